This is an optimization exercise on Yosys and OpenROAD, whose aim is small area, a short achievable clock period and few clock cycles, not a production implementation.
At most, simulation tests tie the RTL to the original design; equivalence was not proved.
Order is by start time. A run may have started before the one above it ended, and the first run may already hold edits.
The series may have gaps, and a smaller design here may also do less where the tests do not look.
No functional check of the RTL was part of run 2.
Power is estimated from default activity; no workload was simulated.

$ cat flow/config.mk
export PLATFORM = sky130hd
export DESIGN_NAME = Histograma
export DESIGN_NICKNAME = Histograma
export VERILOG_FILES = /design/flow/design.v
export SDC_FILE = /design/flow/constraint.sdc
export NUM_CORES = 4
export LEC_CHECK = 0
export CAP_MARGIN = 20
export CORE_MARGIN = 2
export CORE_UTILIZATION = 40
export SLEW_MARGIN = 20
$ cat flow/constraint.sdc
create_clock -name core_clock -period 6.5 [get_ports {clk}]
set_input_delay 1.3000 -clock core_clock [delete_from_list [all_inputs] [get_ports {clk}]]
set_output_delay 1.3000 -clock core_clock [all_outputs]
set_load 0.01 [all_outputs]
$ cat flow/design.v
module Histograma (
    input  wire        clk,
    input  wire        reset,             
    input  wire [13:0] data_ener,
    input  wire [5:0]  data_cant,
    input  wire        enable,
    input  wire        escritura_signal,
    input  wire [9:0]  dir_inicio,
    output reg  [13:0] hist_data,
    output reg  [9:0]  hist_addr,
    output reg         r_w_hist,
    output reg  [10:0] cant_ener_addr,
    output wire        r_w_cant_ener,
    output reg         fin_signal
);
  assign r_w_cant_ener = 1'b0;
  reg        run;           
  reg [5:0]  wcnt;          
  reg [4:0]  ptr;           
  reg        upd1, upd2;    
  reg [4:0]  idx1, idx2;    
  reg [13:0] hbin [0:31];
  wire idle       = !run && !r_w_hist;
  wire start      = idle && enable;
  wire start_wr   = start && escritura_signal;
  wire start_pass = start && !escritura_signal;
  wire ener_zero  = (data_ener == 14'd0);
  wire counted    = run && (data_cant > 6'd1) && !ener_zero && !data_ener[13];
  wire last_word  = (wcnt == 6'd33);
  wire [4:0]  rsel  = upd1 ? idx1 : ptr;
  wire [13:0] rinc  = hist_data + 14'd1;
  wire        fwd   = upd2 && (idx2 == rsel);
  always @(posedge clk) begin
    if (!reset) begin
      run            <= 1'b0;
      r_w_hist       <= 1'b0;
      fin_signal     <= 1'b0;
      cant_ener_addr <= 11'd1;
      ptr            <= 5'd0;
      upd1           <= 1'b0;
      upd2           <= 1'b0;
    end else begin
      upd1 <= counted;
      upd2 <= upd1;
      if (start_pass || (run && !ener_zero))
        cant_ener_addr <= cant_ener_addr + 11'd1;
      else
        cant_ener_addr <= 11'd1;
      if (start_pass)
        run <= 1'b1;
      else if (run && ener_zero)
        run <= 1'b0;
      if (start_wr)
        r_w_hist <= 1'b1;
      else if (r_w_hist && last_word)
        r_w_hist <= 1'b0;
      if (start_wr || (r_w_hist && !last_word))
        ptr <= ptr + 5'd1;
      if (start)
        fin_signal <= 1'b0;
      else if ((run && ener_zero) || (r_w_hist && last_word))
        fin_signal <= 1'b1;
    end
  end
  always @(posedge clk) begin
    idx1      <= data_ener[12:8];
    idx2      <= idx1;
    hist_data <= fwd ? rinc : hbin[rsel];
    wcnt      <= start_wr ? 6'd0 : wcnt + 6'd1;
    hist_addr <= start_wr ? dir_inicio : hist_addr + 10'd1;
  end
  integer k;
  always @(posedge clk) begin
    for (k = 0; k < 32; k = k + 1)
      if (!reset)
        hbin[k] <= 14'd0;
      else if (upd2 && idx2 == k[4:0])
        hbin[k] <= rinc;
  end
endmodule
$ cat flow/run.sh
#!/bin/bash
# synth_recipe.tcl (not shown) runs the flow's synth.tcl, then flattens the netlist and writes it again
# the make line also repeats each setting of config.mk as NAME=value (left out here)
make -C /OpenROAD-flow-scripts/flow DESIGN_CONFIG=/design/flow/config.mk WORK_HOME=/design/flow/orfs CLKGATE_MAP_FILE= SYNTH_SCRIPT=/design/flow/synth_recipe.tcl finish
==> impl_metrics.json, run 1 <==
{
  "hp-class": "flip-flop to flip-flop",
  "fin_area_mm2": 0.02538,
  "yosys_register_bits": 509,
  "start_util_pct": 40.26,
  "crit_slowest_cell": "dfxtp_1",
  "grt_usage_pct": 26.81,
  "setup_viol": 0,
  "cp_max_fo": 22,
  "postCtsSetupBuffers": 0,
  "syn_area_mm2": 0.02209,
  "remaining_drc_errors": 0,
  "wirelength_mm": 77.71,
  "fin_hold_ws_ns": 0.4628,
  "finClkSkew_ns": 0.02271,
  "rows": 86,
  "fin_ws_ns": 2.497,
  "vias": 18950,
  "cp-end-kind": "primary output",
  "status": "timing/DRC/antenna clean",
  "grt_start_max_net_pins": 177,
  "synth_nets": 2357,
  "syn2layout_area_growth_pct": 14.87,
  "clk_latency_ns": 0.62,
  "numCtsBuffers": 56,
  "tightest_slew_ns": 1.277,
  "place_area_mm2": 0.02344,
  "first_iter_violations": 2010,
  "hpwl_mm": 46.24,
  "worstPathArrival_ns": 2.70,
  "wl_per_cell_um": 25.77,
  "die_x_um": 239.0,
  "powerDensity_mw_per_mm2": 296.4,
  "post-route-util_pct": 46.25,
  "final_cell_mix": "509 x dfxtp_1, 462 x nand2_1, 416 x o211a_1",
  "synth-main-ff-cell": "dfxtp_1",
  "dp.cells": 2908,
  "cts_resized": 0,
  "cts_root_buf": "clkbuf_16",
  "synth_top_area_share_pct": 46.12,
  "path_cells": "buf_4, clkdlybuf4s50_1",
  "p_leak_nw": 13.90,
  "grt_pass1_wl_mm": 114.7,
  "ys.warnings.count": 2,
  "slowest_delay_ns": 1.09,
  "drv_slew": 0,
  "antenna_found_initial": 2,
  "synthCells": 2317,
  "fillers": 5088,
  "reg2reg_from": "ptr[2]",
  "slew_headroom_pct": 14.84,
  "seq_area_frac_synth_pct": 46.12,
  "synth_top_cell_by_area": "dfxtp_1",
  "final.min_clock_period_ns": 4.003,
  "crit_type": "flip-flop to primary output",
  "die_h_um": 239.0,
  "min_to": "wcnt[0]",
  "grt-ovfl-total": 0,
  "fin_cells": 3015,
  "worstSetupStartpointType": "flip-flop",
  "drtPass1Iterations": 7,
  "core_mm2": 0.05488,
  "fmax_ghz": 0.2498,
  "rsz0062_at_grt": "false",
  "timing.final.crit_share_pct": 61.59,
  "multi_input_area_mm2": 0.01122,
  "hold_violations": 0,
  "hold_path_startpoint": "wcnt[0]",
  "vias_per_cell": 6.286,
  "finalPower_mw": 7.524,
  "vdd_ir_drop_max_v": 0.0001941,
  "clkTransAtPathRegs_ns": 0.06,
  "required_ns": 5.20,
  "r2r-end": "hist_data[4]",
  "cts_sinks": 509,
  "ys_top_cells_by_area": "dfxtp_1 46%, o211a_1 19%, nand2_1 7.8%",
  "avgSynthCellArea_um2": 9.536,
  "portBuffers": 69,
  "rrSetupSlack_ns": 2.53,
  "ant_nets": 0,
  "cts_tree": "done",
  "cts_buffer_depth": 3,
  "drive_gt1_share_pct": 9.091,
  "layout_commonest_cell": "dfxtp_1",
  "setup_tns_ns": 0,
  "ctsHoldBuffers": 0,
  "dieArea_mm2": 0.05713,
  "synth_edf_count": 0,
  "finalNetCount": 2305,
  "yosysUniqueCellTypes": 62,
  "clock_tree.htree_level_count": 2,
  "pre_cts_slack_ns": 2.645,
  "place_congestion": 0.8845,
  "grt_pass1_vias": 18070,
  "register_area_mm2": 0.01019,
  "cap_violations": 0,
  "hold_depth": 1,
  "io_pins": 72,
  "synthArstFlopShare_pct": 0,
  "r2r_cells": 7
}
==> cell type report <==
class / count / share of cell area (%)
inverters: 8 / 0.1183
flip-flops and latches: 509 / 40.15
clock inverters: 20 / 0.6951
repair buffers: 124 / 4.718
clock buffers: 83 / 6.635
well taps: 704 / 3.471
diodes: 1 / 0.009859
multi-input cells: 1566 / 44.21
==> worst max-delay path: cells and delay by family (launching register included) <==
kind / cells / cell delay [ns]
buf+inv: 2 / 0.98
flops: 1 / 1.09
==> synth_stat cells, drive strengths merged (3+ instances only) <==
cell type,n
xnor2,21
nand2b,7
nand4b,3
a221oi,17
or2,7
and3b,6
nand2,462
dfxtp,509
a222oi,8
and3,12
nor2,70
a22o,22
o22a,28
a32o,3
mux2,3
nor3b,8
o221ai,3
nor3,14
inv,8
nand4,25
and2,7
nor2b,35
o211a,416
ha,6
nand3,35
o22ai,18
xor2,25
a22oi,132
or4,6
a32oi,20
and4,8
o21ai,34
clkbuf,200
a21oi,8
nor4b,17
nor4,13
mux2i,41
nor4bb,6
buf,34
and4b,7
==> flip-flops by register name, indices dropped and copies added, names as in the netlist, 5 cells and up <==
register	count
hbin	448
hist_addr	10
hist_data	14
idx2	5
ptr	5
wcnt	6
cant_ener_addr	11
idx1	5
==> metal layers <==
metal,track usage [%],part of all wire [%]
met1,34.31,41
met2,42.95,45
met3,5.139,8.5
met4,13.86,5.2
met5,0,0.015
==> power by group <==
group | total, mW | internal (mW) | switching (mW)
clock | 3.21 | 1.87 | 1.34
combinational | 0.981 | 0.337 | 0.645
sequential | 3.34 | 3.20 | 0.139
==> cells by family (layout without fill, tap and decap cells) <==
| kind of cell | Yosys count | count (layout) | share of synthesized area [%] |
|---|---|---|---|
| multiplexers | 44 | 44 | 2.010 |
| XOR/XNOR | 46 | 46 | 1.823 |
| buffers and inverters | 242 | 235 | 4.485 |
| other | 1 | 2 | 0.01697 |
| flip-flops | 509 | 509 | 46.12 |
| AO/OA/AOI/OAI | 720 | 720 | 29.29 |
| AND/OR/NAND/NOR | 749 | 749 | 15.91 |
| adder cells (fa/ha/maj) | 6 | 6 | 0.3398 |
==> worst max path at each step <==
stage,to,slack (ns),startpoint,depth (start not counted)
after global routing,hist_data[0],2.47,hist_data[0],2
final,hist_data[0],2.50,hist_data[0],2
after floorplan,cant_ener_addr[1],3.45,data_ener[1],6
after global placement,hist_data[4],2.69,ptr[2],7
after detailed placement,cant_ener_addr[1],2.65,data_ener[1],7
after CTS,hist_data[0],2.53,hist_data[0],2
Testbench counts, summed over its fixed seeds: cycles 19,861.
==> run 2, diff against run 1 <==
--- a/flow/design.v
+++ b/flow/design.v
@@ -69,12 +69,11 @@
     wcnt      <= start_wr ? 6'd0 : wcnt + 6'd1;
     hist_addr <= start_wr ? dir_inicio : hist_addr + 10'd1;
   end
+  wire [13:0] wdata = rinc & {14{reset}};
   integer k;
   always @(posedge clk) begin
     for (k = 0; k < 32; k = k + 1)
-      if (!reset)
-        hbin[k] <= 14'd0;
-      else if (upd2 && idx2 == k[4:0])
-        hbin[k] <= rinc;
+      if (!reset || (upd2 && idx2 == k[4:0]))
+        hbin[k] <= wdata;
   end
 endmodule
--- a/flow/config.mk
+++ b/flow/config.mk
@@ -8,4 +8,5 @@
 export CAP_MARGIN = 20
 export CORE_MARGIN = 2
 export CORE_UTILIZATION = 40
+export SETUP_SLACK_MARGIN = 3.5
 export SLEW_MARGIN = 20
==> impl_metrics.json, run 2 <==
{
  "tightest_slew_ns": 0.9812,
  "synthArstFlopShare_pct": 0,
  "largest_reg_flops": 448,
  "dieArea_mm2": 0.05248,
  "synthCells": 1320,
  "drive_gt1_share_pct": 16.59,
  "syn_area_mm2": 0.02026,
  "cts_root_buf": "clkbuf_16",
  "grt_pass1_wl_mm": 90.05,
  "cap_violations": 0,
  "antenna_found_initial": 2,
  "yosysUniqueCellTypes": 74,
  "place_congestion": 0.8397,
  "final.min_clock_period_ns": 2.967,
  "synth-main-ff-cell": "edfxtp_1",
  "powerDensity_mw_per_mm2": 346.3,
  "pre_cts_slack_ns": 2.280,
  "register_area_mm2": 0.01469,
  "timing.final.crit_share_pct": 45.65,
  "yosysMostFrequentCell": "edfxtp_1",
  "synth_nets": 1360,
  "wl_per_cell_um": 28.97,
  "crit_slowest_cell": "or4_4",
  "yosys_register_bits": 509,
  "worstSetupStartpointType": "flip-flop",
  "met1Wirelength_mm": 24.95,
  "cts_buffer_depth": 3,
  "cts_sinks": 509,
  "drtPass1Iterations": 8,
  "hold_path_startpoint": "cant_ener_addr[0]",
  "seq_area_frac_synth_pct": 72.42,
  "yosys-top-cells-count": "448 x edfxtp_1, 117 x a22oi_1, 61 x dfxtp_1",
  "synth_top_area_share_pct": 66.39,
  "avgSynthCellArea_um2": 15.35,
  "hpwl_mm": 37.29,
  "syn2layout_area_growth_pct": 17.81,
  "grt_start_max_net_pins": 58,
  "grt_usage_pct": 23.53,
  "setup_tns_ns": 0,
  "grt-ovfl-total": 0,
  "fillers": 4319,
  "final_cell_mix": "448 x edfxtp_1, 116 x a22oi_1, 68 x clkdlybuf4s50_1",
  "ant_nets": 0,
  "wl_met3_mm": 5.978,
  "remaining_drc_errors": 0,
  "hp-class": "flip-flop to flip-flop",
  "clkTransAtPathRegs_ns": 0.06,
  "start_util_pct": 40.47,
  "crit_buf_inv": 3,
  "rsz0062_at_grt": "true",
  "fmax_ghz": 0.3370,
  "fin_ws_ns": 3.533,
  "largest_register": "hbin",
  "vias_per_cell": 6.148,
  "required_ns": 6.98,
  "numCtsBuffers": 52,
  "portBuffers": 69,
  "crit_top_cell": "buf_4",
  "ys_top_cells_by_area": "edfxtp_1 66%, dfxtp_1 6.0%, a22oi_1 4.3%",
  "reg2reg_from": "upd1",
  "core_mm2": 0.05007,
  "ctsHoldBuffers": 0,
  "cp_max_fo": 57,
  "wirelength_mm": 62.09,
  "cts_tree": "done",
  "setup_viol": 0,
  "rrSetupSlack_ns": 3.53,
  "wl_met2_mm": 29.30,
  "drv_slew": 0,
  "diodes": 0,
  "vias": 13180,
  "finalNetCount": 1468,
  "rows": 82,
  "status": "timing/DRC/antenna clean",
  "cp-end-kind": "flip-flop",
  "die_x_um": 229.1,
  "clock_tree.htree_level_count": 2,
  "vdd_ir_drop_max_v": 0.0002422,
  "r2r_cells": 9,
  "worstPathArrival_ns": 3.45,
  "io_pins": 72,
  "min_to": "cant_ener_addr[0]",
  "finClkSkew_ns": 0.01857,
  "reg.largest.list": "hbin (448), hist_data (14), cant_ener_addr (11)",
  "first_iter_violations": 1698,
  "synth_top_cell_by_area": "edfxtp_1",
  "crit_type": "flip-flop to flip-flop",
  "slowest_delay_ns": 0.58,
  "multi_input_area_mm2": 0.005329,
  "synth_edf_count": 448,
  "highest_layer": "met5",
  "slew_headroom_pct": 34.59,
  "hold_depth": 1,
  "hold_violations": 0,
  "ys.warnings.count": 2,
  "path_cells": "buf_12, and3_1, buf_4, o22a_2, buf_4, a22o_1, or4_4, nor4_2, o211ai_1",
  "clk_latency_ns": 0.61,
  "postCtsSetupBuffers": 0,
  "r2r-end": "hist_data[7]",
  "die_h_um": 229.1,
  "grt_pass1_vias": 12910,
  "layout_commonest_cell": "edfxtp_1",
  "p_leak_nw": 8.293,
  "path_delay_family": "simple AND/OR/NAND/NOR gates"
}
run 2: final cells by class:
| type | instances | share of cell area, % |
|---|---|---|
| repair buffers | 137 | 5.095 |
| clock buffers | 69 | 5.933 |
| clock inverters | 28 | 1.263 |
| well taps | 672 | 3.522 |
| inverters | 20 | 0.3197 |
| multi-input cells | 708 | 22.32 |
| flip-flops and latches | 509 | 61.54 |
run 2: metrics by stage:
| step | power [mW] | hold WS, ns | std cells | utilization (%) | area (µm²) |
|---|---|---|---|---|---|
| floorplan | 4.820 | 0.3709 | 1320 | - | 20270 |
| global route | 8.535 | 0.4985 | 2143 | 47.68 | 23870 |
| global placement | 5.261 | 0.4382 | 2046 | 43.93 | 21990 |
| CTS | 8.290 | 0.4533 | 2143 | 47.57 | 23820 |
| detailed placement | 5.300 | 0.4447 | 2046 | 43.93 | 21990 |
| finish | 8.266 | 0.4484 | 2143 | 47.68 | 23870 |
run 2: power breakdown:
group	switching [mW]	internal, mW
sequential	0.218	4.20
combinational	0.556	0.289
clock	1.27	1.74
run 2: how the worst max path moves through the flow:
stage / startpoint / to / slack (ns) / cells after the start
floorplan: data_ener[1] / cant_ener_addr[1] / 3.61 / 6
global placement: reset / hbin[15][4] / 2.42 / 3
detailed placement: reset / hbin[27][4] / 2.28 / 3
CTS: ptr[3] / hist_data[8] / 3.49 / 7
global route: upd1 / hist_data[6] / 3.45 / 9
finish: upd1 / hist_data[7] / 3.53 / 9
run 2: routing by layer:
metal	vias up	GRT usage [%]
met2	686	38.03
met1	6715	32.07
met3	127	4.843
li1	5645	-
met4	2	7.143
met5	-	0
run 2: cells by family (layout without fill, tap and decap cells):
| logic type | count (synthesis) | after routing | synth area share (%) |
|---|---|---|---|
| flip-flops | 509 | 509 | 72.42 |
| AO/OA/AOI/OAI | 368 | 368 | 14.26 |
| AND/OR/NAND/NOR | 277 | 277 | 8.052 |
| buffers and inverters | 103 | 254 | 2.346 |
| XOR/XNOR | 41 | 41 | 1.772 |
| multiplexers | 15 | 15 | 0.7657 |
| adder cells (fa/ha/maj) | 6 | 6 | 0.3705 |
| other | 1 | 1 | 0.01851 |
run 2: timing repair:
action                                  CTS  global route
gates resized for setup                  34            18
pin swaps                                 0             0
endpoints found under the setup margin  239            19
==> run 3, diff against run 2 <==
--- a/flow/design.v
+++ b/flow/design.v
@@ -17,8 +17,9 @@
   reg        run;           
   reg [5:0]  wcnt;          
   reg [4:0]  ptr;           
+  reg [4:0]  rsel;          
   reg        upd1, upd2;    
-  reg [4:0]  idx1, idx2;    
+  reg [4:0]  idx2;          
   reg [13:0] hbin [0:31];
   wire idle       = !run && !r_w_hist;
   wire start      = idle && enable;
@@ -27,7 +28,8 @@
   wire ener_zero  = (data_ener == 14'd0);
   wire counted    = run && (data_cant > 6'd1) && !ener_zero && !data_ener[13];
   wire last_word  = (wcnt == 6'd33);
-  wire [4:0]  rsel  = upd1 ? idx1 : ptr;
+  wire advance    = start_wr || (r_w_hist && !last_word);
+  wire [4:0] ptr_next = advance ? ptr + 5'd1 : ptr;
   wire [13:0] rinc  = hist_data + 14'd1;
   wire        fwd   = upd2 && (idx2 == rsel);
   always @(posedge clk) begin
@@ -37,11 +39,14 @@
       fin_signal     <= 1'b0;
       cant_ener_addr <= 11'd1;
       ptr            <= 5'd0;
+      rsel           <= 5'd0;
       upd1           <= 1'b0;
       upd2           <= 1'b0;
     end else begin
       upd1 <= counted;
       upd2 <= upd1;
+      ptr  <= ptr_next;
+      rsel <= counted ? data_ener[12:8] : ptr_next;
       if (start_pass || (run && !ener_zero))
         cant_ener_addr <= cant_ener_addr + 11'd1;
       else
@@ -54,8 +59,6 @@
         r_w_hist <= 1'b1;
       else if (r_w_hist && last_word)
         r_w_hist <= 1'b0;
-      if (start_wr || (r_w_hist && !last_word))
-        ptr <= ptr + 5'd1;
       if (start)
         fin_signal <= 1'b0;
       else if ((run && ener_zero) || (r_w_hist && last_word))
@@ -63,8 +66,7 @@
     end
   end
   always @(posedge clk) begin
-    idx1      <= data_ener[12:8];
-    idx2      <= idx1;
+    idx2      <= rsel;
     hist_data <= fwd ? rinc : hbin[rsel];
     wcnt      <= start_wr ? 6'd0 : wcnt + 6'd1;
     hist_addr <= start_wr ? dir_inicio : hist_addr + 10'd1;
==> flow/flow/run.sh (new file) <==
#!/bin/bash
# The standard layout, with the resizer free to swap cells across footprints
# (so the port buffers it inserts can become plain buffers when timing needs).
set -euo pipefail
bash standard.sh MATCH_CELL_FOOTPRINT=0 finish > flow_make.log 2>&1
==> flow/standard.sh (new file) <==
#!/bin/bash
# synth_recipe.tcl (not shown) runs the flow's synth.tcl, then flattens the netlist and writes it again
# the make line also repeats each setting of config.mk as NAME=value (left out here)
make -C /OpenROAD-flow-scripts/flow DESIGN_CONFIG=/design/flow/config.mk WORK_HOME=/design/flow/orfs CLKGATE_MAP_FILE= SYNTH_SCRIPT=/design/flow/synth_recipe.tcl "${@:-finish}"
--- a/flow/config.mk
+++ b/flow/config.mk
@@ -7,6 +7,8 @@
 export LEC_CHECK = 0
 export CAP_MARGIN = 20
 export CORE_MARGIN = 2
-export CORE_UTILIZATION = 40
-export SETUP_SLACK_MARGIN = 3.5
+export CORE_UTILIZATION = 55
+export CTS_CLUSTER_DIAMETER = 80
+export CTS_CLUSTER_SIZE = 22
+export SETUP_SLACK_MARGIN = 4.2
 export SLEW_MARGIN = 20
removed: flow/run.sh
==> impl_metrics.json, run 3 <==
{
  "status": "timing/DRC/antenna clean",
  "p_leak_nw": 9.012,
  "hpwl_mm": 39.88,
  "drtPass1Iterations": 6,
  "reg.largest.list": "hbin (448), hist_data (14), cant_ener_addr (11)",
  "finClkSkew_ns": 0.02703,
  "antenna_found_initial": 0,
  "portBuffers": 69,
  "path_cells": "buf_6",
  "final.min_clock_period_ns": 2.408,
  "fin_ws_ns": 4.092,
  "yosysMostFrequentCell": "edfxtp_1",
  "grt_usage_pct": 35.99,
  "worstPathArrival_ns": 1.11,
  "cp-end-kind": "primary output",
  "synth_edf_count": 448,
  "crit_type": "flip-flop to primary output",
  "clk_latency_ns": 0.60,
  "internal_power_mw": 5.777,
  "tightest_slew_ns": 1.081,
  "cts_tree": "done",
  "numCtsBuffers": 28,
  "swShare_pct": 27.80,
  "grt_start_max_net_pins": 41,
  "hold_depth": 1,
  "layout_commonest_cell": "edfxtp_1",
  "slowest_delay_ns": 0.40,
  "grt-ovfl-total": 0,
  "yosys_register_bits": 509,
  "path_delay_family": "flip-flops",
  "syn2layout_area_growth_pct": 25.29,
  "start_util_pct": 55.59,
  "cts_buffer_depth": 3,
  "hold_violations": 0,
  "pre_cts_slack_ns": 3.026,
  "die_x_um": 193.4,
  "synth_top_cell_by_area": "edfxtp_1",
  "setup_viol": 0,
  "ys.warnings.count": 2,
  "drv_slew": 0,
  "vdd_ir_drop_max_v": 0.0002455,
  "vias": 13840,
  "cts_root_buf": "clkbuf_16",
  "powerDensity_mw_per_mm2": 323.8,
  "yosysUniqueCellTypes": 70,
  "rows": 69,
  "p_switching_mw": 2.224,
  "timing.final.crit_share_pct": 37.04,
  "vias_per_cell": 6.813,
  "largest_reg_flops": 448,
  "drive_gt1_share_pct": 30.57,
  "fin_hold_ws_ns": 0.4614,
  "cap_violations": 0,
  "die_h_um": 193.4,
  "grt_pass1_vias": 12920,
  "hp-class": "flip-flop to flip-flop",
  "synth_nets": 1344,
  "slew_headroom_pct": 27.67,
  "clock_tree.htree_level_count": 1,
  "remaining_drc_errors": 0,
  "grt_pass1_wl_mm": 94.79,
  "synthArstFlopShare_pct": 0,
  "wirelength_mm": 69.21,
  "r2r_cells": 7,
  "first_iter_violations": 2101,
  "syn_area_mm2": 0.01972,
  "yosys-top-cells-count": "448 x edfxtp_1, 142 x a22oi_1, 70 x nor2_1",
  "post-route-util_pct": 69.65,
  "core_mm2": 0.03548,
  "ant_nets": 0,
  "multi_input_area_mm2": 0.005767,
  "ys_top_cells_by_area": "edfxtp_1 68%, dfxtp_1 6.2%, a22oi_1 5.4%",
  "cp.depth": 1,
  "synth-main-ff-cell": "edfxtp_1",
  "synthCells": 1304,
  "cts_sinks": 509,
  "finalPower_mw": 8.001,
  "io_pins": 72,
  "setup_tns_ns": 0,
  "wl_per_cell_um": 34.06,
  "dieArea_mm2": 0.03739,
  "fillers": 2399,
  "finalNetCount": 1588,
  "seq_area_frac_synth_pct": 74.40,
  "rsz0062_at_grt": "true",
  "worstSetupStartpointType": "flip-flop",
  "fmax_ghz": 0.4153,
  "register_area_mm2": 0.01478,
  "clkTransAtPathRegs_ns": 0.09,
  "clock_power_share_pct": 24.0,
  "place_congestion": 0.8711,
  "cp_max_fo": 3,
  "crit_slowest_cell": "dfxtp_4",
  "p_seq_share_pct": 57.3,
  "required_ns": 5.20,
  "crit_buf_inv": 1,
  "largest_register": "hbin",
  "avgSynthCellArea_um2": 15.13,
  "power_frac_comb_pct": 18.8,
  "synth_top_area_share_pct": 68.21,
  "final_cell_mix": "448 x edfxtp_1, 156 x buf_4, 141 x a22oi_1"
}
[run 3: cells by family (layout without fill, tap and decap cells)]
| group | Yosys count | count (layout) | share of synthesized area, % |
|---|---|---|---|
| xor+xnor | 42 | 42 | 1.865 |
| compound gates | 295 | 295 | 10.53 |
| buf+inv | 71 | 331 | 2.011 |
| flops | 509 | 509 | 74.40 |
| mux | 15 | 15 | 0.7929 |
| fa+ha+maj | 6 | 6 | 0.3806 |
| simple gates | 365 | 371 | 10.00 |
| other cells | 1 | 2 | 0.01901 |
[run 3: timing repair]
action / CTS / global route
pin swaps: 37 / 43
endpoints found under the setup margin: 326 / 456
hold buffers: 0 / 0
gates resized for setup: 335 / 62
gates cloned: 8 / 2
buffers inserted: 85 / 54
[run 3: final cells by class]
class / count / share of cell area (%)
sequential: 509 / 59.82
multi-input combinational: 730 / 23.34
timing repair buffer: 271 / 10.97
clock buffer: 49 / 3.240
tap: 461 / 2.334
clock inverter: 3 / 0.1671
inverter: 8 / 0.1215
antenna: 1 / 0.01013
[run 3: stage by stage]
step,std cells,area (µm²)
final,2032,24710
after global routing,2031,24710
after CTS,1975,23820
after detailed placement,1830,21380
after global placement,1830,21370
after floorplan,1304,19880
[run 3: path summary, 6_finish.rpt]
path              endpoint  slack (ns)         start
min reg2reg           upd2        0.46          upd1
max reg2reg  hist_data[11]        4.15       rsel[1]
min                   upd2        0.46          upd1
max           hist_data[4]        4.09  hist_data[4]
[run 3: power groups by stage]
| stage | sequential [mW] | combinational (mW) | clock [mW] |
|---|---|---|---|
| after floorplan | 4.60 | 0.534 | 0 |
| after global routing | 4.63 | 1.56 | 2.02 |
| final | 4.58 | 1.50 | 1.92 |
| after global placement | 4.63 | 1.06 | 0 |
| after CTS | 4.58 | 1.37 | 1.92 |
| after detailed placement | 4.65 | 1.08 | 0 |
[run 3: routing by layer]
layer	global-route usage, %	up-vias	share of wire (%)
met4	16.94	0	5.9
met5	0	-	0
met1	49.65	6850	36
li1	-	5686	-
met2	55.99	1078	46
met3	6.625	229	13
Testbench counts for the RTL of run 3, summed over its fixed seeds: cycles 19,861.
==> run 4, diff against run 3 <==
==> flow/run.sh (new file) <==
#!/bin/bash
# synth_recipe.tcl (not shown) runs the flow's synth.tcl, then flattens the netlist and writes it again
# the make line also repeats each setting of config.mk as NAME=value (left out here)
make -C /OpenROAD-flow-scripts/flow DESIGN_CONFIG=/design/flow/config.mk WORK_HOME=/design/flow/orfs CLKGATE_MAP_FILE= SYNTH_SCRIPT=/design/flow/synth_recipe.tcl finish
removed: flow/flow/run.sh
removed: flow/standard.sh
==> impl_metrics.json, run 4 <==
{
  "synth_edf_count": 448,
  "ys_top_cells_by_area": "edfxtp_1 68%, dfxtp_1 6.2%, a22oi_1 5.4%",
  "powerDensity_mw_per_mm2": 319.0,
  "syn2layout_area_growth_pct": 28.33,
  "drive_gt1_share_pct": 33.15,
  "rsz0062_at_grt": "true",
  "clkTransAtPathRegs_ns": 0.09,
  "register_area_mm2": 0.01478,
  "hold_path_startpoint": "upd1",
  "slowest_delay_ns": 0.48,
  "yosysMostFrequentCell": "edfxtp_1",
  "multi_input_area_mm2": 0.006003,
  "cts_root_buf": "clkbuf_16",
  "reg2reg_from": "rsel[1]",
  "seq_area_frac_synth_pct": 74.40,
  "cp-end-kind": "flip-flop",
  "finClkSkew_ns": 0.01980,
  "largest_reg_flops": 448,
  "wirelength_mm": 73.03,
  "final.min_clock_period_ns": 2.470,
  "worstPathArrival_ns": 2.96,
  "vias": 14290,
  "yosys-top-cells-count": "448 x edfxtp_1, 142 x a22oi_1, 70 x nor2_1",
  "finalNetCount": 1616,
  "cts_buffer_depth": 3,
  "ant_nets": 0,
  "portBuffers": 69,
  "yosys_register_bits": 509,
  "die_h_um": 193.4,
  "tightest_slew_ns": 1.051,
  "place_congestion": 0.8563,
  "drtPass1Iterations": 6,
  "worstSetupStartpointType": "flip-flop",
  "ctsHoldBuffers": 0,
  "dieArea_mm2": 0.03739,
  "synthArstFlopShare_pct": 0,
  "path_delay_family": "simple AND/OR/NAND/NOR gates",
  "start_util_pct": 55.59,
  "grt_pass1_vias": 13430,
  "layout_commonest_cell": "edfxtp_1",
  "ys.warnings.count": 2,
  "fin_hold_ws_ns": 0.4367,
  "cts_sinks": 509,
  "core_mm2": 0.03548,
  "vdd_ir_drop_max_v": 0.0002062,
  "io_pins": 72,
  "hpwl_mm": 40.13,
  "r2r_cells": 9,
  "rrSetupSlack_ns": 4.03,
  "status": "timing/DRC/antenna clean",
  "min_to": "upd2",
  "grt-ovfl-total": 0,
  "crit_type": "flip-flop to flip-flop",
  "fillers": 2327,
  "r2r-end": "hist_data[4]",
  "numCtsBuffers": 27,
  "timing.final.crit_share_pct": 38.00,
  "wl_per_cell_um": 35.47,
  "vias_per_cell": 6.941,
  "path_cells": "buf_12, buf_16, or3b_4, buf_4, nor2_4, a22oi_1, nand3_1, o31ai_4, mux2i_1",
  "synth-main-ff-cell": "edfxtp_1",
  "rows": 69,
  "grt_start_max_net_pins": 42,
  "setup_viol": 0,
  "crit_slowest_cell": "or3b_4",
  "slew_headroom_pct": 29.65,
  "antenna_found_initial": 1,
  "first_iter_violations": 2390,
  "cts_tree": "done",
  "fmax_ghz": 0.4049,
  "grt_usage_pct": 38.25,
  "synth_nets": 1344,
  "remaining_drc_errors": 0,
  "die_x_um": 193.4,
  "p_leak_nw": 9.174,
  "hold_depth": 1,
  "final_cell_mix": "448 x edfxtp_1, 161 x buf_4, 132 x a22oi_1",
  "crit_buf_inv": 3,
  "setup_tns_ns": 0,
  "drv_slew": 0,
  "synth_top_cell_by_area": "edfxtp_1",
  "clock_tree.htree_level_count": 1,
  "hold_violations": 0,
  "cp_max_fo": 8,
  "hp-class": "flip-flop to flip-flop",
  "yosysUniqueCellTypes": 70,
  "synthCells": 1304,
  "largest_register": "hbin",
  "avgSynthCellArea_um2": 15.13,
  "syn_area_mm2": 0.01972,
  "grt_pass1_wl_mm": 100.1,
  "synth_top_area_share_pct": 68.21,
  "cap_violations": 0,
  "reg.largest.list": "hbin (448), hist_data (14), cant_ener_addr (11)",
  "finalPower_mw": 8.075,
  "required_ns": 6.99,
  "clk_latency_ns": 0.58
}
run 4: cell counts after synthesis:
No cell type changed its count.
run 4: layout make-up:
type | count | share of cell area [%]
diodes | 2 | 0.01977
flip-flops and latches | 509 | 58.39
multi-input cells | 736 | 23.72
clock buffers | 46 | 3.050
repair buffers | 294 | 12.34
clock inverters | 3 | 0.08403
inverters | 8 | 0.1236
well taps | 461 | 2.279
run 4: routing by layer:
metal  track usage [%]  up-vias  wire length, µm
met5             1.277        -               64
met4             21.32        2             5425
met3             10.41      292             9713
met2             57.95     1179            32400
met1             50.31     7081            25420
li1                  -     5738                -
run 4: power breakdown:
| group | internal, mW | switching (mW) |
|---|---|---|
| combinational | 0.638 | 1.00 |
| clock | 0.817 | 1.03 |
| sequential | 4.36 | 0.228 |
| total | 5.81 | 2.26 |
run 4: repair_timing:
item                                    CTS  global route
buffers inserted                        115            49
pin swaps                                52            63
endpoints found under the setup margin  596           479
gates cloned                             16             0
resized for setup                       402            78
run 4: worst max path at each step:
stage,startpoint,cells after the start,endpoint
global placement,reset,5,hbin[26][0]
global route,rsel[1],10,hist_data[0]
finish,rsel[1],9,hist_data[4]
floorplan,reset,3,hbin[1][0]
detailed placement,reset,5,hbin[13][0]
CTS,reset,5,hbin[22][0]
run 4: metrics by stage:
stage / std cells / area (µm²) / worst slack [ns] / util [%]
final: 2059 / 25310 / 4.030 / 71.34
after global routing: 2057 / 25310 / 4.039 / 71.32
after CTS: 2008 / 24250 / 4.019 / 68.34
after detailed placement: 1828 / 21390 / 2.896 / 60.29
after global placement: 1827 / 21370 / 2.959 / 60.23
after floorplan: 1304 / 19890 / 3.998 / -
run 4: cells by family (layout without fill, tap and decap cells):
kind of cell,Yosys count,in the layout,share of synthesized area (%)
xor gates and xnor gates,42,42,1.865
muxes,15,15,0.7929
AOI/OAI and AO/OA,295,295,10.53
other,1,3,0.01901
DFF,509,509,74.40
and+or+nand+nor,365,377,10.00
buffers and inverters,71,351,2.011
adders and majority gates,6,6,0.3806
run 4: worst register-to-register path: cells and delay by family, from the launching register on:
kind / cells / cell delay, ns
flip-flops: 1 / 0.37
buffers and inverters: 3 / 0.46
AND/OR/NAND/NOR: 3 / 1.10
AO/OA/AOI/OAI: 2 / 0.33
multiplexers: 1 / 0.15
==> run 5, diff against run 4 <==
==> flow/design.v (replaced) <==
module Histograma (
    input  wire        clk,
    input  wire        reset,             
    input  wire [13:0] data_ener,
    input  wire [5:0]  data_cant,
    input  wire        enable,
    input  wire        escritura_signal,
    input  wire [9:0]  dir_inicio,
    output reg  [13:0] hist_data,
    output reg  [9:0]  hist_addr,
    output reg         r_w_hist,
    output reg  [10:0] cant_ener_addr,
    output wire        r_w_cant_ener,
    output reg         fin_signal
);
  assign r_w_cant_ener = 1'b0;
  reg        run;           
  reg        e_val;         
  reg        e_zero;        
  reg        e_ok;          
  reg [4:0]  e_bin;         
  reg [5:0]  wcnt;          
  reg [4:0]  ptr;           
  reg [4:0]  rsel;          
  reg [31:0] rsel_oh;       
  reg        upd1;          
  reg        fwd;           
  reg [3:0]  we_lo;         
  reg [7:0]  we_hi;         
  reg        clr;           
  reg [13:0] hbin [0:31];
  wire idle       = !run && !r_w_hist;
  wire start      = idle && enable;
  wire start_wr   = start && escritura_signal;
  wire start_pass = start && !escritura_signal;
  wire last_entry = e_val && e_zero;        
  wire take_e     = e_val && !e_zero;       
  wire counted    = take_e && e_ok;
  wire last_word  = (wcnt == 6'd33);
  wire advance    = start_wr || (r_w_hist && !last_word);
  wire [4:0] ptr_next  = advance ? ptr + 5'd1 : ptr;
  wire [31:0] ptr_oh    = 32'd1 << ptr;
  wire [13:0] rinc  = hist_data + 14'd1;
  integer k;
  reg [13:0] rdata;
  always @(*) begin
    rdata = 14'd0;
    for (k = 0; k < 32; k = k + 1)
      rdata = rdata | (hbin[k] & {14{rsel_oh[k]}});
  end
  always @(posedge clk) begin
    e_zero <= (data_ener == 14'd0);
    e_ok   <= (data_cant > 6'd1) && !data_ener[13];
    e_bin  <= data_ener[12:8];
  end
  always @(posedge clk) begin
    clr <= !reset;
    if (!reset) begin
      run            <= 1'b0;
      e_val          <= 1'b0;
      r_w_hist       <= 1'b0;
      fin_signal     <= 1'b0;
      cant_ener_addr <= 11'd1;
      ptr            <= 5'd0;
      rsel           <= 5'd0;
      rsel_oh        <= 32'd0;
      upd1           <= 1'b0;
      fwd            <= 1'b0;
      we_lo          <= 4'hf;
      we_hi          <= 8'hff;
    end else begin
      e_val   <= run && !last_entry;
      upd1    <= counted;
      fwd     <= upd1 && (take_e ? (rsel == e_bin) : (rsel == ptr));
      ptr     <= ptr_next;
      rsel    <= take_e ? e_bin : ptr_next;
      rsel_oh <= take_e  ? (32'd1 << e_bin) :
                 advance ? {ptr_oh[30:0], ptr_oh[31]} : ptr_oh;
      we_lo   <= upd1 ? (4'd1 << rsel[1:0]) : 4'd0;
      we_hi   <= 8'd1 << rsel[4:2];
      if (start_pass || (run && !last_entry))
        cant_ener_addr <= cant_ener_addr + 11'd1;
      else
        cant_ener_addr <= 11'd1;
      if (start_pass)
        run <= 1'b1;
      else if (last_entry)
        run <= 1'b0;
      if (start_wr)
        r_w_hist <= 1'b1;
      else if (r_w_hist && last_word)
        r_w_hist <= 1'b0;
      if (start)
        fin_signal <= 1'b0;
      else if (last_entry || (r_w_hist && last_word))
        fin_signal <= 1'b1;
    end
  end
  always @(posedge clk) begin
    hist_data <= fwd ? rinc : rdata;
    wcnt      <= start_wr ? 6'd0 : wcnt + 6'd1;
    hist_addr <= start_wr ? dir_inicio : hist_addr + 10'd1;
  end
  wire [13:0] wdata = rinc & {14{!clr}};
  always @(posedge clk) begin
    for (k = 0; k < 32; k = k + 1)
      if (we_lo[k % 4] && we_hi[k / 4])
        hbin[k] <= wdata;
  end
endmodule
==> flow/flow/run.sh (new file) <==
#!/bin/bash
# The standard layout, with the resizer free to swap cells across footprints
# (so the port buffers it inserts can become plain buffers when timing needs).
set -euo pipefail
bash standard.sh MATCH_CELL_FOOTPRINT=0 finish > flow_make.log 2>&1
==> flow/standard.sh (new file) <==
#!/bin/bash
# synth_recipe.tcl (not shown) runs the flow's synth.tcl, then flattens the netlist and writes it again
# the make line also repeats each setting of config.mk as NAME=value (left out here)
make -C /OpenROAD-flow-scripts/flow DESIGN_CONFIG=/design/flow/config.mk WORK_HOME=/design/flow/orfs CLKGATE_MAP_FILE= SYNTH_SCRIPT=/design/flow/synth_recipe.tcl "${@:-finish}"
removed: flow/run.sh
==> impl_metrics.json, run 5 <==
{
  "tightest_slew_ns": 1.263,
  "synthCells": 1258,
  "rows": 70,
  "crit_type": "flip-flop to primary output",
  "fin_area_mm2": 0.02317,
  "finClkSkew_ns": 0.02345,
  "synth-main-ff-cell": "edfxtp_1",
  "portBuffers": 69,
  "cp-end-kind": "primary output",
  "final_cell_mix": "448 x edfxtp_1, 173 x a22oi_1, 83 x buf_4",
  "ys_top_cells_by_area": "edfxtp_1 67%, dfxtp_1 11%, a22oi_1 6.5%",
  "fillers": 2702,
  "grt_pass1_wl_mm": 86.69,
  "start_util_pct": 55.38,
  "setup_tns_ns": 0,
  "vias_per_cell": 6.726,
  "grt-ovfl-total": 0,
  "place_area_mm2": 0.02161,
  "worstSetupStartpointType": "flip-flop",
  "cp_max_fo": 4,
  "path_cells": "buf_6",
  "powerDensity_mw_per_mm2": 343.1,
  "slew_headroom_pct": 15.70,
  "synth_edf_count": 448,
  "hold_violations": 0,
  "crit_buf_inv": 1,
  "place_congestion": 0.8383,
  "yosys-top-cells-count": "448 x edfxtp_1, 173 x a22oi_1, 109 x dfxtp_1",
  "synth-compound-area-share_pct": 11.29,
  "vias": 12720,
  "crit_slowest_cell": "dfxtp_4",
  "grt_pass1_vias": 12270,
  "grt_usage_pct": 32.43,
  "clock_tree.htree_level_count": 1,
  "ys.warnings.count": 2,
  "clkTransAtPathRegs_ns": 0.09,
  "seq_area_frac_synth_pct": 77.67,
  "synthSimpleGateAreaFrac_pct": 6.881,
  "layout_commonest_cell": "edfxtp_1",
  "synthMuxAreaShare_pct": 0.4848,
  "remaining_drc_errors": 0,
  "yosys_register_bits": 557,
  "drv_slew": 0,
  "status": "timing/DRC/antenna clean",
  "drtPass1Iterations": 6,
  "cts_tree": "done",
  "yosysUniqueCellTypes": 44,
  "yosysMostFrequentCell": "edfxtp_1",
  "cts_buffer_depth": 3,
  "wirelength_mm": 62.16,
  "ant_nets": 0,
  "timing.final.crit_share_pct": 36.97,
  "antenna_found_initial": 0,
  "cts_root_buf": "clkbuf_16",
  "slowest_delay_ns": 0.41,
  "post-route-util_pct": 63.76,
  "dieArea_mm2": 0.03814,
  "finalNetCount": 1445,
  "synth_top_family_by_area": "compound AO/OA/AOI/OAI gates",
  "cp-startpoint": "hist_data[11]",
  "hold_path_startpoint": "e_ok",
  "numCtsBuffers": 30,
  "die_h_um": 195.3,
  "largest_reg_flops": 448,
  "hp-class": "flip-flop to flip-flop",
  "fmax_ghz": 0.4162,
  "avgSynthCellArea_um2": 16.00,
  "wl_per_cell_um": 32.87,
  "synth_top_cell_by_area": "edfxtp_1",
  "cts_sinks": 557,
  "reg2reg_from": "hist_data[2]",
  "setup_viol": 0,
  "largest_register": "hbin",
  "core_mm2": 0.03635,
  "finalPower_mw": 7.951,
  "grt_start_max_net_pins": 33,
  "synth_xor_area_share_pct": 1.784,
  "yosys.area_share.adder_pct": 0.6837,
  "synthArstFlopShare_pct": 0,
  "cap_violations": 0,
  "worstPathArrival_ns": 1.10,
  "p_leak_nw": 7.883,
  "path_delay_family": "flip-flops",
  "io_pins": 72,
  "synth_top_area_share_pct": 66.83,
  "drive_gt1_share_pct": 17.43,
  "first_iter_violations": 1664,
  "die_x_um": 195.3,
  "final.min_clock_period_ns": 2.403,
  "diodes": 0,
  "hpwl_mm": 35.26,
  "rsz0062_at_grt": "true",
  "vdd_ir_drop_max_v": 0.0002062,
  "syn2layout_area_growth_pct": 15.13,
  "clk_latency_ns": 0.59,
  "syn_area_mm2": 0.02013,
  "synth_nets": 1303,
  "reg.largest.list": "hbin (448), rsel_oh (32), hist_data (14)",
  "required_ns": 5.20
}
## run 5: cell count changes after synthesis, moves of 12 or more
cell and delta:
dfxtp_1 +48, buf_2 -25, o21ai_0 -33, and2_1 +25, clkbuf_1 +27, nor2_1 -18, a222oi_1 +13, a22oi_1 +31
nand2_1 -21, a221oi_1 +12, xor2_1 -12, o22ai_1 +24, and3_1 -40
## run 5: path summary, 6_finish.rpt
kind                        end  slack (ns)  depth (start not counted)
hold / removal             upd1        0.46                          1
setup reg to reg   hbin[14][11]        4.16                          5
hold reg to reg            upd1        0.46                          1
setup / recovery  hist_data[11]        4.10                          1
## run 5: cells by family (layout without fill, tap and decap cells)
| group | after synthesis | in the layout |
|---|---|---|
| DFF | 557 | 557 |
| and+or+nand+nor | 265 | 268 |
| xor gates and xnor gates | 41 | 41 |
| AOI/OAI and AO/OA | 313 | 313 |
| adders and majority gates | 11 | 11 |
| buffers and inverters | 61 | 223 |
| muxes | 9 | 9 |
| other | 1 | 1 |
## run 5: what timing repair did
item                                    4_1_cts  5_1_grt
gates resized for setup                     228       14
pin swaps                                     2        4
hold buffers                                  0        0
cloned                                        1        3
setup buffers                                30       11
endpoints found under the setup margin      379      171
## run 5: area by class of cell
class | count | area [µm²] | area share [%]
sequential | 557 | 15740 | 67.91
multi-input combinational | 643 | 4483 | 19.34
timing repair buffer | 158 | 1439 | 6.209
clock buffer | 50 | 847.1 | 3.655
tap | 468 | 585.6 | 2.527
clock inverter | 5 | 45.04 | 0.1944
inverter | 10 | 37.54 | 0.1620
## run 5: through the flow
stage	setup slack, ns	hold slack (ns)	std cells
global placement	2.892	0.4455	1789
detailed placement	2.875	0.4447	1790
floorplan	3.926	0.4334	1258
global route	4.074	0.4919	1891
finish	4.097	0.4606	1891
CTS	3.991	0.4656	1876
## run 5: where the power goes
part	total, mW	switching (mW)	internal, mW	leakage [nW]
clock network	2.01	1.11	0.906	0.430
logic	1.25	0.763	0.487	2.17
registers	4.69	0.255	4.43	5.29
total	7.95	2.12	5.83	7.88
## run 5: routing by layer
| layer | up-vias | GRT usage [%] | share of wire (%) |
|---|---|---|---|
| met2 | 811 | 52.58 | 47 |
| met4 | 0 | 10.35 | 3.5 |
| met5 | - | 0 | 0 |
| met1 | 6453 | 45.44 | 39 |
| li1 | 5330 | - | - |
| met3 | 124 | 5.389 | 10 |
Testbench counts for the RTL of run 5, summed over its fixed seeds: cycles 19,957.
==> run 6, diff against run 5 <==
--- a/flow/config.mk
+++ b/flow/config.mk
@@ -10,5 +10,5 @@
 export CORE_UTILIZATION = 55
 export CTS_CLUSTER_DIAMETER = 80
 export CTS_CLUSTER_SIZE = 22
-export SETUP_SLACK_MARGIN = 4.2
+export SETUP_SLACK_MARGIN = 3.9
 export SLEW_MARGIN = 20
==> impl_metrics.json, run 6 <==
{
  "status": "timing/DRC/antenna clean",
  "vdd_ir_drop_max_v": 0.0002781,
  "layout_commonest_cell": "edfxtp_1",
  "grt_pass1_wl_mm": 86.10,
  "crit_type": "flip-flop to primary output",
  "wirelength_mm": 61.37,
  "synth_edf_count": 448,
  "synth_top_cell_by_area": "edfxtp_1",
  "cts_sinks": 557,
  "yosysMostFrequentCell": "edfxtp_1",
  "ys_top_cells_by_area": "edfxtp_1 67%, dfxtp_1 11%, a22oi_1 6.5%",
  "rows": 70,
  "first_iter_violations": 1860,
  "setup_tns_ns": 0,
  "path_cells": "dlymetal6s2s_1",
  "tightest_slew_ns": 1.195,
  "portBuffers": 69,
  "fmax_ghz": 0.3983,
  "register_area_mm2": 0.01567,
  "ys.warnings.count": 2,
  "cts_tree": "done",
  "fin_cells": 1866,
  "path_delay_family": "flip-flops",
  "hold_violations": 0,
  "die_h_um": 195.3,
  "post-route-util_pct": 62.93,
  "seq_area_frac_synth_pct": 77.67,
  "cp_max_fo": 5,
  "crit_buf_inv": 1,
  "core_mm2": 0.03635,
  "syn2layout_area_growth_pct": 13.63,
  "multi_input_area_mm2": 0.004380,
  "numCtsBuffers": 30,
  "io_pins": 72,
  "clock_tree.htree_level_count": 1,
  "vias": 12600,
  "remaining_drc_errors": 0,
  "worstSetupStartpointType": "flip-flop",
  "worstPathArrival_ns": 1.21,
  "largest_register": "hbin",
  "grt_pass1_vias": 11980,
  "wl_per_cell_um": 32.89,
  "hold_path_startpoint": "cant_ener_addr[0]",
  "yosys-top-cells-count": "448 x edfxtp_1, 173 x a22oi_1, 109 x dfxtp_1",
  "crit_slowest_cell": "dfxtp_2",
  "r2r-end": "hist_data[6]",
  "vias_per_cell": 6.755,
  "grt_use_met3_pct": 6.425,
  "drive_gt1_share_pct": 10.95,
  "synth-main-ff-cell": "edfxtp_1",
  "drtPass1Iterations": 6,
  "slew_headroom_pct": 20.31,
  "clk_latency_ns": 0.60,
  "top_usage_layer": "met2",
  "syn_area_mm2": 0.02013,
  "antenna_found_initial": 1,
  "cap_violations": 0,
  "yosysUniqueCellTypes": 44,
  "r2r_cells": 4,
  "rrSetupSlack_ns": 4.13,
  "die_x_um": 195.3,
  "cts_buffer_depth": 3,
  "grtUsageMet1_pct": 45.83,
  "grt-ovfl-total": 0,
  "clkTransAtPathRegs_ns": 0.09,
  "ant_nets": 0,
  "timing.final.crit_share_pct": 38.63,
  "place_congestion": 0.8262,
  "finalNetCount": 1418,
  "yosys_register_bits": 557,
  "hp-class": "flip-flop to flip-flop",
  "met2_usage_pct": 50.73,
  "largest_reg_flops": 448,
  "cts_root_buf": "clkbuf_16",
  "reg2reg_from": "rsel_oh[9]",
  "required_ns": 5.20,
  "fillers": 2717,
  "hpwl_mm": 35.51,
  "powerDensity_mw_per_mm2": 343.0,
  "synth_nets": 1303,
  "dieArea_mm2": 0.03814,
  "setup_viol": 0,
  "fin_hold_ws_ns": 0.4458,
  "slowest_delay_ns": 0.42,
  "reg.largest.list": "hbin (448), rsel_oh (32), hist_data (14)",
  "final.min_clock_period_ns": 2.511,
  "p_leak_nw": 8.174,
  "avgSynthCellArea_um2": 16.00,
  "dp.cells": 1794,
  "drv_slew": 0,
  "ctsHoldBuffers": 0,
  "grt_start_max_net_pins": 33,
  "start_util_pct": 55.38,
  "synthCells": 1258,
  "min_to": "cant_ener_addr[0]",
  "grt_usage_pct": 32.18,
  "synth_top_area_share_pct": 66.83,
  "final_cell_mix": "448 x edfxtp_1, 173 x a22oi_1, 89 x dfxtp_1",
  "rsz0062_at_grt": "true",
  "hold_depth": 1,
  "synthArstFlopShare_pct": 0,
  "finClkSkew_ns": 0.02349,
  "cp-end-kind": "primary output"
}
run 6: cell counts after synthesis:
No cell type changed its count.
run 6: power breakdown:
part	internal (mW)	switching, mW
registers	4.42	0.225
logic	0.407	0.743
clock network	0.927	1.12
run 6: cell type report:
type | count | share of cell area [%]
Clock inverter | 5 | 0.2735
Sequential cell | 557 | 68.51
Timing Repair Buffer | 134 | 5.596
Antenna cell | 1 | 0.01094
Clock buffer | 51 | 3.720
Tap cell | 468 | 2.560
Inverter | 10 | 0.1805
Multi-Input combinational cell | 640 | 19.15
run 6: per-layer routing:
metal / vias up / routed length, µm
met5: - / 0
met4: 0 / 2107
met3: 119 / 7603
met2: 852 / 28190
met1: 6369 / 23460
li1: 5264 / -
run 6: worst register-to-register path: stages (launching register included):
cell     delay (ns)
dfxtp_1        0.71
a22oi_1        0.44
nand4_1        0.13
nor4_1         0.79
a22oi_1        0.15
run 6: how the worst max path moves through the flow:
stage                       startpoint            to  slack, ns  cells past startpoint
after floorplan                 enable       rsel[3]       3.92                      7
after global placement           reset   rsel_oh[27]       2.59                      5
after detailed placement         reset   rsel_oh[27]       2.58                      5
after CTS                 hist_data[0]   hbin[2][10]       3.90                      5
after global routing             reset   rsel_oh[27]       3.86                      5
final                     hist_data[2]  hist_data[2]       3.99                      1
run 6: stage by stage:
stage | setup WS (ns) | power [mW] | cell area [µm²]
after global routing | 3.856 | 8.084 | 22870
after global placement | 2.592 | 5.773 | 21630
final | 3.989 | 7.845 | 22870
after detailed placement | 2.576 | 5.798 | 21630
after CTS | 3.900 | 7.783 | 22720
after floorplan | 3.918 | 5.223 | 20130
run 6: what timing repair did:
action                                 4_1_cts  5_1_grt
pin swaps                                    1        4
endpoints found under the hold margin        0        0
setup buffers                                2       10
gates resized for setup                     69        8
cloned                                       1        0
setup endpoints to repair                  218       60
run 6: cells by family after synthesis:
group | Yosys count | synth area share, %
mux | 9 | 0.4848
other cells | 1 | 0.01863
buf+inv | 61 | 1.181
flops | 557 | 77.67
fa+ha+maj | 11 | 0.6837
compound gates | 313 | 11.29
simple gates | 265 | 6.881
xor+xnor | 41 | 1.784
==> run 7, diff against run 6 <==
--- a/flow/config.mk
+++ b/flow/config.mk
@@ -10,5 +10,5 @@
 export CORE_UTILIZATION = 55
 export CTS_CLUSTER_DIAMETER = 80
 export CTS_CLUSTER_SIZE = 22
-export SETUP_SLACK_MARGIN = 3.9
+export SETUP_SLACK_MARGIN = 4.45
 export SLEW_MARGIN = 20
==> impl_metrics.json, run 7 <==
{
  "wl_per_cell_um": 33.48,
  "dp.cells": 1799,
  "final.min_clock_period_ns": 2.400,
  "swShare_pct": 27.07,
  "setup_viol": 0,
  "vdd_ir_drop_max_v": 0.0002254,
  "hold_depth": 2,
  "ys_top_cells_by_area": "edfxtp_1 67%, dfxtp_1 11%, a22oi_1 6.5%",
  "reg2reg_from": "hist_data[2]",
  "cts_sinks": 557,
  "yosysUniqueCellTypes": 44,
  "p_leak_nw": 8.081,
  "syn2layout_area_growth_pct": 18.20,
  "vias": 12910,
  "largest_reg_flops": 448,
  "cts_root_buf": "clkbuf_16",
  "start_util_pct": 55.38,
  "grt_usage_pct": 33.53,
  "cts_buffer_depth": 3,
  "register_area_mm2": 0.01574,
  "avgSynthCellArea_um2": 16.00,
  "drtPass1Iterations": 5,
  "grt_pass1_vias": 12250,
  "yosysMostFrequentCell": "edfxtp_1",
  "ys.warnings.count": 2,
  "clk_latency_ns": 0.58,
  "synth_top_cell_by_area": "edfxtp_1",
  "tightest_slew_ns": 1.407,
  "rows": 70,
  "power_frac_comb_pct": 17.6,
  "synthArstFlopShare_pct": 0,
  "layout_commonest_cell": "edfxtp_1",
  "synthCells": 1258,
  "rrSetupSlack_ns": 4.34,
  "clock_power_share_pct": 24.5,
  "synth_nets": 1303,
  "clock_tree.htree_level_count": 1,
  "cts_tree": "done",
  "cp-end-kind": "primary output",
  "crit_type": "flip-flop to primary output",
  "grt-ovfl-total": 0,
  "path_cells": "buf_6",
  "syn_area_mm2": 0.02013,
  "timing.final.crit_share_pct": 36.93,
  "core_mm2": 0.03635,
  "internal_power_mw": 5.871,
  "antenna_found_initial": 0,
  "drv_slew": 0,
  "reg.largest.list": "hbin (448), rsel_oh (32), hist_data (14)",
  "finClkSkew_ns": 0.01733,
  "yosys-top-cells-count": "448 x edfxtp_1, 173 x a22oi_1, 109 x dfxtp_1",
  "path_delay_family": "flip-flops",
  "fillers": 2601,
  "numCtsBuffers": 29,
  "fin_hold_ws_ns": 0.4610,
  "r2r_cells": 5,
  "finalNetCount": 1473,
  "required_ns": 5.20,
  "p_switching_mw": 2.179,
  "hold_violations": 0,
  "first_iter_violations": 2054,
  "drive_gt1_share_pct": 22.55,
  "r2r-end": "hbin[30][11]",
  "synth_edf_count": 448,
  "portBuffers": 69,
  "seq_area_frac_synth_pct": 77.67,
  "diodes": 0,
  "powerDensity_mw_per_mm2": 338.3,
  "dieArea_mm2": 0.03814,
  "largest_register": "hbin",
  "hpwl_mm": 35.84,
  "grt_pass1_wl_mm": 88.90,
  "die_x_um": 195.3,
  "fmax_ghz": 0.4166,
  "slew_headroom_pct": 6.203,
  "die_h_um": 195.3,
  "setup_tns_ns": 0,
  "vias_per_cell": 6.729,
  "io_pins": 72,
  "yosys_register_bits": 557,
  "slowest_delay_ns": 0.41,
  "worstSetupStartpointType": "flip-flop",
  "fin_cells": 1918,
  "grt_start_max_net_pins": 33,
  "final_cell_mix": "448 x edfxtp_1, 173 x a22oi_1, 97 x buf_4",
  "synth_top_area_share_pct": 66.83,
  "hp-class": "flip-flop to flip-flop",
  "min_to": "fwd",
  "worstPathArrival_ns": 1.10,
  "crit_buf_inv": 1,
  "remaining_drc_errors": 0,
  "status": "timing/DRC/antenna clean",
  "clkTransAtPathRegs_ns": 0.09,
  "ctsHoldBuffers": 0,
  "place_congestion": 0.8210,
  "synth-main-ff-cell": "edfxtp_1",
  "cap_violations": 0,
  "hold_path_startpoint": "upd1",
  "wirelength_mm": 64.22,
  "cp_max_fo": 4,
  "crit_slowest_cell": "dfxtp_4",
  "ant_nets": 0,
  "multi_input_area_mm2": 0.004875,
  "rsz0062_at_grt": "true",
  "p_seq_share_pct": 58.0
}
==> run 7: cell counts after synthesis <==
No cell type changed its count.
==> run 7: cells by family after synthesis <==
family / synth area share (%)
xor+xnor: 1.784
fa+ha+maj: 0.6837
flops: 77.67
simple gates: 6.881
other cells: 0.01863
compound gates: 11.29
buf+inv: 1.181
mux: 0.4848
==> run 7: cell type report <==
class | count | area share, %
clock inverter | 6 | 0.2366
tap | 468 | 2.461
multi-input combinational | 649 | 20.49
timing repair buffer | 181 | 7.178
sequential | 557 | 66.14
clock buffer | 47 | 3.334
inverter | 10 | 0.1578
==> run 7: repair_timing <==
action | CTS | global route
cloned | 5 | 6
resized for setup | 262 | 56
setup endpoints to repair | 553 | 330
setup buffers | 45 | 10
pin swaps | 14 | 31
==> run 7: routing by layer <==
| layer | global-route usage, % | share of wire, % | routed length [µm] |
|---|---|---|---|
| met1 | 49.14 | 38 | 24250 |
| met5 | 0 | 0 | 0 |
| met4 | 11.51 | 3.7 | 2373 |
| met2 | 51.85 | 46 | 29290 |
| met3 | 5.250 | 13 | 8313 |
==> run 7: power by group through the flow <==
stage,clock [mW],combinational [mW],sequential (mW)
final,1.97,1.41,4.67
after global routing,2.11,1.50,4.70
after CTS,1.98,1.29,4.66
after detailed placement,0,1.08,4.73
after global placement,0,1.06,4.72
after floorplan,0,0.567,4.67
==> run 7: worst max-delay path by stage <==
| stage | slack [ns] | endpoint | startpoint | cells past startpoint |
|---|---|---|---|---|
| 3_3_place_gp | 2.91 | rsel_oh[14] | enable | 7 |
| 4_1_cts | 4.10 | hist_data[11] | hist_data[11] | 1 |
| 2_1_floorplan | 3.94 | rsel_oh[10] | enable | 6 |
| 6_report | 4.10 | hist_data[11] | hist_data[11] | 1 |
| 5_1_grt | 4.08 | hist_data[11] | hist_data[11] | 1 |
| 3_5_place_dp | 2.88 | rsel_oh[14] | enable | 7 |
==> run 7: stage by stage <==
step	power [mW]	util, %	cell area (µm²)	worst slack (ns)
final	8.050	65.46	23790	4.100
after global routing	8.309	65.46	23790	4.075
after CTS	7.930	64.09	23300	4.098
after detailed placement	5.813	59.66	21680	2.882
after global placement	5.779	59.65	21680	2.908
after floorplan	5.234	-	20190	3.939
==> run 8, diff against run 7 <==
--- a/flow/design.v
+++ b/flow/design.v
@@ -22,7 +22,8 @@
   reg [5:0]  wcnt;          
   reg [4:0]  ptr;           
   reg [4:0]  rsel;          
-  reg [31:0] rsel_oh;       
+  reg [3:0]  rs_lo;         
+  reg [7:0]  rs_hi;         
   reg        upd1;          
   reg        fwd;           
   reg [3:0]  we_lo;         
@@ -39,14 +40,15 @@
   wire last_word  = (wcnt == 6'd33);
   wire advance    = start_wr || (r_w_hist && !last_word);
   wire [4:0] ptr_next  = advance ? ptr + 5'd1 : ptr;
-  wire [31:0] ptr_oh    = 32'd1 << ptr;
+  wire [3:0] ptr_lo = 4'd1 << ptr[1:0];
+  wire [7:0] ptr_hi = 8'd1 << ptr[4:2];
   wire [13:0] rinc  = hist_data + 14'd1;
   integer k;
   reg [13:0] rdata;
   always @(*) begin
     rdata = 14'd0;
     for (k = 0; k < 32; k = k + 1)
-      rdata = rdata | (hbin[k] & {14{rsel_oh[k]}});
+      rdata = rdata | (hbin[k] & {14{rs_lo[k % 4] && rs_hi[k / 4]}});
   end
   always @(posedge clk) begin
     e_zero <= (data_ener == 14'd0);
@@ -63,7 +65,8 @@
       cant_ener_addr <= 11'd1;
       ptr            <= 5'd0;
       rsel           <= 5'd0;
-      rsel_oh        <= 32'd0;
+      rs_lo          <= 4'd0;
+      rs_hi          <= 8'd0;
       upd1           <= 1'b0;
       fwd            <= 1'b0;
       we_lo          <= 4'hf;
@@ -74,8 +77,10 @@
       fwd     <= upd1 && (take_e ? (rsel == e_bin) : (rsel == ptr));
       ptr     <= ptr_next;
       rsel    <= take_e ? e_bin : ptr_next;
-      rsel_oh <= take_e  ? (32'd1 << e_bin) :
-                 advance ? {ptr_oh[30:0], ptr_oh[31]} : ptr_oh;
+      rs_lo   <= take_e  ? (4'd1 << e_bin[1:0]) :
+                 advance ? {ptr_lo[2:0], ptr_lo[3]} : ptr_lo;
+      rs_hi   <= take_e  ? (8'd1 << e_bin[4:2]) :
+                 (advance && ptr[1:0] == 2'd3) ? {ptr_hi[6:0], ptr_hi[7]} : ptr_hi;
       we_lo   <= upd1 ? (4'd1 << rsel[1:0]) : 4'd0;
       we_hi   <= 8'd1 << rsel[4:2];
       if (start_pass || (run && !last_entry))
==> flow/flow/run.sh (replaced) <==
#!/bin/bash
# The standard layout, with the resizer free to swap cells across footprints
# and the ports buffered with the smallest buffer (the resizer sizes them up
# where timing needs).
set -euo pipefail
bash standard.sh MATCH_CELL_FOOTPRINT=0 "BUFFER_PORTS_ARGS=-buffer_cell sky130_fd_sc_hd__buf_1" finish > flow_make.log 2>&1
--- a/flow/config.mk
+++ b/flow/config.mk
@@ -10,5 +10,5 @@
 export CORE_UTILIZATION = 55
 export CTS_CLUSTER_DIAMETER = 80
 export CTS_CLUSTER_SIZE = 22
-export SETUP_SLACK_MARGIN = 4.45
+export SETUP_SLACK_MARGIN = 4.25
 export SLEW_MARGIN = 20
==> impl_metrics.json, run 8 <==
{
  "pre_cts_slack_ns": 3.242,
  "largest_register": "hbin",
  "first_iter_violations": 1877,
  "wl_per_cell_um": 30.52,
  "start_util_pct": 55.32,
  "cts_buffer_depth": 3,
  "seq_area_frac_synth_pct": 75.76,
  "grt_pass1_wl_mm": 81.77,
  "power_frac_comb_pct": 10.9,
  "cp-end-kind": "primary output",
  "largest_reg_flops": 448,
  "required_ns": 5.20,
  "rows": 70,
  "multi_input_area_mm2": 0.004646,
  "crit_type": "flip-flop to primary output",
  "drv_slew": 0,
  "grt_start_max_net_pins": 54,
  "ys.warnings.count": 2,
  "p_seq_share_pct": 60.8,
  "clkTransAtPathRegs_ns": 0.08,
  "synth_nets": 1341,
  "final.min_clock_period_ns": 2.410,
  "grt_pass1_vias": 12120,
  "tightest_slew_ns": 1.184,
  "drive_gt1_share_pct": 17.33,
  "syn_area_mm2": 0.02011,
  "path_cells": "buf_6",
  "finalNetCount": 1458,
  "vias": 12520,
  "antenna_found_initial": 0,
  "die_h_um": 195.2,
  "finalPower_mw": 6.798,
  "wirelength_mm": 58.15,
  "clock_tree.htree_level_count": 1,
  "synth_edf_count": 448,
  "grt_usage_pct": 29.72,
  "worstPathArrival_ns": 1.11,
  "final_cell_mix": "448 x edfxtp_1, 126 x a22oi_1, 77 x buf_4",
  "p_switching_mw": 1.643,
  "cts_sinks": 537,
  "synth_top_area_share_pct": 66.90,
  "remaining_drc_errors": 0,
  "yosys_register_bits": 537,
  "fin_cells": 1905,
  "synthCells": 1298,
  "hpwl_mm": 30.94,
  "io_pins": 72,
  "dp.cells": 1793,
  "path_delay_family": "flip-flops",
  "avgSynthCellArea_um2": 15.49,
  "register_area_mm2": 0.01536,
  "portBuffers": 69,
  "place_congestion": 0.7801,
  "hp-class": "flip-flop to flip-flop",
  "cts_tree": "done",
  "ant_nets": 0,
  "slowest_delay_ns": 0.41,
  "reg.largest.list": "hbin (448), hist_data (14), cant_ener_addr (11)",
  "timing.final.crit_share_pct": 37.08,
  "vdd_ir_drop_max_v": 0.0002441,
  "slew_headroom_pct": 21.09,
  "cts_root_buf": "clkbuf_16",
  "synth_top_cell_by_area": "edfxtp_1",
  "drtPass1Iterations": 7,
  "setup_tns_ns": 0,
  "core_mm2": 0.03635,
  "dieArea_mm2": 0.03811,
  "fin_ws_ns": 4.090,
  "rsz0062_at_grt": "true",
  "yosysMostFrequentCell": "edfxtp_1",
  "synth-main-ff-cell": "edfxtp_1",
  "ys_top_cells_by_area": "edfxtp_1 67%, dfxtp_1 8.9%, a22oi_1 4.7%",
  "layout_commonest_cell": "edfxtp_1",
  "crit_buf_inv": 1,
  "fmax_ghz": 0.4149,
  "yosys-top-cells-count": "448 x edfxtp_1, 126 x a22oi_1, 89 x dfxtp_1",
  "powerDensity_mw_per_mm2": 297.3,
  "internal_power_mw": 5.155,
  "cap_violations": 0,
  "grt-ovfl-total": 0,
  "clock_power_share_pct": 28.3,
  "ctsHoldBuffers": 0,
  "p_leak_nw": 7.625,
  "hold_violations": 0,
  "yosysUniqueCellTypes": 58,
  "cp_max_fo": 5,
  "worstSetupStartpointType": "flip-flop",
  "fillers": 2741,
  "vias_per_cell": 6.573,
  "finClkSkew_ns": 0.01493,
  "setup_viol": 0,
  "synthArstFlopShare_pct": 0,
  "die_x_um": 195.2,
  "swShare_pct": 24.17,
  "numCtsBuffers": 28,
  "crit_slowest_cell": "dfxtp_4",
  "diodes": 0,
  "syn2layout_area_growth_pct": 13.73,
  "status": "timing/DRC/antenna clean",
  "clk_latency_ns": 0.59
}
==> run 8: cell types whose count changed after synthesis, sizes merged, moves of 18 or more <==
cell / before / now
nand2: 36 / 63
o22ai: 32 / 9
nand4: 39 / 4
a222oi: 14 / 32
a22oi: 173 / 126
dfxtp: 109 / 89
a22o: 17 / 49
buf: 7 / 32
==> run 8: cell families after synthesis <==
family,share of synthesized area (%)
compound gates,13.24
other cells,0.01865
fa+ha+maj,0.5600
xor+xnor,1.867
buf+inv,1.985
simple gates,6.173
flops,75.76
mux,0.3982
==> run 8: path summary, 6_finish.rpt <==
path                      from             to  slack, ns  cells after the start
setup / recovery  hist_data[0]   hist_data[0]       4.09                      1
hold reg to reg        wcnt[0]        wcnt[0]       0.47                      1
setup reg to reg      rs_hi[2]  hist_data[12]       4.28                      5
hold / removal         wcnt[0]        wcnt[0]       0.47                      1
==> run 8: worst reg2reg max path: cells and delay by family, from the launching register on <==
| family | cells | cell delay, ns |
|---|---|---|
| AO/OA/AOI/OAI | 3 | 1.26 |
| flip-flops | 1 | 0.44 |
| buffers and inverters | 1 | 0.23 |
| AND/OR/NAND/NOR | 1 | 0.12 |
==> run 8: through the flow <==
stage                     area (µm²)  hold WS (ns)  util, %
after floorplan                20120        0.4334        -
after global placement         20930        0.4352    57.57
after detailed placement       20960        0.4454    57.66
after CTS                      22590        0.4752    62.14
after global routing           22870        0.4990    62.92
final                          22870        0.4740    62.92
==> run 8: power by group through the flow <==
stage                     clock network (mW)  registers [mW]  logic (mW)
after detailed placement                   0            4.22       0.568
final                                   1.92            4.13       0.742
after global placement                     0            4.21       0.556
after floorplan                            0            4.20       0.316
after CTS                               1.94            4.13       0.711
after global routing                    2.05            4.16       0.791
==> run 8: area by class of cell <==
type | count | area share, %
well taps | 468 | 2.561
clock inverters | 2 | 0.05471
repair buffers | 161 | 5.947
flip-flops and latches | 537 | 67.15
inverters | 21 | 0.3939
clock buffers | 50 | 3.578
multi-input cells | 666 | 20.32
==> run 8: metal layers <==
metal	routed length [µm]	share of wire [%]	up-vias	track usage, %
li1	-	-	5388	-
met1	23250	40	6347	42.08
met2	27430	47	704	48.16
met3	6137	11	83	5.544
met4	1335	2.3	0	7.323
met5	0	0	-	0
==> run 8: timing repair <==
| item | CTS | global route |
|---|---|---|
| endpoints found under the setup margin | 262 | 214 |
| resized for setup | 193 | 21 |
| cloned | 2 | 3 |
| setup buffers | 42 | 13 |
| pin swaps | 6 | 10 |
Testbench counts for the RTL of run 8, summed over its fixed seeds: cycles 19,957.
==> run 9, diff against run 8 <==
--- a/flow/design.v
+++ b/flow/design.v
@@ -15,10 +15,8 @@
 );
   assign r_w_cant_ener = 1'b0;
   reg        run;           
-  reg        e_val;         
-  reg        e_zero;        
-  reg        e_ok;          
-  reg [4:0]  e_bin;         
+  reg        stale;         
+  reg        wr_pend;       
   reg [5:0]  wcnt;          
   reg [4:0]  ptr;           
   reg [4:0]  rsel;          
@@ -32,11 +30,12 @@
   reg [13:0] hbin [0:31];
   wire idle       = !run && !r_w_hist;
   wire start      = idle && enable;
-  wire start_wr   = start && escritura_signal;
+  wire start_wr   = (start && escritura_signal && !stale) || wr_pend;
   wire start_pass = start && !escritura_signal;
-  wire last_entry = e_val && e_zero;        
-  wire take_e     = e_val && !e_zero;       
-  wire counted    = take_e && e_ok;
+  wire ener_zero  = (data_ener == 14'd0);
+  wire [4:0] ebin = data_ener[12:8];
+  wire last_entry = run && ener_zero;       
+  wire counted    = run && (data_cant > 6'd1) && !ener_zero && !data_ener[13];
   wire last_word  = (wcnt == 6'd33);
   wire advance    = start_wr || (r_w_hist && !last_word);
   wire [4:0] ptr_next  = advance ? ptr + 5'd1 : ptr;
@@ -51,15 +50,11 @@
       rdata = rdata | (hbin[k] & {14{rs_lo[k % 4] && rs_hi[k / 4]}});
   end
   always @(posedge clk) begin
-    e_zero <= (data_ener == 14'd0);
-    e_ok   <= (data_cant > 6'd1) && !data_ener[13];
-    e_bin  <= data_ener[12:8];
-  end
-  always @(posedge clk) begin
     clr <= !reset;
     if (!reset) begin
       run            <= 1'b0;
-      e_val          <= 1'b0;
+      stale          <= 1'b0;
+      wr_pend        <= 1'b0;
       r_w_hist       <= 1'b0;
       fin_signal     <= 1'b0;
       cant_ener_addr <= 11'd1;
@@ -72,18 +67,19 @@
       we_lo          <= 4'hf;
       we_hi          <= 8'hff;
     end else begin
-      e_val   <= run && !last_entry;
+      stale   <= last_entry;
+      wr_pend <= start && escritura_signal && stale;
       upd1    <= counted;
-      fwd     <= upd1 && (take_e ? (rsel == e_bin) : (rsel == ptr));
+      fwd     <= upd1 && (run ? (rsel == ebin) : (rsel == ptr));
       ptr     <= ptr_next;
-      rsel    <= take_e ? e_bin : ptr_next;
-      rs_lo   <= take_e  ? (4'd1 << e_bin[1:0]) :
+      rsel    <= run ? ebin : ptr_next;
+      rs_lo   <= run     ? (4'd1 << ebin[1:0]) :
                  advance ? {ptr_lo[2:0], ptr_lo[3]} : ptr_lo;
-      rs_hi   <= take_e  ? (8'd1 << e_bin[4:2]) :
+      rs_hi   <= run     ? (8'd1 << ebin[4:2]) :
                  (advance && ptr[1:0] == 2'd3) ? {ptr_hi[6:0], ptr_hi[7]} : ptr_hi;
       we_lo   <= upd1 ? (4'd1 << rsel[1:0]) : 4'd0;
       we_hi   <= 8'd1 << rsel[4:2];
-      if (start_pass || (run && !last_entry))
+      if (start_pass || (run && !ener_zero))
         cant_ener_addr <= cant_ener_addr + 11'd1;
       else
         cant_ener_addr <= 11'd1;
==> impl_metrics.json, run 9 <==
{
  "yosys_register_bits": 531,
  "cts_buffer_depth": 3,
  "layout_commonest_cell": "edfxtp_1",
  "ys.warnings.count": 2,
  "fmax_ghz": 0.4112,
  "synth-main-ff-cell": "edfxtp_1",
  "seq_area_frac_synth_pct": 75.42,
  "synth_top_area_share_pct": 67.13,
  "cts_tree": "done",
  "ctsHoldBuffers": 0,
  "syn_area_mm2": 0.02004,
  "portBuffers": 69,
  "largest_reg_flops": 448,
  "synthArstFlopShare_pct": 0,
  "yosys-top-cells-count": "448 x edfxtp_1, 113 x a22oi_1, 83 x dfxtp_1",
  "p_leak_nw": 7.728,
  "grt-ovfl-total": 0,
  "setup_viol": 0,
  "finalNetCount": 1449,
  "met2_usage_pct": 49.15,
  "rows": 69,
  "drive_gt1_share_pct": 17.86,
  "worstSetupStartpointType": "flip-flop",
  "start_util_pct": 56.07,
  "die_x_um": 194.9,
  "fin_area_mm2": 0.02287,
  "antenna_found_initial": 1,
  "synth_top_cell_by_area": "edfxtp_1",
  "yosysMostFrequentCell": "edfxtp_1",
  "top_usage_layer": "met2",
  "final.min_clock_period_ns": 2.432,
  "drtPass1Iterations": 6,
  "ant_nets": 0,
  "timing.final.crit_share_pct": 37.41,
  "synth_nets": 1337,
  "diodes": 0,
  "synth_edf_count": 448,
  "grt_start_max_net_pins": 44,
  "finClkSkew_ns": 0.02306,
  "hold_violations": 0,
  "wl_per_cell_um": 30.67,
  "first_iter_violations": 1652,
  "clk_latency_ns": 0.59,
  "powerDensity_mw_per_mm2": 298.3,
  "reg.largest.list": "hbin (448), hist_data (14), cant_ener_addr (11)",
  "vias": 12670,
  "remaining_drc_errors": 0,
  "rsz0062_at_grt": "true",
  "vias_per_cell": 6.708,
  "synthCells": 1294,
  "rrSetupSlack_ns": 4.29,
  "cp_max_fo": 4,
  "vdd_ir_drop_max_v": 0.0002179,
  "core_mm2": 0.03574,
  "setup_tns_ns": 0,
  "io_pins": 72,
  "status": "timing/DRC/antenna clean",
  "path_cells": "buf_6",
  "path_delay_family": "flip-flops",
  "place_congestion": 0.8495,
  "slew_headroom_pct": 18.40,
  "drv_slew": 0,
  "ys_top_cells_by_area": "edfxtp_1 67%, dfxtp_1 8.3%, a22oi_1 4.2%",
  "grt_pass1_wl_mm": 82.38,
  "largest_register": "hbin",
  "final_cell_mix": "448 x edfxtp_1, 113 x a22oi_1, 65 x buf_4",
  "grt_pass1_vias": 12260,
  "cts_sinks": 531,
  "grt_use_met3_pct": 4.112,
  "clkTransAtPathRegs_ns": 0.09,
  "hpwl_mm": 31.59,
  "fin_cells": 1889,
  "cp-end-kind": "primary output",
  "die_h_um": 194.9,
  "syn2layout_area_growth_pct": 14.12,
  "required_ns": 5.20,
  "numCtsBuffers": 28,
  "fillers": 2658,
  "finalPower_mw": 6.822,
  "grt_usage_pct": 29.82,
  "crit_buf_inv": 1,
  "tightest_slew_ns": 1.224,
  "hp-class": "flip-flop to flip-flop",
  "avgSynthCellArea_um2": 15.49,
  "crit_type": "flip-flop to primary output",
  "dieArea_mm2": 0.03798,
  "crit_slowest_cell": "dfxtp_4",
  "yosysUniqueCellTypes": 64,
  "worstPathArrival_ns": 1.13,
  "dp.cells": 1782,
  "cap_violations": 0,
  "cts_root_buf": "clkbuf_16",
  "place_area_mm2": 0.02091,
  "wirelength_mm": 57.93,
  "grtUsageMet1_pct": 41.84,
  "slowest_delay_ns": 0.41,
  "clock_tree.htree_level_count": 1
}
run 9: final cells by class:
cell class                      instances  area [µm²]  share of cell area [%]
Clock buffer                           49       820.8                   3.589
Clock inverter                          3       20.02                 0.08753
Inverter                               21       86.33                  0.3775
Multi-Input combinational cell        668        4732                   20.69
Sequential cell                       531       15230                   66.57
Tap cell                              461       576.8                   2.522
Timing Repair Buffer                  156        1409                   6.160
run 9: path summary, 6_finish.rpt:
kind,start,to,cells after the start
min reg2reg,stale,wr_pend,2
max reg2reg,rs_hi[3],hist_data[6],5
min,stale,wr_pend,2
max,hist_data[0],hist_data[0],1
run 9: cell families after synthesis:
kind of cell | Yosys count | synth area share [%]
multiplexers | 11 | 0.5494
adder cells (fa/ha/maj) | 9 | 0.5619
flip-flops | 531 | 75.42
AND/OR/NAND/NOR | 266 | 6.674
XOR/XNOR | 42 | 1.836
buffers and inverters | 96 | 1.892
AO/OA/AOI/OAI | 338 | 13.05
other | 1 | 0.01871
run 9: layer usage:
layer  part of all wire [%]  up-vias
met5                      0        -
met4                    2.8        0
met3                    9.3      104
met2                     48      692
met1                     40     6474
li1                       -     5401
run 9: through the flow:
step	hold WS [ns]	setup slack, ns	utilization [%]
2_1_floorplan	0.4334	4.042	-
3_3_place_gp	0.4345	3.431	58.46
3_5_place_dp	0.4341	3.406	58.50
4_1_cts	0.4745	4.080	63.06
5_1_grt	0.4911	4.068	63.99
6_report	0.4752	4.068	63.99
run 9: report_power, final:
| part | switching, mW | internal (mW) |
|---|---|---|
| sequential | 0.123 | 4.00 |
| clock | 1.06 | 0.864 |
| combinational | 0.486 | 0.284 |
| total | 1.67 | 5.15 |
run 9: worst min-delay path: cells and delay by family, from the launching register on:
family | cells | cell delay (ns)
flops | 1 | 0.32
simple gates | 2 | 0.11
run 9: repair_timing:
action,in CTS,in global routing
endpoints found under the setup margin,211,57
pin swaps,5,7
resized for setup,196,17
cloned,1,1
setup buffers,38,12
Testbench counts for the RTL of run 9, summed over its fixed seeds: cycles 19,861.
==> run 10, diff against run 9 <==
--- a/flow/config.mk
+++ b/flow/config.mk
@@ -7,7 +7,7 @@
 export LEC_CHECK = 0
 export CAP_MARGIN = 20
 export CORE_MARGIN = 2
-export CORE_UTILIZATION = 55
+export CORE_UTILIZATION = 65
 export CTS_CLUSTER_DIAMETER = 80
 export CTS_CLUSTER_SIZE = 22
 export SETUP_SLACK_MARGIN = 4.25
==> impl_metrics.json, run 10 <==
{
  "status": "timing/DRC/antenna clean",
  "synthCells": 1294,
  "core_mm2": 0.03051,
  "place_area_mm2": 0.02077,
  "cp_max_fo": 4,
  "path_delay_family": "flip-flops",
  "vias_per_cell": 7.045,
  "hp-class": "flip-flop to flip-flop",
  "ant_nets": 0,
  "r2r-end": "hbin[25][13]",
  "cts_tree": "done",
  "final.min_clock_period_ns": 2.408,
  "setup_tns_ns": 0,
  "yosysMostFrequentCell": "edfxtp_1",
  "remaining_drc_errors": 0,
  "final_cell_mix": "448 x edfxtp_1, 113 x a22oi_1, 70 x buf_4",
  "cts_sinks": 531,
  "cap_violations": 0,
  "rsz0062_at_grt": "true",
  "clk_latency_ns": 0.58,
  "crit_type": "flip-flop to primary output",
  "drv_slew": 0,
  "rows": 64,
  "yosys-top-cells-count": "448 x edfxtp_1, 113 x a22oi_1, 83 x dfxtp_1",
  "dp.cells": 1709,
  "antenna_found_initial": 0,
  "diodes": 0,
  "clock_tree.htree_level_count": 1,
  "fin_hold_ws_ns": 0.4754,
  "synth_nets": 1337,
  "rrSetupSlack_ns": 4.15,
  "powerDensity_mw_per_mm2": 301.3,
  "first_iter_violations": 2031,
  "reg2reg_from": "hist_data[6]",
  "fmax_ghz": 0.4152,
  "finClkSkew_ns": 0.01498,
  "syn2layout_area_growth_pct": 12.53,
  "vdd_ir_drop_max_v": 0.0002385,
  "fillers": 1928,
  "slew_headroom_pct": 18.35,
  "die_x_um": 179.6,
  "fin_cells": 1814,
  "cp-startpoint": "hist_data[0]",
  "path_cells": "buf_6",
  "crit_path_end": "hist_data[0]",
  "crit_slowest_cell": "dfxtp_4",
  "grt_usage_pct": 33.50,
  "vias": 12780,
  "slowest_delay_ns": 0.42,
  "io_pins": 72,
  "start_util_pct": 65.69,
  "syn_area_mm2": 0.02004,
  "synthArstFlopShare_pct": 0,
  "drtPass1Iterations": 6,
  "cts_root_buf": "clkbuf_16",
  "synth-main-ff-cell": "edfxtp_1",
  "grt-ovfl-total": 0,
  "p_leak_nw": 7.599,
  "largest_register": "hbin",
  "cp-end-kind": "primary output",
  "synth_top_area_share_pct": 67.13,
  "cp.depth": 1,
  "synth_top_cell_by_area": "edfxtp_1",
  "clkTransAtPathRegs_ns": 0.09,
  "timing.final.crit_share_pct": 37.05,
  "ys.warnings.count": 2,
  "worstPathArrival_ns": 1.11,
  "largest_reg_flops": 448,
  "fin_area_mm2": 0.02255,
  "tightest_slew_ns": 1.225,
  "crit_buf_inv": 1,
  "hpwl_mm": 29.58,
  "portBuffers": 69,
  "drive_gt1_share_pct": 16.78,
  "yosysUniqueCellTypes": 64,
  "grt_start_max_net_pins": 51,
  "synth_edf_count": 448,
  "dieArea_mm2": 0.03225,
  "layout_commonest_cell": "edfxtp_1",
  "r2r_cells": 7,
  "avgSynthCellArea_um2": 15.49,
  "finalPower_mw": 6.794,
  "yosys_register_bits": 531,
  "ys_top_cells_by_area": "edfxtp_1 67%, dfxtp_1 8.3%, a22oi_1 4.2%",
  "die_h_um": 179.6,
  "ctsHoldBuffers": 0,
  "required_ns": 5.20,
  "hold_violations": 0,
  "wirelength_mm": 55.17,
  "grt_pass1_wl_mm": 79.32,
  "seq_area_frac_synth_pct": 75.42,
  "numCtsBuffers": 28,
  "reg.largest.list": "hbin (448), hist_data (14), cant_ener_addr (11)",
  "place_congestion": 0.9350,
  "grt_pass1_vias": 12310,
  "cts_buffer_depth": 3,
  "worstSetupStartpointType": "flip-flop",
  "setup_viol": 0,
  "finalNetCount": 1441,
  "wl_per_cell_um": 30.42
}
-- run 10: cell counts after synthesis --
No cell type changed its count.
-- run 10: repair_timing --
item / 4_1_cts / 5_1_grt
cloned: 0 / 5
resized for setup: 184 / 13
setup endpoints to repair: 403 / 174
pin swaps: 1 / 7
buffers inserted: 34 / 16
-- run 10: per-stage QoR --
step / setup WS [ns] / util, %
floorplan: 4.042 / -
global placement: 3.497 / 68.02
detailed placement: 3.465 / 68.07
CTS: 4.094 / 73.14
global route: 4.074 / 73.92
finish: 4.092 / 73.92
-- run 10: how the worst min path moves through the flow --
stage / start / end / depth (start not counted)
after floorplan: wcnt[0] / wcnt[0] / 1
after global placement: cant_ener_addr[0] / cant_ener_addr[0] / 1
after detailed placement: cant_ener_addr[0] / cant_ener_addr[0] / 1
after CTS: rsel[0] / we_lo[0] / 1
after global routing: stale / wr_pend / 2
final: rsel[0] / we_lo[0] / 1
-- run 10: logic make-up after synthesis --
| group | after synthesis | synth area share (%) |
|---|---|---|
| compound gates | 338 | 13.05 |
| mux | 11 | 0.5494 |
| flops | 531 | 75.42 |
| simple gates | 266 | 6.674 |
| xor+xnor | 42 | 1.836 |
| other cells | 1 | 0.01871 |
| buf+inv | 96 | 1.892 |
| fa+ha+maj | 9 | 0.5619 |
-- run 10: area by class of cell --
type	instances	area, µm²	share of cell area (%)
clock buffers	49	822.0	3.645
repair buffers	144	1126	4.993
well taps	396	495.5	2.197
inverters	21	86.33	0.3828
clock inverters	1	16.27	0.07213
flip-flops and latches	531	15220	67.49
multi-input cells	672	4786	21.22
-- run 10: report_power, final --
group	switching (mW)	internal, mW
clock	1.03	0.868
combinational	0.491	0.274
sequential	0.121	4.01
-- run 10: routing by layer --
layer | routed length (µm) | global-route usage [%]
met3 | 7084 | 7.131
met2 | 25980 | 52.35
met4 | 2089 | 11.35
met5 | 0 | 0
met1 | 20020 | 47.70
==> run 11, diff against run 10 <==
--- a/flow/config.mk
+++ b/flow/config.mk
@@ -7,8 +7,8 @@
 export LEC_CHECK = 0
 export CAP_MARGIN = 20
 export CORE_MARGIN = 2
-export CORE_UTILIZATION = 65
+export CORE_UTILIZATION = 55
 export CTS_CLUSTER_DIAMETER = 80
 export CTS_CLUSTER_SIZE = 22
-export SETUP_SLACK_MARGIN = 4.25
+export SETUP_SLACK_MARGIN = 4.3
 export SLEW_MARGIN = 20
==> impl_metrics.json, run 11 <==
{
  "drv_slew": 0,
  "crit_type": "flip-flop to primary output",
  "remaining_drc_errors": 0,
  "diodes": 0,
  "core_mm2": 0.03574,
  "cts_buffer_depth": 3,
  "fmax_ghz": 0.4190,
  "grt_usage_pct": 31.16,
  "fin_cells": 1917,
  "path_delay_family": "flip-flops",
  "final_cell_mix": "448 x edfxtp_1, 113 x a22oi_1, 97 x buf_4",
  "synthArstFlopShare_pct": 0,
  "layout_commonest_cell": "edfxtp_1",
  "dp.cells": 1797,
  "finalPower_mw": 6.850,
  "fin_hold_ws_ns": 0.4791,
  "grt_pass1_wl_mm": 84.41,
  "grt-ovfl-total": 0,
  "cp-startpoint": "hist_data[0]",
  "clock_power_share_pct": 27.8,
  "finalNetCount": 1477,
  "crit_slowest_cell": "dfxtp_4",
  "syn2layout_area_growth_pct": 15.32,
  "cts_tree": "done",
  "grt_pass1_vias": 12190,
  "place_congestion": 0.8302,
  "antenna_found_initial": 3,
  "grt_start_max_net_pins": 42,
  "powerDensity_mw_per_mm2": 296.4,
  "p_seq_share_pct": 60.2,
  "syn_area_mm2": 0.02004,
  "dieArea_mm2": 0.03798,
  "drive_gt1_share_pct": 19.78,
  "setup_tns_ns": 0,
  "ant_nets": 0,
  "finClkSkew_ns": 0.01858,
  "slew_headroom_pct": 19.84,
  "clock_tree.htree_level_count": 1,
  "final.min_clock_period_ns": 2.386,
  "ys.warnings.count": 2,
  "hp-class": "flip-flop to flip-flop",
  "hpwl_mm": 32.10,
  "seq_area_frac_synth_pct": 75.42,
  "wirelength_mm": 60.60,
  "ys_top_cells_by_area": "edfxtp_1 67%, dfxtp_1 8.3%, a22oi_1 4.2%",
  "vdd_ir_drop_max_v": 0.0001989,
  "synth_top_area_share_pct": 67.13,
  "cap_violations": 0,
  "ctsHoldBuffers": 0,
  "numCtsBuffers": 28,
  "post-route-util_pct": 64.66,
  "start_util_pct": 56.07,
  "cts_sinks": 531,
  "synth-main-ff-cell": "edfxtp_1",
  "die_x_um": 194.9,
  "crit_buf_inv": 1,
  "vias_per_cell": 6.715,
  "die_h_um": 194.9,
  "largest_register": "hbin",
  "timing.final.crit_share_pct": 36.71,
  "synth_edf_count": 448,
  "wl_per_cell_um": 31.61,
  "r2r-end": "hist_data[12]",
  "reg.largest.list": "hbin (448), hist_data (14), cant_ener_addr (11)",
  "rsz0062_at_grt": "true",
  "status": "timing/DRC/antenna clean",
  "setup_viol": 0,
  "path_cells": "buf_6",
  "reg2reg_from": "rs_hi[3]",
  "vias": 12870,
  "tightest_slew_ns": 1.202,
  "yosys_register_bits": 531,
  "worstSetupStartpointType": "flip-flop",
  "largest_reg_flops": 448,
  "clkTransAtPathRegs_ns": 0.09,
  "internal_power_mw": 5.161,
  "hold_violations": 0,
  "synthCells": 1294,
  "slowest_delay_ns": 0.40,
  "synth_nets": 1337,
  "first_iter_violations": 1747,
  "cp-end-kind": "primary output",
  "cp_max_fo": 5,
  "rows": 69,
  "portBuffers": 69,
  "synth_top_cell_by_area": "edfxtp_1",
  "rrSetupSlack_ns": 4.15,
  "r2r_cells": 5,
  "required_ns": 5.20,
  "swShare_pct": 24.65,
  "clk_latency_ns": 0.58,
  "avgSynthCellArea_um2": 15.49,
  "cts_root_buf": "clkbuf_16",
  "p_switching_mw": 1.689,
  "yosysUniqueCellTypes": 64,
  "power_frac_comb_pct": 12.0,
  "cp.depth": 1,
  "crit_path_end": "hist_data[0]",
  "drtPass1Iterations": 6,
  "worstPathArrival_ns": 1.09,
  "fillers": 2596,
  "yosys-top-cells-count": "448 x edfxtp_1, 113 x a22oi_1, 83 x dfxtp_1",
  "yosysMostFrequentCell": "edfxtp_1",
  "io_pins": 72,
  "p_leak_nw": 7.846
}
[run 11: cell counts after synthesis]
Identical to the previous run, type by type.
[run 11: cell type report]
| type | instances | area [µm²] | area share, % |
|---|---|---|---|
| well taps | 461 | 576.8 | 2.496 |
| multi-input cells | 673 | 4887 | 21.15 |
| inverters | 21 | 90.09 | 0.3898 |
| clock buffers | 49 | 810.8 | 3.508 |
| flip-flops and latches | 531 | 15230 | 65.91 |
| repair buffers | 179 | 1491 | 6.453 |
| clock inverters | 3 | 21.27 | 0.09204 |
[run 11: stage by stage]
| stage | instance area [µm²] | setup slack, ns |
|---|---|---|
| detailed placement | 21010 | 3.437 |
| finish | 23110 | 4.114 |
| CTS | 22780 | 4.082 |
| floorplan | 20090 | 4.042 |
| global placement | 21010 | 3.485 |
| global route | 23110 | 4.088 |
[run 11: what timing repair did]
| action | CTS | global route |
|---|---|---|
| setup endpoints to repair | 231 | 275 |
| endpoints found under the hold margin | 0 | 0 |
| cloned | 3 | 6 |
| pin swaps | 6 | 11 |
| gates resized for setup | 203 | 34 |
| buffers inserted | 47 | 12 |
[run 11: cell families (layout without fill, tap and decap cells)]
kind of cell	count (synthesis)	after routing	synth area share [%]
compound gates	338	339	13.05
simple gates	266	271	6.674
fa+ha+maj	9	9	0.5619
mux	11	11	0.5494
buf+inv	96	252	1.892
other cells	1	1	0.01871
flops	531	531	75.42
xor+xnor	42	42	1.836
[run 11: worst min path at each step]
| stage | slack, ns | from | cells past startpoint | end |
|---|---|---|---|---|
| after CTS | 0.48 | rsel[0] | 1 | we_lo[2] |
| after floorplan | 0.43 | wcnt[0] | 1 | wcnt[0] |
| final | 0.48 | wcnt[0] | 1 | wcnt[0] |
| after detailed placement | 0.44 | cant_ener_addr[0] | 1 | cant_ener_addr[0] |
| after global placement | 0.44 | cant_ener_addr[0] | 1 | cant_ener_addr[0] |
| after global routing | 0.51 | rsel[0] | 1 | we_lo[2] |
[run 11: power groups by stage]
stage	Sequential, mW	Combinational [mW]	Clock, mW
final	4.12	0.822	1.90
after global routing	4.15	0.869	2.03
after CTS	4.12	0.767	1.91
after detailed placement	4.20	0.608	0
after global placement	4.19	0.599	0
after floorplan	4.18	0.331	0
[run 11: metal layers]
layer  share of wire, %  GRT usage [%]
met5              0.023              0
met4                3.3          9.500
met3                 11          5.900
met2                 47          49.74
met1                 39          43.93
==> run 12, diff against run 11 <==
--- a/flow/config.mk
+++ b/flow/config.mk
@@ -7,8 +7,8 @@
 export LEC_CHECK = 0
 export CAP_MARGIN = 20
 export CORE_MARGIN = 2
-export CORE_UTILIZATION = 55
+export CORE_UTILIZATION = 65
 export CTS_CLUSTER_DIAMETER = 80
-export CTS_CLUSTER_SIZE = 22
-export SETUP_SLACK_MARGIN = 4.3
+export CTS_CLUSTER_SIZE = 25
+export SETUP_SLACK_MARGIN = 4.25
 export SLEW_MARGIN = 20
==> impl_metrics.json, run 12 <==
{
  "status": "timing/DRC/antenna clean",
  "path_cells": "buf_6",
  "setup_tns_ns": 0,
  "grt_start_max_net_pins": 51,
  "synth_edf_count": 448,
  "timing.final.crit_share_pct": 37.05,
  "worstSetupStartpointType": "flip-flop",
  "ys_top_cells_by_area": "edfxtp_1 67%, dfxtp_1 8.3%, a22oi_1 4.2%",
  "crit_buf_inv": 1,
  "largest_reg_flops": 448,
  "rows": 64,
  "diodes": 0,
  "drv_slew": 0,
  "cp_max_fo": 5,
  "synthArstFlopShare_pct": 0,
  "antenna_found_initial": 0,
  "worstPathArrival_ns": 1.11,
  "slew_headroom_pct": 17.19,
  "clkTransAtPathRegs_ns": 0.10,
  "grt-ovfl-total": 0,
  "hpwl_mm": 29.58,
  "fin_hold_ws_ns": 0.4750,
  "final_cell_mix": "448 x edfxtp_1, 113 x a22oi_1, 68 x buf_4",
  "first_iter_violations": 2008,
  "numCtsBuffers": 25,
  "dieArea_mm2": 0.03225,
  "synth_nets": 1337,
  "hold_violations": 0,
  "ys.warnings.count": 2,
  "place_congestion": 0.9350,
  "slowest_delay_ns": 0.42,
  "rsz0062_at_grt": "true",
  "crit_slowest_cell": "dfxtp_4",
  "powerDensity_mw_per_mm2": 295.9,
  "cts_root_buf": "clkbuf_16",
  "cap_violations": 0,
  "clock_power_share_pct": 26.3,
  "remaining_drc_errors": 0,
  "p_leak_nw": 7.542,
  "ant_nets": 0,
  "reg.largest.list": "hbin (448), hist_data (14), cant_ener_addr (11)",
  "wirelength_mm": 55.04,
  "power_frac_comb_pct": 11.5,
  "ctsHoldBuffers": 0,
  "syn2layout_area_growth_pct": 12.02,
  "finalNetCount": 1437,
  "grt_pass1_vias": 12310,
  "path_delay_family": "flip-flops",
  "synthCells": 1294,
  "io_pins": 72,
  "largest_register": "hbin",
  "cts_buffer_depth": 3,
  "dp.cells": 1709,
  "seq_area_frac_synth_pct": 75.42,
  "internal_power_mw": 5.022,
  "synth-main-ff-cell": "edfxtp_1",
  "vias": 12670,
  "fmax_ghz": 0.4152,
  "core_mm2": 0.03051,
  "synth_top_cell_by_area": "edfxtp_1",
  "tightest_slew_ns": 1.242,
  "avgSynthCellArea_um2": 15.49,
  "wl_per_cell_um": 30.44,
  "p_seq_share_pct": 62.2,
  "cp-end-kind": "primary output",
  "die_h_um": 179.6,
  "drtPass1Iterations": 8,
  "clk_latency_ns": 0.57,
  "yosys_register_bits": 531,
  "start_util_pct": 65.69,
  "die_x_um": 179.6,
  "hp-class": "flip-flop to flip-flop",
  "syn_area_mm2": 0.02004,
  "grt_pass1_wl_mm": 78.73,
  "layout_commonest_cell": "edfxtp_1",
  "yosysUniqueCellTypes": 64,
  "p_switching_mw": 1.621,
  "vdd_ir_drop_max_v": 0.0002292,
  "drive_gt1_share_pct": 16.43,
  "vias_per_cell": 7.008,
  "required_ns": 5.20,
  "portBuffers": 69,
  "setup_viol": 0,
  "cts_tree": "done",
  "clock_tree.htree_level_count": 1,
  "yosysMostFrequentCell": "edfxtp_1",
  "crit_type": "flip-flop to primary output",
  "grt_usage_pct": 33.29,
  "fin_cells": 1808,
  "synth_top_area_share_pct": 67.13,
  "cts_sinks": 531,
  "final.min_clock_period_ns": 2.409,
  "swShare_pct": 24.40,
  "finClkSkew_ns": 0.01941,
  "yosys-top-cells-count": "448 x edfxtp_1, 113 x a22oi_1, 83 x dfxtp_1"
}
==> run 12: cell counts after synthesis <==
No cell type changed its count.
==> run 12: worst paths after layout <==
check / to / slack (ns) / from / depth (start not counted)
setup / recovery: hist_data[6] / 4.09 / hist_data[6] / 1
hold / removal: wr_pend / 0.47 / stale / 2
setup reg to reg: hbin[13][8] / 4.26 / hist_data[4] / 6
hold reg to reg: wr_pend / 0.47 / stale / 2
==> run 12: kinds of logic after synthesis <==
| family | Yosys count | synth area share [%] |
|---|---|---|
| AO/OA/AOI/OAI | 338 | 13.05 |
| multiplexers | 11 | 0.5494 |
| AND/OR/NAND/NOR | 266 | 6.674 |
| other | 1 | 0.01871 |
| XOR/XNOR | 42 | 1.836 |
| adder cells (fa/ha/maj) | 9 | 0.5619 |
| flip-flops | 531 | 75.42 |
| buffers and inverters | 96 | 1.892 |
==> run 12: layout make-up <==
type / count / area [µm²]
sequential: 531 / 15220
timing repair buffer: 143 / 1139
tap: 396 / 495.5
fill: 1951 / 8060
clock inverter: 2 / 25.02
clock buffer: 43 / 693.2
multi-input combinational: 672 / 4793
inverter: 21 / 86.33
==> run 12: stage by stage <==
stage | area, µm² | utilization, % | power (mW) | setup slack [ns]
final | 22450 | 73.58 | 6.643 | 4.091
after global placement | 20750 | 68.02 | 4.763 | 3.497
after global routing | 22450 | 73.58 | 6.836 | 4.079
after floorplan | 20080 | - | 4.509 | 4.042
after detailed placement | 20770 | 68.07 | 4.787 | 3.465
after CTS | 22180 | 72.70 | 6.589 | 4.099
==> run 12: per-layer routing <==
| layer | routed length (µm) | GRT usage (%) | vias to the layer above |
|---|---|---|---|
| li1 | - | - | 5384 |
| met1 | 19770 | 46.55 | 6254 |
| met2 | 25930 | 52.06 | 889 |
| met3 | 6960 | 7.881 | 142 |
| met4 | 2282 | 11.41 | 2 |
| met5 | 101 | 2.074 | - |
==> run 12: repair_timing <==
action,CTS,global route
cloned,0,5
endpoints found under the hold margin,0,0
endpoints found under the setup margin,404,174
pin swaps,1,7
buffers inserted,32,16
resized for setup,184,18
==> run 12: power by group through the flow <==
stage          sequential, mW  clock [mW]  combinational [mW]
2_1_floorplan            4.18           0               0.330
3_3_place_gp             4.19           0               0.570
3_5_place_dp             4.20           0               0.583
4_1_cts                  4.12        1.75               0.719
5_1_grt                  4.15        1.87               0.811
6_report                 4.13        1.75               0.766
==> run 13, diff against run 12 <==
--- a/flow/config.mk
+++ b/flow/config.mk
@@ -7,8 +7,8 @@
 export LEC_CHECK = 0
 export CAP_MARGIN = 20
 export CORE_MARGIN = 2
-export CORE_UTILIZATION = 65
+export CORE_UTILIZATION = 70
 export CTS_CLUSTER_DIAMETER = 80
-export CTS_CLUSTER_SIZE = 25
+export CTS_CLUSTER_SIZE = 28
 export SETUP_SLACK_MARGIN = 4.25
 export SLEW_MARGIN = 20
==> impl_metrics.json, run 13 <==
{
  "finalPower_mw": 6.530,
  "ys_top_cells_by_area": "edfxtp_1 67%, dfxtp_1 8.3%, a22oi_1 4.2%",
  "powerDensity_mw_per_mm2": 292.2,
  "setup_tns_ns": 0,
  "final_cell_mix": "448 x edfxtp_1, 113 x a22oi_1, 77 x buf_4",
  "antenna_found_initial": 0,
  "ctsHoldBuffers": 0,
  "post-route-util_pct": 79.78,
  "cts_buffer_depth": 3,
  "finalNetCount": 1439,
  "setup_viol": 0,
  "fin_hold_ws_ns": 0.4396,
  "seq_area_frac_synth_pct": 75.42,
  "grt_pass1_wl_mm": 78.64,
  "wl_per_cell_um": 30.19,
  "p_seq_share_pct": 63.2,
  "grt_pass1_vias": 12450,
  "ant_nets": 0,
  "synth_nets": 1337,
  "reg.largest.list": "hbin (448), hist_data (14), cant_ener_addr (11)",
  "crit_slowest_cell": "dfxtp_4",
  "r2r_cells": 6,
  "path_delay_family": "flip-flops",
  "first_iter_violations": 2177,
  "core_mm2": 0.02801,
  "pre_cts_slack_ns": 3.448,
  "hold_violations": 0,
  "finClkSkew_ns": 0.01601,
  "timing.final.crit_share_pct": 36.97,
  "die_x_um": 173.2,
  "p_leak_nw": 7.550,
  "slowest_delay_ns": 0.42,
  "avgSynthCellArea_um2": 15.49,
  "syn_area_mm2": 0.02004,
  "synth-main-ff-cell": "edfxtp_1",
  "cp_max_fo": 4,
  "p_switching_mw": 1.566,
  "start_util_pct": 71.55,
  "internal_power_mw": 4.964,
  "hpwl_mm": 29.20,
  "rsz0062_at_grt": "true",
  "syn2layout_area_growth_pct": 11.51,
  "cts_root_buf": "clkbuf_16",
  "clk_latency_ns": 0.56,
  "crit_buf_inv": 1,
  "clkTransAtPathRegs_ns": 0.11,
  "tightest_slew_ns": 1.250,
  "yosys_register_bits": 531,
  "cp.depth": 1,
  "layout_commonest_cell": "edfxtp_1",
  "final.min_clock_period_ns": 2.403,
  "vias_per_cell": 7.112,
  "hold_path_startpoint": "wcnt[0]",
  "clock_power_share_pct": 25.0,
  "die_h_um": 173.2,
  "numCtsBuffers": 22,
  "yosysUniqueCellTypes": 64,
  "status": "timing/DRC/antenna clean",
  "worstSetupStartpointType": "flip-flop",
  "synth_edf_count": 448,
  "drv_slew": 0,
  "cts_sinks": 531,
  "synthCells": 1294,
  "worstPathArrival_ns": 1.10,
  "grt_start_max_net_pins": 49,
  "fmax_ghz": 0.4161,
  "grt-ovfl-total": 0,
  "crit_type": "flip-flop to primary output",
  "drtPass1Iterations": 6,
  "remaining_drc_errors": 0,
  "fin_ws_ns": 4.097,
  "path_cells": "buf_6",
  "wirelength_mm": 54.04,
  "place_congestion": 0.8638,
  "swShare_pct": 23.98,
  "hp-class": "flip-flop to flip-flop",
  "cap_violations": 0,
  "grt_usage_pct": 36.03,
  "largest_register": "hbin",
  "rows": 61,
  "vias": 12730,
  "synthArstFlopShare_pct": 0,
  "io_pins": 72,
  "ys.warnings.count": 2,
  "vdd_ir_drop_max_v": 0.0002645,
  "reg2reg_from": "rs_lo[2]",
  "yosys-top-cells-count": "448 x edfxtp_1, 113 x a22oi_1, 83 x dfxtp_1",
  "clock_tree.htree_level_count": 1,
  "r2r-end": "hist_data[11]",
  "synth_top_cell_by_area": "edfxtp_1",
  "drive_gt1_share_pct": 17.00,
  "cts_tree": "done",
  "synth_top_area_share_pct": 67.13,
  "cp-end-kind": "primary output",
  "power_frac_comb_pct": 11.7,
  "required_ns": 5.20,
  "portBuffers": 69,
  "rrSetupSlack_ns": 4.23,
  "slew_headroom_pct": 16.69,
  "min_to": "wcnt[0]",
  "diodes": 0,
  "largest_reg_flops": 448,
  "hold_depth": 1,
  "dieArea_mm2": 0.03000,
  "yosysMostFrequentCell": "edfxtp_1"
}
==> run 13: cell counts after synthesis <==
No cell type changed its count.
==> run 13: logic make-up after synthesis <==
logic type / Yosys count / share of synthesized area, %
mux: 11 / 0.5494
xor+xnor: 42 / 1.836
compound gates: 338 / 13.05
other cells: 1 / 0.01871
fa+ha+maj: 9 / 0.5619
buf+inv: 96 / 1.892
simple gates: 266 / 6.674
flops: 531 / 75.42
==> run 13: cell type report <==
cell class,count,area [µm²]
timing repair buffer,150,1165
fill,1564,5663
inverter,21,82.58
tap,378,473.0
clock buffer,40,639.4
sequential,531,15210
multi-input combinational,670,4777
==> run 13: how the worst max path moves through the flow <==
stage	start	end
CTS	hist_data[0]	hist_data[0]
detailed placement	enable	rs_hi[4]
finish	hist_data[0]	hist_data[0]
global placement	data_ener[9]	cant_ener_addr[1]
global route	hist_data[0]	hist_data[0]
floorplan	data_ener[9]	cant_ener_addr[1]
==> run 13: repair_timing <==
action | 4_1_cts | 5_1_grt
pin swaps | 2 | 7
setup endpoints to repair | 224 | 182
cloned | 1 | 2
gates resized for setup | 176 | 18
setup buffers | 38 | 13
==> run 13: routing by layer <==
metal	GRT usage [%]	routed length [µm]	vias up
li1	-	-	5377
met1	49.77	18670	6205
met2	58.45	25900	1018
met3	6.069	7417	131
met4	14.05	2052	0
met5	0	0	-
==> run 13: power by group through the flow <==
stage | registers (mW) | logic [mW] | clock network, mW
6_report | 4.13 | 0.767 | 1.63
5_1_grt | 4.15 | 0.808 | 1.74
3_3_place_gp | 4.19 | 0.562 | 0
3_5_place_dp | 4.21 | 0.577 | 0
2_1_floorplan | 4.18 | 0.330 | 0
4_1_cts | 4.12 | 0.717 | 1.62
==> run 13: per-stage QoR <==
step | std cells | cell area, µm²
floorplan | 1294 | 20080
global route | 1790 | 22350
detailed placement | 1696 | 20770
CTS | 1775 | 22140
global placement | 1695 | 20760
finish | 1790 | 22350
==> run 14, diff against run 13 <==
--- a/flow/config.mk
+++ b/flow/config.mk
@@ -9,6 +9,6 @@
 export CORE_MARGIN = 2
 export CORE_UTILIZATION = 70
 export CTS_CLUSTER_DIAMETER = 80
-export CTS_CLUSTER_SIZE = 28
-export SETUP_SLACK_MARGIN = 4.25
+export CTS_CLUSTER_SIZE = 25
+export SETUP_SLACK_MARGIN = 4.15
 export SLEW_MARGIN = 20
==> impl_metrics.json, run 14 <==
{
  "crit_buf_inv": 1,
  "clock_tree.htree_level_count": 1,
  "diodes": 0,
  "grt_pass1_wl_mm": 77.84,
  "cp_max_fo": 2,
  "tightest_slew_ns": 1.230,
  "synthArstFlopShare_pct": 0,
  "rsz0062_at_grt": "true",
  "cts_sinks": 531,
  "vias": 12820,
  "final.min_clock_period_ns": 2.362,
  "avgSynthCellArea_um2": 15.49,
  "largest_reg_flops": 448,
  "cap_violations": 0,
  "wl_per_cell_um": 30.37,
  "grt_usage_pct": 35.70,
  "dp.cells": 1701,
  "remaining_drc_errors": 0,
  "p_leak_nw": 7.555,
  "ys_top_cells_by_area": "edfxtp_1 67%, dfxtp_1 8.3%, a22oi_1 4.2%",
  "fin_cells": 1787,
  "ys.warnings.count": 2,
  "synth_top_area_share_pct": 67.13,
  "wirelength_mm": 54.26,
  "first_iter_violations": 1988,
  "die_x_um": 173.2,
  "path_delay_family": "flip-flops",
  "cts_buffer_depth": 3,
  "syn_area_mm2": 0.02004,
  "reg.largest.list": "hbin (448), hist_data (14), cant_ener_addr (11)",
  "synth-main-ff-cell": "edfxtp_1",
  "setup_tns_ns": 0,
  "finalNetCount": 1435,
  "seq_area_frac_synth_pct": 75.42,
  "fin_ws_ns": 4.138,
  "grt_start_max_net_pins": 42,
  "synth_edf_count": 448,
  "place_congestion": 0.8600,
  "yosys-top-cells-count": "448 x edfxtp_1, 113 x a22oi_1, 83 x dfxtp_1",
  "fin_hold_ws_ns": 0.4722,
  "crit_slowest_cell": "dfxtp_4",
  "fmax_ghz": 0.4234,
  "slew_headroom_pct": 18.02,
  "pre_cts_slack_ns": 3.477,
  "yosysMostFrequentCell": "edfxtp_1",
  "vias_per_cell": 7.175,
  "ant_nets": 0,
  "drtPass1Iterations": 7,
  "path_cells": "buf_6",
  "crit_type": "flip-flop to primary output",
  "hp-class": "flip-flop to flip-flop",
  "hold_violations": 0,
  "required_ns": 5.20,
  "drv_slew": 0,
  "worstSetupStartpointType": "flip-flop",
  "yosys_register_bits": 531,
  "numCtsBuffers": 25,
  "io_pins": 72,
  "grt-ovfl-total": 0,
  "start_util_pct": 71.55,
  "core_mm2": 0.02801,
  "clkTransAtPathRegs_ns": 0.10,
  "status": "timing/DRC/antenna clean",
  "dieArea_mm2": 0.03000,
  "cp-end-kind": "primary output",
  "finClkSkew_ns": 0.02576,
  "powerDensity_mw_per_mm2": 295.6,
  "synth_top_cell_by_area": "edfxtp_1",
  "setup_viol": 0,
  "clk_latency_ns": 0.57,
  "drive_gt1_share_pct": 15.26,
  "synthCells": 1294,
  "worstPathArrival_ns": 1.06,
  "portBuffers": 69,
  "slowest_delay_ns": 0.38,
  "timing.final.crit_share_pct": 36.33,
  "rows": 61,
  "yosysUniqueCellTypes": 64,
  "ctsHoldBuffers": 0,
  "final_cell_mix": "448 x edfxtp_1, 113 x a22oi_1, 65 x buf_4",
  "hpwl_mm": 28.48,
  "syn2layout_area_growth_pct": 11.11,
  "cts_tree": "done",
  "antenna_found_initial": 0,
  "vdd_ir_drop_max_v": 0.0002984,
  "cts_root_buf": "clkbuf_16",
  "layout_commonest_cell": "edfxtp_1",
  "grt_pass1_vias": 12200,
  "largest_register": "hbin",
  "synth_nets": 1337,
  "die_h_um": 173.2
}
-- run 14: final cells by class --
type,instances,area (µm²)
sequential,531,15220
fill,1584,5743
multi-input combinational,668,4648
timing repair buffer,145,1131
clock buffer,43,693.2
tap,378,473.0
inverter,21,78.83
clock inverter,1,20.02
-- run 14: metal layers --
metal	up-vias	track usage, %	routed length (µm)
li1	5366	-	-
met1	6252	51.33	18790
met4	0	12.68	2104
met5	-	0	0
met2	1050	56.70	25340
met3	153	5.739	8031
-- run 14: what timing repair did --
action | 4_1_cts | 5_1_grt
gates resized for setup | 128 | 44
setup endpoints to repair | 42 | 40
setup buffers | 29 | 10
pin swaps | 3 | 5
cloned | 1 | 1
-- run 14: cells by family after synthesis --
family,after synthesis,share of synthesized area [%]
buffers and inverters,96,1.892
flip-flops,531,75.42
AO/OA/AOI/OAI,338,13.05
other,1,0.01871
AND/OR/NAND/NOR,266,6.674
adder cells (fa/ha/maj),9,0.5619
XOR/XNOR,42,1.836
multiplexers,11,0.5494
-- run 14: path summary, 6_finish.rpt --
kind	startpoint	end	slack [ns]	cells after the start
worst max-delay path	hist_data[0]	hist_data[0]	4.14	1
worst min-delay path	wcnt[0]	wcnt[0]	0.47	1
worst max register to register	rs_hi[1]	hist_data[12]	4.19	5
worst min register to register	wcnt[0]	wcnt[0]	0.47	1
-- run 14: worst reg2reg max path, stage by stage, from the launching register on --
cell and delay [ns]:
dfxtp_4 0.45, buf_12 0.23, a22oi_1 0.25, nand3_1 0.11, a222oi_1 0.88, a32oi_1 0.22
-- run 14: report_power, final --
group / leakage [nW] / switching, mW / total [mW] / internal (mW)
Sequential: 5.09 / 0.122 / 4.13 / 4.00
Combinational: 2.13 / 0.468 / 0.717 / 0.249
Clock: 0.339 / 0.998 / 1.74 / 0.740
-- run 14: per-stage QoR --
stage | area, µm² | utilization [%] | power (mW)
after floorplan | 20070 | - | 4.509
after global placement | 20770 | 74.16 | 4.755
after detailed placement | 20780 | 74.18 | 4.782
after CTS | 22010 | 78.56 | 6.510
after global routing | 22270 | 79.50 | 6.743
final | 22270 | 79.50 | 6.582
==> run 15, diff against run 14 <==
--- a/flow/config.mk
+++ b/flow/config.mk
@@ -7,7 +7,7 @@
 export LEC_CHECK = 0
 export CAP_MARGIN = 20
 export CORE_MARGIN = 2
-export CORE_UTILIZATION = 70
+export CORE_UTILIZATION = 75
 export CTS_CLUSTER_DIAMETER = 80
 export CTS_CLUSTER_SIZE = 25
 export SETUP_SLACK_MARGIN = 4.15
==> impl_metrics.json, run 15 <==
{
  "worstSetupStartpointType": "flip-flop",
  "ys.warnings.count": 2,
  "grt_pass1_wl_mm": 78.30,
  "crit_slowest_cell": "dfxtp_4",
  "cap_violations": 0,
  "grt_start_max_net_pins": 55,
  "yosys_register_bits": 531,
  "antenna_found_initial": 0,
  "diodes": 0,
  "layout_commonest_cell": "edfxtp_1",
  "cp-end-kind": "primary output",
  "avgSynthCellArea_um2": 15.49,
  "largest_reg_flops": 448,
  "final_cell_mix": "448 x edfxtp_1, 113 x a22oi_1, 64 x nand3_1",
  "remaining_drc_errors": 0,
  "rows": 59,
  "syn_area_mm2": 0.02004,
  "numCtsBuffers": 25,
  "wl_per_cell_um": 31.00,
  "p_leak_nw": 7.468,
  "finalNetCount": 1425,
  "worstPathArrival_ns": 1.09,
  "first_iter_violations": 2424,
  "cts_root_buf": "clkbuf_16",
  "drv_slew": 0,
  "timing.final.crit_share_pct": 36.70,
  "vdd_ir_drop_max_v": 0.0002546,
  "path_delay_family": "flip-flops",
  "dieArea_mm2": 0.02804,
  "crit_buf_inv": 1,
  "synthArstFlopShare_pct": 0,
  "final.min_clock_period_ns": 2.386,
  "start_util_pct": 76.69,
  "place_congestion": 0.9048,
  "rsz0062_at_grt": "true",
  "finalPower_mw": 6.601,
  "seq_area_frac_synth_pct": 75.42,
  "reg.largest.list": "hbin (448), hist_data (14), cant_ener_addr (11)",
  "synth_top_area_share_pct": 67.13,
  "die_x_um": 167.5,
  "cts_buffer_depth": 3,
  "drtPass1Iterations": 19,
  "clock_tree.htree_level_count": 1,
  "core_mm2": 0.02613,
  "finClkSkew_ns": 0.02284,
  "tightest_slew_ns": 1.225,
  "grt-ovfl-total": 0,
  "clkTransAtPathRegs_ns": 0.10,
  "vias_per_cell": 7.502,
  "cts_sinks": 531,
  "portBuffers": 69,
  "cts_tree": "done",
  "synth_top_cell_by_area": "edfxtp_1",
  "wirelength_mm": 53.78,
  "required_ns": 5.20,
  "ant_nets": 0,
  "setup_tns_ns": 0,
  "yosysMostFrequentCell": "edfxtp_1",
  "yosys-top-cells-count": "448 x edfxtp_1, 113 x a22oi_1, 83 x dfxtp_1",
  "ctsHoldBuffers": 0,
  "synth-main-ff-cell": "edfxtp_1",
  "cp_max_fo": 3,
  "slowest_delay_ns": 0.40,
  "die_h_um": 167.5,
  "clk_latency_ns": 0.57,
  "hpwl_mm": 28.36,
  "vias": 13020,
  "yosysUniqueCellTypes": 64,
  "powerDensity_mw_per_mm2": 297.8,
  "ys_top_cells_by_area": "edfxtp_1 67%, dfxtp_1 8.3%, a22oi_1 4.2%",
  "hold_violations": 0,
  "synthCells": 1294,
  "fillers": 1219,
  "io_pins": 72,
  "hp-class": "flip-flop to flip-flop",
  "synth_nets": 1337,
  "grt_pass1_vias": 12640,
  "syn2layout_area_growth_pct": 10.60,
  "synth_edf_count": 448,
  "drive_gt1_share_pct": 15.14,
  "slew_headroom_pct": 18.32,
  "path_cells": "buf_6",
  "largest_register": "hbin",
  "crit_type": "flip-flop to primary output",
  "status": "timing/DRC/antenna clean",
  "grt_usage_pct": 38.41,
  "setup_viol": 0,
  "fmax_ghz": 0.4192
}
-- run 15: cell types whose count changed in the layout (fill, tap and decap cells not counted), sizes merged --
cell    before  now
clkbuf      55   51
buf        133  125
nor2        49   52
-- run 15: where the power goes --
| group | internal (mW) | total [mW] | leakage [nW] | switching, mW |
|---|---|---|---|---|
| registers | 4.01 | 4.13 | 5.08 | 0.123 |
| clock network | 0.742 | 1.73 | 0.340 | 0.985 |
| logic | 0.253 | 0.743 | 2.04 | 0.490 |
-- run 15: per-stage QoR --
stage / setup WS, ns / cell area [µm²] / hold slack (ns) / cells / utilization (%)
3_3_place_gp: 3.506 / 20600 / 0.4161 / 1638 / 78.84
2_1_floorplan: 4.042 / 20070 / 0.4334 / 1294 / -
5_1_grt: 4.098 / 22160 / 0.5013 / 1735 / 84.81
3_5_place_dp: 3.429 / 20610 / 0.4241 / 1638 / 78.86
4_1_cts: 4.073 / 21830 / 0.4784 / 1716 / 83.54
6_report: 4.114 / 22160 / 0.4737 / 1735 / 84.81
-- run 15: per-layer routing --
| layer | wire length (µm) | vias up | GRT usage (%) |
|---|---|---|---|
| met5 | 0 | - | 0 |
| met4 | 3251 | 0 | 19.74 |
| met1 | 17630 | 6213 | 51.56 |
| met3 | 7415 | 212 | 7.091 |
| met2 | 25480 | 1236 | 61.61 |
| li1 | - | 5355 | - |
-- run 15: what timing repair did --
action                                  4_1_cts  5_1_grt
gates cloned                                  2        2
gates resized for setup                     124       43
endpoints found under the setup margin      328      119
setup buffers                                31       14
pin swaps                                     2        3
-- run 15: cell type report --
type	instances	area (µm²)	share of cell area, %
inverters	21	78.83	0.3557
flip-flops and latches	531	15210	68.63
multi-input cells	671	4762	21.49
well taps	335	419.2	1.891
clock buffers	44	696.9	3.144
repair buffers	132	974.7	4.398
clock inverters	1	20.02	0.09032
-- run 15: cells by family after synthesis --
group                    count (synthesis)  share of synthesized area [%]
flip-flops                             531                          75.42
AO/OA/AOI/OAI                          338                          13.05
AND/OR/NAND/NOR                        266                          6.674
buffers and inverters                   96                          1.892
XOR/XNOR                                42                          1.836
multiplexers                            11                         0.5494
adder cells (fa/ha/maj)                  9                         0.5619
other                                    1                        0.01871
-- run 15: worst paths after layout --
| path | startpoint | end | slack [ns] | cells after the start |
|---|---|---|---|---|
| hold / removal | rsel[0] | we_lo[0] | 0.47 | 1 |
| setup / recovery | hist_data[0] | hist_data[0] | 4.11 | 1 |
| hold reg to reg | rsel[0] | we_lo[0] | 0.47 | 1 |
| setup reg to reg | rs_hi[2] | hist_data[11] | 4.16 | 6 |
==> run 16, diff against run 15 <==
--- a/flow/config.mk
+++ b/flow/config.mk
@@ -7,8 +7,8 @@
 export LEC_CHECK = 0
 export CAP_MARGIN = 20
 export CORE_MARGIN = 2
-export CORE_UTILIZATION = 75
+export CORE_UTILIZATION = 70
 export CTS_CLUSTER_DIAMETER = 80
 export CTS_CLUSTER_SIZE = 25
-export SETUP_SLACK_MARGIN = 4.15
+export SETUP_SLACK_MARGIN = 4.05
 export SLEW_MARGIN = 20
==> impl_metrics.json, run 16 <==
{
  "status": "timing/DRC/antenna clean",
  "register_area_mm2": 0.01518,
  "synth-main-ff-cell": "edfxtp_1",
  "rsz0062_at_grt": "false",
  "setup_viol": 0,
  "setup_tns_ns": 0,
  "synthArstFlopShare_pct": 0,
  "grt_pass1_wl_mm": 75.11,
  "start_util_pct": 71.55,
  "vdd_ir_drop_max_v": 0.0002061,
  "synth_xor_area_share_pct": 1.836,
  "synth_nets": 1337,
  "p_leak_nw": 7.111,
  "path_delay_family": "flip-flops",
  "reg2reg_from": "rs_hi[4]",
  "finClkSkew_ns": 0.04030,
  "fin_cells": 1736,
  "synth_top_family_by_area": "compound AO/OA/AOI/OAI gates",
  "finalNetCount": 1384,
  "die_h_um": 173.2,
  "cts_sinks": 531,
  "crit_slowest_cell": "dfxtp_4",
  "yosys-top-cells-count": "448 x edfxtp_1, 113 x a22oi_1, 83 x dfxtp_1",
  "powerDensity_mw_per_mm2": 299.0,
  "cp-end-kind": "primary output",
  "dp.cells": 1688,
  "path_cells": "buf_1",
  "first_iter_violations": 2281,
  "timing.final.crit_share_pct": 37.41,
  "slowest_delay_ns": 0.41,
  "slew_headroom_pct": 19.76,
  "cp_max_fo": 5,
  "synthSimpleGateAreaFrac_pct": 6.674,
  "syn_area_mm2": 0.02004,
  "worstPathArrival_ns": 1.13,
  "synth_top_area_share_pct": 67.13,
  "place_congestion": 0.9025,
  "ant_nets": 0,
  "synth-compound-area-share_pct": 13.05,
  "reg.largest.list": "hbin (448), hist_data (14), cant_ener_addr (11)",
  "synthCells": 1294,
  "remaining_drc_errors": 0,
  "antenna_found_initial": 0,
  "fmax_ghz": 0.4112,
  "layout_commonest_cell": "edfxtp_1",
  "rows": 61,
  "grt_start_max_net_pins": 45,
  "hold_violations": 0,
  "drv_slew": 0,
  "syn2layout_area_growth_pct": 7.748,
  "hp-class": "flip-flop to flip-flop",
  "clock_tree.htree_level_count": 1,
  "wl_per_cell_um": 29.51,
  "crit_type": "flip-flop to primary output",
  "largest_reg_flops": 448,
  "cp-startpoint": "hist_data[0]",
  "die_x_um": 173.2,
  "ys.warnings.count": 2,
  "yosys.area_share.adder_pct": 0.5619,
  "pre_cts_slack_ns": 3.466,
  "synth_edf_count": 448,
  "ys_top_cells_by_area": "edfxtp_1 67%, dfxtp_1 8.3%, a22oi_1 4.2%",
  "fin_area_mm2": 0.02159,
  "crit_buf_inv": 1,
  "tightest_slew_ns": 1.202,
  "hold_path_startpoint": "cant_ener_addr[0]",
  "worstSetupStartpointType": "flip-flop",
  "synthMuxAreaShare_pct": 0.5494,
  "clk_latency_ns": 0.56,
  "grt-ovfl-total": 0,
  "vias": 12380,
  "final_cell_mix": "448 x edfxtp_1, 113 x a22oi_1, 64 x nand3_1",
  "cts_buffer_depth": 3,
  "cts_root_buf": "clkbuf_16",
  "drive_gt1_share_pct": 9.352,
  "core_mm2": 0.02801,
  "diodes": 0,
  "portBuffers": 69,
  "finalPower_mw": 6.456,
  "yosysMostFrequentCell": "edfxtp_1",
  "seq_area_frac_synth_pct": 75.42,
  "drtPass1Iterations": 8,
  "cap_violations": 0,
  "multi_input_area_mm2": 0.004658,
  "avgSynthCellArea_um2": 15.49,
  "fin_ws_ns": 4.068,
  "yosysUniqueCellTypes": 64,
  "wirelength_mm": 51.23,
  "yosys_register_bits": 531,
  "largest_register": "hbin",
  "grt_usage_pct": 34.30,
  "io_pins": 72,
  "dieArea_mm2": 0.03000,
  "fillers": 1643,
  "synth_top_cell_by_area": "edfxtp_1",
  "required_ns": 5.20,
  "final.min_clock_period_ns": 2.432,
  "ctsHoldBuffers": 0,
  "cts_tree": "done",
  "clkTransAtPathRegs_ns": 0.10,
  "vias_per_cell": 7.132,
  "place_area_mm2": 0.02070,
  "numCtsBuffers": 25,
  "hpwl_mm": 28.73,
  "grt_pass1_vias": 12040
}
==> run 16: cell counts after synthesis <==
No cell type changed its count.
==> run 16: layout make-up <==
cell class | count | share of cell area (%)
clock inverters | 1 | 0.09271
clock buffers | 43 | 3.210
repair buffers | 95 | 2.271
flip-flops and latches | 531 | 70.30
inverters | 21 | 0.3650
well taps | 378 | 2.190
multi-input cells | 667 | 21.57
==> run 16: kinds of logic (layout without fill, tap and decap cells) <==
kind of cell / count (synthesis) / count (layout)
adders and majority gates: 9 / 9
AOI/OAI and AO/OA: 338 / 338
and+or+nand+nor: 266 / 266
xor gates and xnor gates: 42 / 42
buffers and inverters: 96 / 160
muxes: 11 / 11
other: 1 / 1
DFF: 531 / 531
==> run 16: path summary, 6_finish.rpt <==
check / to / slack (ns) / cells after the start
min: cant_ener_addr[0] / 0.43 / 1
max reg2reg: hist_data[11] / 4.14 / 6
max: hist_data[0] / 4.07 / 1
min reg2reg: cant_ener_addr[0] / 0.43 / 1
==> run 16: power breakdown <==
group          internal, mW  switching [mW]  total, mW
Sequential             4.00           0.146       4.15
Combinational         0.171           0.417      0.587
Clock                 0.741           0.979       1.72
==> run 16: metrics by stage <==
stage	util, %	hold slack [ns]
floorplan	-	0.4334
global placement	73.84	0.4139
detailed placement	73.90	0.4324
CTS	76.70	0.4304
global route	77.09	0.4553
finish	77.09	0.4325
==> run 16: repair_timing <==
item | 4_1_cts | 5_1_grt
gates resized for setup | 27 | 26
buffers inserted | 2 | 0
setup endpoints to repair | 147 | 62
==> run 16: layer usage <==
layer / wire (µm) / vias to the layer above / share of wire [%] / track usage, %
met3: 6395 / 141 / 12 / 5.431
met5: 0 / - / 0 / 0
met4: 2008 / 0 / 3.9 / 13.49
met2: 24350 / 932 / 48 / 55.13
met1: 18470 / 6049 / 36 / 48.13
li1: - / 5259 / - / -
==> run 17, diff against run 16 <==
--- a/flow/config.mk
+++ b/flow/config.mk
@@ -10,5 +10,5 @@
 export CORE_UTILIZATION = 70
 export CTS_CLUSTER_DIAMETER = 80
 export CTS_CLUSTER_SIZE = 25
-export SETUP_SLACK_MARGIN = 4.05
+export SETUP_SLACK_MARGIN = 3.95
 export SLEW_MARGIN = 20
==> impl_metrics.json, run 17 <==
{
  "status": "timing/DRC/antenna clean",
  "p_leak_nw": 7.068,
  "required_ns": 6.91,
  "drtPass1Iterations": 8,
  "synth-main-ff-cell": "edfxtp_1",
  "wl_per_cell_um": 29.74,
  "clock_tree.htree_level_count": 1,
  "yosys-top-cells-count": "448 x edfxtp_1, 113 x a22oi_1, 83 x dfxtp_1",
  "dieArea_mm2": 0.03000,
  "place_congestion": 0.9171,
  "setup_viol": 0,
  "timing.final.crit_share_pct": 39.94,
  "fmax_ghz": 0.3852,
  "remaining_drc_errors": 0,
  "final_cell_mix": "448 x edfxtp_1, 113 x a22oi_1, 69 x buf_1",
  "worstPathArrival_ns": 3.01,
  "grt_start_max_net_pins": 55,
  "crit_slowest_cell": "a222oi_1",
  "grt-ovfl-total": 0,
  "seq_area_frac_synth_pct": 75.42,
  "clkTransAtPathRegs_ns": 0.09,
  "fin_ws_ns": 3.904,
  "hold_violations": 0,
  "drv_slew": 0,
  "path_cells": "buf_4, a222oi_1, nand3_1, a222oi_1, a32oi_1",
  "grt_pass1_wl_mm": 74.94,
  "slowest_delay_ns": 0.72,
  "yosysUniqueCellTypes": 64,
  "fin_hold_ws_ns": 0.4438,
  "cts_root_buf": "clkbuf_16",
  "finClkSkew_ns": 0.01663,
  "layout_commonest_cell": "edfxtp_1",
  "reg2reg_from": "rs_hi[2]",
  "vdd_ir_drop_max_v": 0.0002146,
  "first_iter_violations": 2116,
  "largest_reg_flops": 448,
  "syn_area_mm2": 0.02004,
  "drive_gt1_share_pct": 7.448,
  "synthArstFlopShare_pct": 0,
  "cts_buffer_depth": 3,
  "ant_nets": 0,
  "synth_top_area_share_pct": 67.13,
  "die_x_um": 173.2,
  "synth_nets": 1337,
  "powerDensity_mw_per_mm2": 299.8,
  "slew_headroom_pct": 18.03,
  "hpwl_mm": 27.98,
  "ctsHoldBuffers": 0,
  "cap_violations": 0,
  "vias_per_cell": 7.172,
  "largest_register": "hbin",
  "ys.warnings.count": 2,
  "numCtsBuffers": 25,
  "diodes": 0,
  "postCtsSetupBuffers": 0,
  "synthCells": 1294,
  "hold_path_startpoint": "cant_ener_addr[0]",
  "grt_pass1_vias": 11950,
  "portBuffers": 69,
  "die_h_um": 173.2,
  "crit_top_cell": "a222oi_1",
  "hp-class": "flip-flop to flip-flop",
  "yosys_register_bits": 531,
  "avgSynthCellArea_um2": 15.49,
  "place_area_mm2": 0.02071,
  "final.min_clock_period_ns": 2.596,
  "cts_sinks": 531,
  "cp-startpoint": "rs_hi[2]",
  "rows": 61,
  "synth_top_cell_by_area": "edfxtp_1",
  "pre_cts_slack_ns": 3.368,
  "cts_tree": "done",
  "worstSetupStartpointType": "flip-flop",
  "io_pins": 72,
  "setup_tns_ns": 0,
  "cp_max_fo": 26,
  "vias": 12440,
  "finalNetCount": 1381,
  "cp-end-kind": "flip-flop",
  "clk_latency_ns": 0.56,
  "antenna_found_initial": 0,
  "rsz0062_at_grt": "false",
  "syn2layout_area_growth_pct": 7.511,
  "crit_type": "flip-flop to flip-flop",
  "core_mm2": 0.02801,
  "ys_top_cells_by_area": "edfxtp_1 67%, dfxtp_1 8.3%, a22oi_1 4.2%",
  "synth_edf_count": 448,
  "wirelength_mm": 51.57,
  "reg.largest.list": "hbin (448), hist_data (14), cant_ener_addr (11)",
  "tightest_slew_ns": 1.230,
  "fin_area_mm2": 0.02155,
  "grt_usage_pct": 34.34,
  "start_util_pct": 71.55,
  "yosysMostFrequentCell": "edfxtp_1"
}
-- run 17: cell count changes in the layout (fill, tap and decap cells not counted), moves of 3 or more --
cell	change
dfxtp_2	-9
dfxtp_4	-8
buf_4	-4
buf_1	+6
nor2_4	+4
clkbuf_2	-5
dfxtp_1	+17
nor2_1	-3
-- run 17: kinds of logic after synthesis --
kind of cell	after synthesis	synth area share, %
flops	531	75.42
compound gates	338	13.05
buf+inv	96	1.892
mux	11	0.5494
xor+xnor	42	1.836
fa+ha+maj	9	0.5619
other cells	1	0.01871
simple gates	266	6.674
-- run 17: metrics by stage --
step / total power [mW] / util (%) / instances
after floorplan: 4.507 / - / 1294
after global placement: 4.748 / 73.79 / 1685
after detailed placement: 4.782 / 73.95 / 1687
after CTS: 6.431 / 76.58 / 1732
after global routing: 6.638 / 76.92 / 1734
final: 6.458 / 76.92 / 1734
-- run 17: worst max-delay path: cells and delay by family (launching register included) --
family	cells	cell delay, ns
flip-flops	1	0.54
buffers and inverters	1	0.39
AO/OA/AOI/OAI	3	1.33
AND/OR/NAND/NOR	1	0.17
-- run 17: path summary, 6_finish.rpt --
path	end	slack, ns	cells past startpoint
min	cant_ener_addr[0]	0.44	1
max reg2reg	hist_data[6]	3.90	5
max	hist_data[6]	3.90	5
min reg2reg	cant_ener_addr[0]	0.44	1
-- run 17: what timing repair did --
action | in CTS | in global routing
pin swaps | 0 | 1
setup endpoints to repair | 194 | 10
gates resized for setup | 4 | 9
-- run 17: metal layers --
| metal | global-route usage, % | wire [µm] |
|---|---|---|
| met1 | 47.89 | 18040 |
| met2 | 53.65 | 23880 |
| met3 | 6.882 | 7122 |
| met4 | 15.08 | 2521 |
| met5 | 0 | 0 |
-- run 17: cell type report --
| type | instances | area (µm²) |
|---|---|---|
| inverters | 21 | 78.83 |
| clock inverters | 1 | 20.02 |
| multi-input cells | 667 | 4664 |
| well taps | 378 | 473.0 |
| fillers | 1701 | 6465 |
| flip-flops and latches | 531 | 15140 |
| repair buffers | 92 | 474.2 |
| clock buffers | 44 | 696.9 |
-- run 17: power by group --
part	internal, mW	switching, mW	total [mW]	leakage, nW
Clock	0.742	0.984	1.73	0.340
Combinational	0.166	0.430	0.596	1.66
Sequential	4.00	0.138	4.14	5.07
Total	4.91	1.55	6.46	7.07

what the ideal ports hide:
No port has a modelled driver above. Below, the same layouts with a new extraction and two added sets of constraints.
Step 1 assumes that a clkbuf_16 drives the clock port and a buf_2 every other input.
Step 2 adds t to the input delays and takes it off the output delays; t is the mean of the earliest and latest rising clock arrival at the registers after step 1. Input paths then give back, and output paths get back, about the clock's delay inside the block.
Slacks: ideal / step 1 / step 2; pairs: ideal / step 1.
run	shift t [ns]	slack for setup (ns)	worst slew at a driven data input, ns	pins driven straight from the clock port
run 1	0.671	2.497 / 2.437 / 2.527	0.05	1
run 2	0.658	3.533 / 3.481 / 3.048	0.05	1
run 3	0.637	4.092 / 4.037 / 3.517	0.04	1
run 4	0.625	4.030 / 4.030 / 3.626	0.04	1
run 5	0.631	4.097 / 4.042 / 3.632	0.03	1
run 6	0.641	3.989 / 3.934 / 3.426	0.03	1
run 7	0.629	4.100 / 4.045 / 3.726	0.04	1
run 8	0.637	4.090 / 4.032 / 3.868	0.03	1
run 9	0.641	4.068 / 4.011 / 3.731	0.03	1
run 10	0.629	4.092 / 4.037 / 3.749	0.03	1
run 11	0.631	4.114 / 4.056 / 3.798	0.03	1
run 12	0.617	4.091 / 4.037 / 3.760	0.03	1
run 13	0.607	4.097 / 4.043 / 3.725	0.03	1
run 14	0.609	4.138 / 4.085 / 3.670	0.04	1
run 15	0.609	4.114 / 4.062 / 3.653	0.04	1
run 16	0.593	4.068 / 4.019 / 3.664	0.03	1
run 17	0.605	3.904 / 3.904 / 3.552	0.03	1
After both steps every run listed still meets setup and hold. For run 3, which loses most, drivers alone change the setup slack by -0.055 ns; drivers and shift together by -0.575 ns.
